What follows belongs to an exercise in optimizing a design on an open flow for small area, a short achievable clock period and few clock cycles; a production flow would make more cautious choices.
At most, simulation tests tie the RTL to the original design; equivalence was not proved.
Runs are listed by start time; runs that overlapped did not see each other's results, and the first one shown may already differ from the original design.
Some runs may be left out. An edit can pass the tests and still lose a function that they never use.
For run 3, only the layout was checked, not whether the RTL still works.
Power figures rest on the tool's default switching activity, not on a simulated workload.

`design.v`:
```
module ALU(
    input [31:0]A,
    input [31:0]B,
    input [3:0]op,
    output reg [31:0]result,
    output reg branch
    );
    reg [31:0]temp;
    always@(*)
    begin
        temp = 32'b0;
        branch = 1'b0;
        case(op)
            4'b0000:begin 
                result = A + B;
            end    
            4'b0001:begin 
                result = A - B;
            end
            4'b0010:begin 
                result = A & B;
            end
            4'b0011:begin 
                result = A | B;
            end
            4'b0100:begin 
                result = A ^ B;
            end
            4'b0101:begin 
                temp = B[0]?{A[30:0],1'b0}:A;
                temp = B[1]?{temp[29:0],2'b0}:temp;
                temp = B[2]?{temp[27:0],4'b0}:temp;
                temp = B[3]?{temp[23:0],8'b0}:temp;
                temp = B[4]?{temp[15:0],16'b0}:temp;
                result =temp;
            end
            4'b0110:begin 
                temp = B[0]?{1'b0,A[31:1]}:A;
                temp = B[1]?{2'b0,temp[31:2]}:temp;
                temp = B[2]?{4'b0,temp[31:4]}:temp;
                temp = B[3]?{8'b0,temp[31:8]}:temp;
                temp = B[4]?{16'b0,temp[31:16]}:temp;
                result =temp;
            end
            4'b0111:begin 
                temp = B[0]?{A[31],A[31:1]}:A;
                temp = B[1]?{{2{temp[31]}},temp[31:2]}:temp;
                temp = B[2]?{{4{temp[31]}},temp[31:4]}:temp;
                temp = B[3]?{{8{temp[31]}},temp[31:8]}:temp;
                temp = B[4]?{{16{temp[31]}},temp[31:16]}:temp;
                result =temp;
            end
            4'b1000:begin 
                result = A - B;
                branch = (A == B)?1:0;
            end
            4'b1001:begin 
                result = A - B;
                branch = (A == B)?0:1;
            end
            4'b1010:begin 
                result = A-B;
                if($signed(A) < $signed(B))
                    branch = 1;
                else
                    branch = 0;
            end
            4'b1011:begin 
                result = A-B;
                if($signed(A) < $signed(B))
                    branch = 0;
                else
                    branch = 1;
            end
            4'b1100:begin 
                result = {B[19:0],{12{1'b0}}};
            end
            default : result = 32'b0;
        endcase
    end
endmodule
module NPC(
    input [31:0]cur_pc,          
    input [1:0]pc_sel,           
    input [31:0]pc_imm,          
    input branch,
    input Branch,
    input [31:0 ]rs1,
    output reg [31:0]next_pc,     
    output reg jump
    );
always@(*)begin
    case(pc_sel)
        2'b00:begin
            next_pc = cur_pc+4;
            jump = 0;
        end
        2'b11:begin 
            next_pc = (pc_imm+rs1) & 32'hFFFFFFFE;
            jump = 1;
        end
        2'b01:begin
            if(Branch == 1 && branch == 1) begin
                next_pc = pc_imm;
                jump = 1;
            end
            else begin
                next_pc = cur_pc+4;
                jump = 0;
            end
        end
        2'b10:begin 
            next_pc = pc_imm;
            jump = 1;
        end
        default:begin
            next_pc = 0;
            jump = 0;
        end
    endcase
end
endmodule
module PC(
    input clk,               
    input reset,             
    input [31:0]next_pc,   
    output reg [31:0]cur_pc,     
    input stop,
    input jump
    );
always@(posedge clk or negedge reset)
begin
    if(!reset)
        begin
            cur_pc <= 32'h0000_0000;
        end    
    else
        begin
            if(jump) begin
                cur_pc <= next_pc;
            end    
            else if(stop)
                cur_pc <= cur_pc;
            else begin
                cur_pc <= cur_pc+4;
            end
        end
end    
endmodule
module RF(
        input clk,           
        input reset,
        input [4:0] rR1,     
        input [4:0] rR2,     
        input [4:0] wR,      
        input WE,
        input [31:0] wD,     
        output  [31:0] rD1,   
        output  [31:0] rD2    
    );
    reg [31:0] regfile[1:31];
    assign rD1 = (rR1 == 5'd0) ? 32'd0 : regfile[rR1];
    assign rD2 = (rR2 == 5'd0) ? 32'd0 : regfile[rR2];
    always @ (posedge clk)begin
    if(reset == 1)begin
        if(WE == 1'b1 && wR != 5'd0)begin
            regfile[wR] <= wD;
        end
    end
    end
 endmodule
module controlunit(
    input [6:0]opcode,
    input [2:0]func3,
    input [6:0]func7,
    output reg [1:0] npc_op,
    output reg rf_we,
    output reg [3:0]alu_op,
    output reg alub_sel,
    output reg Branch,
    output reg [2:0]imm_sel,
    output reg dram_we,
    output reg j_type,
    output reg mem2reg,
    output reg id_re1,
    output reg id_re2,
    input jump
    );
    always@(*)begin
    npc_op = 2'b00;
    rf_we = 1'b0;
    alu_op = 4'b0000;
    alub_sel = 1'b0;
    Branch = 1'b0;
    imm_sel = 3'b000;
    dram_we = 1'b0;
    j_type = 1'b0;
    mem2reg = 1'b0;
    id_re1 = 1'b0;
    id_re2 = 1'b0;
    if(jump)begin
        npc_op = 2'b00;
        rf_we = 1'b0;
        alub_sel = 1'b0;
        Branch = 1'b0;
        dram_we = 1'b0;
        mem2reg = 1'b0;
        j_type = 1'b0;
        id_re1 = 1'b0;
        id_re2 = 1'b0;
        alu_op = 4'b0000;
    end
    else begin
        if(opcode == 7'b0110011)begin 
            npc_op = 2'b00;
            rf_we = 1'b1;
            alub_sel = 1'b1;
            Branch = 1'b0;
            dram_we = 1'b0;
            mem2reg = 1'b0;
            j_type = 1'b0;
            id_re1 = 1'b1;
            id_re2 = 1'b1;
            case(func3)
                3'b000: begin 
                    case(func7)
                        7'b0000000:begin
                            alu_op = 4'b0000;
                        end
                        7'b0100000:begin
                            alu_op = 4'b0001;
                        end
                    endcase
                end
                3'b111:begin 
                    alu_op = 4'b0010;
                end
                3'b110:begin 
                    alu_op = 4'b0011;
                end
                3'b100:begin 
                    alu_op = 4'b0100;
                end
                3'b001:begin 
                    alu_op = 4'b0101;
                end
                3'b101:begin
                    case(func7)
                        7'b0000000:begin 
                            alu_op = 4'b0110;
                        end
                        7'b0100000:begin 
                            alu_op = 4'b0111;
                        end
                    endcase
                end
            endcase
        end
        else if(opcode == 7'b0010011) begin 
            npc_op = 2'b00;
            rf_we = 1'b1;
            imm_sel = 3'b000;
            alub_sel = 1'b0;
            Branch = 1'b0;
            dram_we = 1'b0;  
            mem2reg = 1'b0;
            j_type = 1'b0;  
            id_re1 = 1'b1;
            id_re2 = 1'b0;  
            case(func3)
                3'b000: begin 
                    alu_op = 4'b0000;
                end
                3'b111:begin 
                    alu_op = 4'b0010;
                end
                3'b110:begin 
                    alu_op = 4'b0011;
                end
                3'b100:begin
                    alu_op = 4'b0100;
                end
                3'b001:begin
                    alu_op = 4'b0101;
                end
                3'b101:begin
                    case(func7)
                        7'b0000000:begin
                            alu_op = 4'b0110;
                        end
                        7'b0100000:begin
                            alu_op = 4'b0111;
                        end
                    endcase
                end
            endcase
        end
        else if(opcode == 7'b0000011) begin 
            npc_op = 2'b00;
            rf_we = 1'b1;
            imm_sel = 2'b000;
            alub_sel = 1'b0;
            Branch = 1'b0;
            alu_op = 4'b0000;
            dram_we = 1'b0;
            mem2reg = 1'b1;
            j_type = 1'b0;
            id_re1 = 1'b1;
            id_re2 = 1'b0;
        end
        else if(opcode == 7'b1100111) begin 
            npc_op = 2'b11;
            rf_we = 1'b1;
            imm_sel = 2'b000;
            alub_sel = 1'b0;
            Branch = 1'b0;
            alu_op = 4'b0000;
            dram_we = 1'b0;    
            j_type = 1'b1;
            id_re1 = 1'b1;
            id_re2 = 1'b0;        
        end
        else if(opcode == 7'b0100011) begin 
            npc_op = 2'b00;
            rf_we = 1'b0;
            imm_sel = 3'b001;
            alub_sel = 1'b0;
            Branch = 1'b0;
            alu_op = 4'b0000;
            dram_we = 1'b1; 
            mem2reg = 1'b1; 
            j_type = 1'b0;    
            id_re1 = 1'b1;
            id_re2 = 1'b1;      
        end
        else if(opcode == 7'b1100011) begin 
            npc_op = 2'b01;
            rf_we = 1'b0;
            imm_sel = 3'b010;
            alub_sel = 1'b1;
            Branch = 1'b1;
            dram_we = 1'b0;
            id_re1 = 1'b1;
            id_re2 = 1'b1;
            case(func3)
                3'b000:begin 
                    alu_op = 4'b1000;
                end
                3'b001:begin 
                    alu_op = 4'b1001;
                end
                3'b100:begin 
                    alu_op = 4'b1010;
                end
                3'b101:begin 
                    alu_op = 4'b1011;
                end
                default:alu_op = 4'b0000;
            endcase
        end
        else if(opcode == 7'b0110111) begin 
            npc_op = 2'b00;
            rf_we = 1'b1;
            imm_sel = 3'b011;
            Branch = 1'b0;
            dram_we = 1'b0;
            alu_op = 4'b1100;
            mem2reg = 1'b0;
            alub_sel = 1'b0;
            j_type = 1'b0;
            id_re1 = 1'b0;
            id_re2 = 1'b0;
        end
        else if(opcode == 7'b1101111) begin 
            npc_op = 2'b10;
            rf_we = 1'b1;
            imm_sel = 3'b100;
            Branch = 1'b0;
            dram_we = 1'b0;
            alu_op = 4'b0000;
            alub_sel = 1'b0;
            j_type = 1'b1; 
            id_re1 = 1'b0;
            id_re2 = 1'b0;
        end
    end
    end  
endmodule
module imm(
    input [31:0]cur_pc,
    input [31:0]ins,
    input [2:0]imm_sel,
    output reg [31:0]imm_i
    );
    always@(*) begin
        if(imm_sel == 3'b000) begin 
            imm_i = {{20{ins[31]}},ins[31:20]};
        end
        else if(imm_sel == 3'b001)begin 
            imm_i = {{20{ins[31]}},ins[31:25],ins[11:7]};
        end
        else if(imm_sel == 3'b010)begin 
            imm_i = {{19{ins[31]}},ins[31],ins[7],ins[30:25],ins[11:8],1'b0}+cur_pc;
        end
        else if(imm_sel == 3'b011)begin 
            imm_i = {{12{1'b0}},ins[31:12]};
        end
        else if(imm_sel == 3'b100)begin 
            imm_i = {{11{ins[31]}},ins[31],ins[19:12],ins[20],ins[30:21],1'b0}+cur_pc;
        end
        else begin
            imm_i = cur_pc;
        end
    end
endmodule
module ins_cut(
    input [31:0] ins,
    output reg [6:0] opcode,
    output reg [2:0] func3,
    output reg [6:0] func7,
    output reg [4:0] rs1,
    output reg [4:0] rs2,
    output reg [4:0] rd,
    input jump
    );
    always@(*) begin
    opcode = 7'b0;
    func3 = ins[14:12];
    func7 = ins[31:25];
    rs1 = ins[19:15];
    rs2 = ins[24:20];
    rd = ins[11:7];
    if(jump)begin
        opcode = 7'b0;
        func3 = 3'b0;
        func7 = 7'b0;
        rs1 = 5'b0;
        rs2 = 5'b0;
        rd = 5'b0;        
    end
    else begin
        if(ins[6:0] == 7'b0110011) begin 
            opcode = 7'b0110011;
            func3 = ins[14:12];
            func7 = ins[31:25];
            rs1 = ins[19:15];
            rs2 = ins[24:20];
            rd = ins[11:7];
        end
        else if(ins[6:0] == 7'b0010011 || ins[6:0] == 7'b0000011 || ins[6:0] == 7'b1100111) begin 
            opcode = ins[6:0];
            func7 = ins[31:25];
            func3 = ins[14:12];
            rs1 = ins[19:15];
            rd = ins[11:7];
        end
        else if(ins[6:0] == 7'b0100011)begin 
            opcode = 7'b0100011;
            func3 = ins[14:12];
            rs1 = ins[19:15];
            rs2 = ins[24:20];
        end
        else if(ins[6:0] == 7'b1100011)begin 
            opcode = 7'b1100011;
            func3 = ins[14:12];
            rs1 = ins[19:15];
            rs2 = ins[24:20];
        end
        else if(ins[6:0] == 7'b0110111)begin 
            opcode = 7'b0110111;
            rd = ins[11:7];
        end
         else if(ins[6:0] == 7'b1101111)begin 
            opcode = 7'b1101111;
            rd = ins[11:7];
        end
    end
    end
endmodule
module reg_if_id(
    input clk,
    input reset,
    input [31:0]if_pc,
    input [31:0]if_inst,
    output reg [31:0]id_pc,
    output reg [31:0]id_inst,
    input stop,
    input jump,
    output reg id_have_inst
    );
    always @(posedge clk or negedge reset) begin
        if(~reset)
            id_pc <= 32'b0;
        else if(jump)
            id_pc <= 32'b0;
        else if(stop)
            id_pc <= id_pc;
        else
            id_pc <= if_pc;
    end
    always @(posedge clk or negedge reset) begin
        if(~reset)
            id_inst <= 32'b0;
        else if(jump)
            id_inst <= 32'b0;
        else if(stop)
            id_inst <= id_inst;
        else
            id_inst <= if_inst;
    end
    always @(posedge clk or negedge reset) begin
        if(~reset)
            id_have_inst <= 32'b0;
        else if(jump)
            id_have_inst <= 32'b0;
        else if(stop)
            id_have_inst <= id_have_inst;
        else
            id_have_inst <= 1;
    end
endmodule
module reg_id_ex(
    input clk,
    input reset,
    input id_mem2reg,
    input [1:0]id_pc_sel,
    input id_dram_we,
    input id_Branch,
    input [3:0]id_alu_op,
    input [31:0]id_pc,
    input [31:0]id_imm,
    input [31:0]id_rd1,
    input [31:0]id_op_a,
    input [31:0]id_op_b,
    input [31:0]id_rd2,
    input [4:0]id_RD,
    input id_rf_WE,
    output reg ex_mem2reg,
    output reg [1:0]ex_pc_sel,
    output reg ex_dram_we,
    output reg ex_Branch,
    output reg [3:0]ex_alu_op,
    output reg [31:0]ex_pc,
    output reg [31:0]ex_imm,
    output reg [31:0]ex_rd1,
    output reg [31:0]ex_op_a,
    output reg [31:0]ex_op_b,
    output reg [31:0]ex_rd2,
    output reg [4:0]ex_RD,
    output reg ex_rf_WE,
    input stop,
    input jump,
    input id_have_inst,
    output reg ex_have_inst,
    input id_j_type,
    output reg ex_j_type
    );
    always @(posedge clk or negedge reset) begin
        if(~reset)
            ex_mem2reg <= 1'b0;
        else if(jump | stop)
            ex_mem2reg <= 1'b0;
        else
            ex_mem2reg <= id_mem2reg;
    end
    always @(posedge clk or negedge reset) begin
        if(~reset)
            ex_pc_sel <= 2'b0; 
        else if(jump | stop)
            ex_pc_sel <= 2'b0;
        else
            ex_pc_sel <= id_pc_sel;
    end
    always @(posedge clk or negedge reset) begin
        if(~reset)
            ex_dram_we <= 1'b0;
        else if(jump | stop)
            ex_dram_we <= 1'b0;
        else
            ex_dram_we <= id_dram_we;
    end
    always @(posedge clk or negedge reset) begin
        if(~reset)
            ex_Branch <= 1'b0;
        else if(jump | stop)
            ex_Branch <= 1'b0;
        else
            ex_Branch <= id_Branch;
    end
    always @(posedge clk or negedge reset) begin
        if(~reset)
            ex_alu_op <= 4'b0;
        else if(jump | stop)
            ex_alu_op <= 4'b0;
        else
            ex_alu_op <= id_alu_op;
    end
    always @(posedge clk or negedge reset) begin
        if(~reset)
            ex_pc <= 32'b0;
        else if(jump | stop)
            ex_pc <= 32'b0;
        else
            ex_pc <= id_pc;
    end
    always @(posedge clk or negedge reset) begin
        if(~reset)
            ex_imm <= 32'b0;
        else if(jump | stop)
            ex_imm <= 32'b0;
        else
            ex_imm <= id_imm;
    end
    always @(posedge clk or negedge reset) begin
        if(~reset)
            ex_rd1 <= 32'b0;
        else if(jump | stop)
            ex_rd1 <= 32'b0;
        else
            ex_rd1 <= id_rd1;
    end
    always @(posedge clk or negedge reset) begin
        if(~reset)
            ex_op_a <= 32'b0;
        else if(jump | stop)
            ex_op_a <= 32'b0;
        else
            ex_op_a <= id_op_a;
    end
    always @(posedge clk or negedge reset) begin
        if(~reset)
            ex_op_b <= 32'b0;
        else if(jump | stop)
            ex_op_b <= 32'b0;
        else
            ex_op_b <= id_op_b;
    end
    always @(posedge clk or negedge reset) begin
        if(~reset)
            ex_rd2 <= 32'b0;
        else if(jump | stop)
            ex_rd2 <= 32'b0;
        else
            ex_rd2 <= id_rd2;
    end
    always @(posedge clk or negedge reset) begin
        if(~reset)
            ex_RD <= 32'b0;
        else if(jump | stop)
            ex_RD <= 32'b0;
        else
            ex_RD <= id_RD;
    end
    always @(posedge clk or negedge reset) begin
        if(~reset)
            ex_rf_WE <= 1'b0;
        else if(jump | stop)
            ex_rf_WE <= 1'b0;
        else
            ex_rf_WE <= id_rf_WE;
    end
    always @(posedge clk or negedge reset) begin
        if(~reset)
            ex_have_inst <= 1'b0;
        else if(jump | stop)
            ex_have_inst <= 1'b0;
        else
            ex_have_inst <= id_have_inst;
    end
    always @(posedge clk or negedge reset) begin
        if(~reset)
            ex_j_type <= 1'b0;
        else if(jump | stop)
            ex_j_type <= 1'b0;
        else
            ex_j_type <= id_j_type;
    end
endmodule
module reg_ex_mem(
    input ex_mem2reg,
    input ex_dram_we,
    input [31:0]ex_result,
    input [31:0]ex_rd2,
    input ex_rf_WE,
    input clk,
    input reset,
    input [4:0]ex_RD,
    output reg [4:0]mem_RD,
    output reg mem_mem2reg,
    output reg mem_dram_we,
    output reg [31:0]mem_result,
    output reg [31:0]mem_rd2,
    output reg mem_rf_WE,
    input ex_have_inst,
    output reg mem_have_inst,
    input ex_j_type,
    output reg mem_j_type,
    input [31:0]ex_pc,
    output reg [31:0]mem_pc
    );
    always @(posedge clk or negedge reset) begin
        if(~reset)
            mem_mem2reg <= 32'b0;
        else
            mem_mem2reg <= ex_mem2reg;
    end
    always @(posedge clk or negedge reset) begin
        if(~reset)
            mem_RD <= 32'b0;
        else
            mem_RD <= ex_RD;
    end
    always @(posedge clk or negedge reset) begin
        if(~reset)
            mem_dram_we <= 32'b0;
        else
            mem_dram_we <= ex_dram_we;
    end
    always @(posedge clk or negedge reset) begin
        if(~reset)
            mem_result <= 32'b0;
        else
            mem_result <= ex_result;
    end
    always @(posedge clk or negedge reset) begin
        if(~reset)
            mem_rd2 <= 32'b0;
        else
            mem_rd2 <= ex_rd2;
    end
    always @(posedge clk or negedge reset) begin
        if(~reset)
            mem_rf_WE <= 1'b0;
        else
            mem_rf_WE <= ex_rf_WE;
    end
    always @(posedge clk or negedge reset) begin
        if(~reset)
            mem_have_inst <= 1'b0;
        else
            mem_have_inst <= ex_have_inst;
    end
    always @(posedge clk or negedge reset) begin
        if(~reset)
            mem_j_type <= 1'b0;
        else
            mem_j_type <= ex_j_type;
    end
    always @(posedge clk or negedge reset) begin
        if(~reset)
            mem_pc <= 1'b0;
        else
            mem_pc <= ex_pc;
    end
endmodule
module reg_mem_wb(
    input [4:0]mem_RD,
    input [31:0]mem_wreg,
    input mem_rf_WE,
    output reg [31:0]wb_wreg,
    output reg [4:0]wb_RD,
    output reg wb_rf_WE,
    input clk,
    input reset,
    input mem_have_inst,
    output reg wb_have_inst,
    input mem_j_type,
    output reg wb_j_type,
    input [31:0]mem_pc,
    output reg [31:0]wb_pc
    );
    always @(posedge clk or negedge reset) begin
        if(~reset)
            wb_RD <= 32'b0;
        else
            wb_RD <= mem_RD;
    end
    always @(posedge clk or negedge reset) begin
        if(~reset)
            wb_wreg <= 32'b0;
        else
            wb_wreg <= mem_wreg;
    end
    always @(posedge clk or negedge reset) begin
        if(~reset)
            wb_rf_WE <= 1'b0;
        else
            wb_rf_WE <= mem_rf_WE;
    end
    always @(posedge clk or negedge reset) begin
        if(~reset)
            wb_have_inst <= 1'b0;
        else
            wb_have_inst <= mem_have_inst;
    end
    always @(posedge clk or negedge reset) begin
        if(~reset)
            wb_j_type <= 1'b0;
        else
            wb_j_type <= mem_j_type;
    end
    always @(posedge clk or negedge reset) begin
        if(~reset)
            wb_pc <= 1'b0;
        else
            wb_pc <= mem_pc;
    end
endmodule
module test_hazard(
    input [4:0]id_rs1,
    input [4:0]id_rs2,
    input [4:0]ex_RD,
    input [4:0]mem_RD,
    input [4:0]wb_RD,
    input ex_rf_WE,
    input mem_rf_WE,
    input wb_rf_WE,
    input id_re1,
    input id_re2,
    output stop
    );
    wire stop_id_ex_1;
    assign stop_id_ex_1 = ((id_rs1 == ex_RD) & ex_rf_WE & id_re1) &&id_rs1;
    wire stop_id_ex_2;
    assign stop_id_ex_2 = ((id_rs2 == ex_RD) & ex_rf_WE & id_re2) &&id_rs2;
    wire stop_id_mem_1;
    assign stop_id_mem_1 = ((id_rs1 == mem_RD) & mem_rf_WE & id_re1) &&id_rs1;
    wire stop_id_mem_2;
    assign stop_id_mem_2 = ((id_rs2 == mem_RD) & mem_rf_WE & id_re2) &&id_rs2;
    wire stop_id_wb_1;
    assign stop_id_wb_1 = ((id_rs1 == wb_RD) & wb_rf_WE & id_re1) &&id_rs1;
    wire stop_id_wb_2;
    assign stop_id_wb_2 = ((id_rs2 == wb_RD) & wb_rf_WE & id_re2) &&id_rs2;
    assign stop = stop_id_ex_1 | stop_id_ex_2 | stop_id_mem_1 | stop_id_mem_2 | stop_id_wb_1 | stop_id_wb_2;
endmodule
module mini_rv(
    input clk,
    input reset,
    input [31:0]mem_rdata,
    input [31:0]if_inst,
    output [31:0]mem_result,
    output mem_dram_we,    
    output [31:0] mem_rd2,
    output [31:0] wb_pc,
    output debug_wb_have_inst,
    output wb_rf_WE,
    output [4:0]wb_RD,
    output [31:0]wb_data,
    output [31:0]if_pc
    );
    wire stop;
    wire jump;
    wire id_re1;
    wire id_re2;
    wire [31:0]next_pc;
    PC pc(
        .clk(clk),               
        .reset(reset),             
        .next_pc(next_pc),   
        .cur_pc(if_pc),     
        .stop(stop),
        .jump(jump)
    );
    wire id_rf_WE;
    wire [4:0]wR;
    wire [6:0]op;
    wire [2:0]func3;
    wire [6:0]func7;
    wire [4:0]rR1;
    wire [4:0]rR2;
    wire [3:0]alu_op;
    wire alub_sel;
    wire id_j_type;
    wire [2:0] imm_sel;
    wire [4:0]id_RD;
    wire [31:0]id_inst;
    wire [31:0]id_pc;
    wire [31:0]id_op_a;
    wire [31:0]id_op_b;
    wire [31:0]id_imm;
    wire [31:0]id_rd1;
    wire [31:0]id_rd2;
    wire [1:0]id_pc_sel;
    wire [3:0]id_alu_op;
    wire id_Branch;
    wire id_dram_we;
    wire id_mem2reg;
    wire id_have_inst;
    assign id_op_a = id_rd1;
    assign id_op_b = alub_sel ? id_rd2:id_imm;
    assign id_RD = wR;
    reg_if_id IF_ID(
    .clk(clk),
    .reset(reset),
    .if_pc(if_pc),
    .if_inst(if_inst),
    .id_pc(id_pc),
    .id_inst(id_inst),
    .stop(stop),
    .jump(jump),
    .id_have_inst(id_have_inst)
    );
    imm IMM(
        .cur_pc(id_pc),
        .ins(id_inst),
        .imm_sel(imm_sel),
        .imm_i(id_imm)
    );
    ins_cut CUT(
        .ins(id_inst),
        .opcode(op),
        .func3(func3),
        .func7(func7),
        .rs1(rR1),
        .rs2(rR2),
        .rd(wR),
        .jump(jump)
    );
    controlunit control(
        .opcode(op),
        .func3(func3),
        .func7(func7),
        .npc_op(id_pc_sel),
        .rf_we(id_rf_WE),
        .alu_op(id_alu_op),
        .alub_sel(alub_sel),
        .Branch(id_Branch),
        .imm_sel(imm_sel),
        .dram_we(id_dram_we),
        .j_type(id_j_type),
        .mem2reg(id_mem2reg),
        .id_re1(id_re1),
        .id_re2(id_re2),
        .jump(jump)
    );
    wire ex_mem2reg;
    wire [1:0]ex_pc_sel;
    wire ex_dram_we;
    wire ex_Branch;
    wire [3:0]ex_alu_op;
    wire [31:0]ex_pc;
    wire [31:0]ex_imm;
    wire [31:0]ex_rd1;
    wire [31:0]ex_rd2;
    wire [4:0]ex_RD;
    wire branch;
    wire [31:0]ex_op_a;
    wire [31:0]ex_op_b;
    wire [31:0]ex_result;
    wire ex_rf_WE;
    wire ex_have_inst;
    wire ex_j_type;
    reg_id_ex ID_EX(
        .clk(clk),
        .reset(reset),
        .id_mem2reg(id_mem2reg),
        .id_pc_sel(id_pc_sel),
        .id_dram_we(id_dram_we),
        .id_Branch(id_Branch),
        .id_alu_op(id_alu_op),
        .id_pc(id_pc),
        .id_imm(id_imm),
        .id_rd1(id_rd1),
        .id_op_a(id_op_a),
        .id_op_b(id_op_b),
        .id_rd2(id_rd2),
        .id_RD(id_RD),
        .id_rf_WE(id_rf_WE),
        .ex_mem2reg(ex_mem2reg),
        .ex_pc_sel(ex_pc_sel),
        .ex_dram_we(ex_dram_we),
        .ex_Branch(ex_Branch),
        .ex_alu_op(ex_alu_op),
        .ex_pc(ex_pc),
        .ex_imm(ex_imm),
        .ex_rd1(ex_rd1),
        .ex_op_a(ex_op_a),
        .ex_op_b(ex_op_b),
        .ex_rd2(ex_rd2),
        .ex_RD(ex_RD),
        .ex_rf_WE(ex_rf_WE),
        .stop(stop),
        .jump(jump),
        .ex_have_inst(ex_have_inst),
        .id_have_inst(id_have_inst),
        .id_j_type(id_j_type),
        .ex_j_type(ex_j_type)
    );
    ALU alu(
        .A(ex_op_a),
        .B(ex_op_b),
        .op(ex_alu_op),
        .result(ex_result),
        .branch(branch)
    );
    NPC npc(
        .cur_pc(ex_pc),
        .pc_sel(ex_pc_sel),
        .pc_imm(ex_imm),
        .branch(branch),
        .Branch(ex_Branch),
        .rs1(ex_rd1),
        .next_pc(next_pc),
        .jump(jump)
    );
    wire [4:0]mem_RD;
    wire mem_mem2reg;
    wire [31:0]mem_wreg;
    wire mem_rf_WE;
    wire mem_have_inst;
    wire mem_j_type;
    wire [31:0]mem_pc;
    assign mem_wreg = mem_mem2reg?mem_rdata:mem_result;
    reg_ex_mem EX_MEM(
        .ex_mem2reg(ex_mem2reg),
        .ex_dram_we(ex_dram_we),
        .ex_result(ex_result),
        .ex_rd2(ex_rd2),
        .ex_rf_WE(ex_rf_WE),
        .clk(clk),
        .reset(reset),
        .ex_RD(ex_RD),
        .mem_RD(mem_RD),
        .mem_mem2reg(mem_mem2reg),
        .mem_dram_we(mem_dram_we),
        .mem_result(mem_result),
        .mem_rd2(mem_rd2),
        .mem_rf_WE(mem_rf_WE),
        .ex_have_inst(ex_have_inst),
        .mem_have_inst(mem_have_inst),
        .ex_j_type(ex_j_type),
        .mem_j_type(mem_j_type),
        .ex_pc(ex_pc),
        .mem_pc(mem_pc)
    );
    wire [31:0]wb_wreg;
    wire wb_j_type;
    assign wb_data = wb_j_type?wb_pc+4:wb_wreg;
    reg_mem_wb MEM_WB(
        .mem_RD(mem_RD),
        .mem_wreg(mem_wreg),
        .mem_rf_WE(mem_rf_WE),
        .wb_wreg(wb_wreg),
        .wb_RD(wb_RD),
        .wb_rf_WE(wb_rf_WE),
        .clk(clk),
        .reset(reset),
        .mem_have_inst(mem_have_inst),
        .wb_have_inst(debug_wb_have_inst),
        .mem_j_type(mem_j_type),
        .wb_j_type(wb_j_type),
        .mem_pc(mem_pc),
        .wb_pc(wb_pc)
    );
    RF regfile(
        .clk(clk),
        .reset(reset),
        .rR1(rR1),
        .rR2(rR2),
        .wR(wb_RD),
        .WE(wb_rf_WE),
        .wD(wb_data),
        .rD1(id_rd1),
        .rD2(id_rd2)
    );
    test_hazard test(
        .id_rs1(rR1),
        .id_rs2(rR2),
        .ex_RD(ex_RD),
        .mem_RD(mem_RD),
        .wb_RD(wb_RD),
        .ex_rf_WE(ex_rf_WE),
        .mem_rf_WE(mem_rf_WE),
        .wb_rf_WE(wb_rf_WE),
        .id_re1(id_re1),
        .id_re2(id_re2),
        .stop(stop)
    );
endmodule
/*verilator lint_off UNOPTFLAT*/
module pipelined_cpu(
    input clk,
    input rst_n,
    output [15:0]imem_addr,
    input [31:0]imem_rdata,
    output [15:0]dmem_addr,
    output dmem_we,
    output [31:0]dmem_wdata,
    input [31:0]dmem_rdata,
    output debug_wb_have_inst,
    output [31:0]debug_wb_pc,
    output debug_wb_ena,
    output [4:0]debug_wb_reg,
    output [31:0]debug_wb_value
    );
   wire [31:0]ins;
   wire [31:0]result;
   wire dram_we;
   wire [31:0]rD2;
   wire [31:0]RD;
   wire [31:0]if_pc;
   mini_rv mini_rv_u(
    .clk(clk),
    .reset(rst_n),
    .mem_rdata(RD),
    .if_inst(ins),
    .mem_result(result),
    .mem_dram_we(dram_we),
    .mem_rd2(rD2),
    .wb_pc(debug_wb_pc),
    .debug_wb_have_inst(debug_wb_have_inst),
    .wb_rf_WE(debug_wb_ena),
    .wb_RD(debug_wb_reg),
    .wb_data(debug_wb_value),
    .if_pc(if_pc)
   );
    assign imem_addr = if_pc[17:2];
    assign ins = imem_rdata;
    assign dmem_addr = result[17:2];
    assign dmem_we = dram_we;
    assign dmem_wdata = rD2;
    assign RD = dmem_rdata;
endmodule
```
`run.sh`:
```
#!/bin/bash
# synth_recipe.tcl (not shown) runs the flow's synth.tcl, then flattens the netlist and writes it again
# the make line also repeats each setting of config.mk as NAME=value (left out here)
make -C /OpenROAD-flow-scripts/flow DESIGN_CONFIG=/design/flow/config.mk WORK_HOME=/design/flow/orfs CLKGATE_MAP_FILE= SYNTH_SCRIPT=/design/flow/synth_recipe.tcl finish
```
`constraint.sdc`:
```
create_clock -name core_clock -period 9.0 [get_ports {clk}]
set_input_delay 1.8000 -clock core_clock [delete_from_list [all_inputs] [get_ports {clk}]]
set_output_delay 1.8000 -clock core_clock [all_outputs]
set_load 0.01 [all_outputs]
```
`config.mk`:
```
export PLATFORM = sky130hd
export DESIGN_NAME = pipelined_cpu
export DESIGN_NICKNAME = pipelined_cpu
export VERILOG_FILES = /design/flow/design.v
export SDC_FILE = /design/flow/constraint.sdc
export NUM_CORES = 8
export LEC_CHECK = 0
export CAP_MARGIN = 20
export CORE_MARGIN = 2
export CORE_UTILIZATION = 40
export SLEW_MARGIN = 20
```
==> results of run 1 <==
==> per-stage QoR <==
| stage | cell area (µm²) | total power [mW] | instances |
|---|---|---|---|
| after floorplan | 76200 | 11.2 | 7257 |
| after global placement | 81200 | 13.6 | 9552 |
| after detailed placement | 81200 | 13.7 | 9552 |
| after CTS | 86500 | 20.3 | 9846 |
| after global routing | 86500 | 21.0 | 9852 |
| final | 86500 | 20.4 | 9856 |
==> synth_stat cells, types with 139 or more instances <==
library cell  number  area (µm²)
a21oi_1          778        3890
clkbuf_1         388        1460
dfrtp_1          451       11300
edfxtp_1         992       29800
ha_1             172        2150
inv_1            139         522
mux2i_1          231        2310
nand2_1          709        2660
nor2_1           573        2150
nor3_1           185         926
o21ai_0          430        2150
o221ai_1         139        1220
o22ai_1          220        1380
==> layer usage <==
layer,share of wire,routed length (µm),up-vias,GRT usage
met2,0.43,146000,4743,0.510
met5,0.0011,374,-,0.00298
met4,0.084,28200,24,0.237
li1,-,-,27500,-
met3,0.11,38500,1172,0.0818
met1,0.37,123000,32500,0.425
==> how the worst min path moves through the flow <==
| stage | cells past startpoint | start | to |
|---|---|---|---|
| global route | 0 | mini_rv_u.ID_EX.ex_pc[20] | mini_rv_u.EX_MEM.mem_pc[20] |
| global placement | 0 | mini_rv_u.ID_EX.ex_pc[15] | mini_rv_u.EX_MEM.mem_pc[15] |
| CTS | 0 | mini_rv_u.ID_EX.ex_pc[20] | mini_rv_u.EX_MEM.mem_pc[20] |
| floorplan | 0 | mini_rv_u.ID_EX.ex_dram_we | mini_rv_u.EX_MEM.mem_dram_we |
| finish | 0 | mini_rv_u.ID_EX.ex_pc[20] | mini_rv_u.EX_MEM.mem_pc[20] |
| detailed placement | 0 | mini_rv_u.EX_MEM.mem_pc[30] | mini_rv_u.MEM_WB.wb_pc[30] |
==> power by group through the flow <==
| stage | logic, mW | clock network [mW] | registers [mW] |
|---|---|---|---|
| 6_report | 5.06 | 6.70 | 8.68 |
| 5_1_grt | 5.32 | 7.00 | 8.69 |
| 4_1_cts | 4.92 | 6.74 | 8.64 |
| 3_5_place_dp | 4.90 | 0 | 8.77 |
| 3_3_place_gp | 4.88 | 0 | 8.77 |
| 2_1_floorplan | 2.77 | 0 | 8.42 |
==> worst max-delay path, cell delays in order, from the launching register on <==
cell       delay [ns]
dfrtp_1          0.85
inv_1            0.14
ha_1             0.49
inv_1            0.12
a21oi_1          0.39
a21oi_1          0.12
a2111oi_0        0.82
a311oi_2         0.34
o21a_2           0.42
nor3_4           0.81
nand2_1          0.35
nand2_1          0.84
buf_4            0.52
o32ai_1          0.26
a221o_1          0.47
or3_1            0.39
a22oi_1          0.17
==> cell families (layout without fill, tap and decap cells) <==
kind of cell	Yosys count	after routing
buffers and inverters	771	851
multiplexers	344	344
flip-flops	1443	1443
other	0	8
XOR/XNOR	123	123
adder cells (fa/ha/maj)	177	177
AO/OA/AOI/OAI	2515	2515
AND/OR/NAND/NOR	1884	1884
==> cell type report <==
class                      count  area, µm²
clock buffer                 213       4490
clock inverter                81        795
sequential                  1443      41100
tap                         2511       3140
antenna                        8       20.0
fill                       17500     103000
timing repair buffer         413       3870
multi-input combinational   5043      32600
inverter                     144        541
==> results.txt, run 1 <==
Final TNS setup 0 ns; GRT Util Overall 0.337; main combinational cell family by area after synthesis compound AO/OA/AOI/OAI gates; Setup CP Type flip-flop to flip-flop; Comb pwr share 0.247; RR Endpoint mini_rv_u.ID_EX.ex_op_b[4]; Power Dens Cells 236 nW/µm²; number of global-route vias before repair around 63000; fin util 0.456; Main synth FF type edfxtp_1; sequential fraction of the synthesis area 0.539; Num CTS Buffers 161; maximum VDD drop 0.139 mV; Worst Reg-to-Reg Cells 16; core region area 190000 µm²; Syn Area/Cell ~11 µm²; reg2reg start mini_rv_u.ID_EX.ex_rd1[23]; final wirelength 335000 µm; Resized Gates After CTS 0; max reg flops 992; Routed WL per cell ~34 µm; clock latency on the worst-skew pair between 0.8 and 0.9 ns; max-slew violations 0; initial antenna violation count 26; post-route ant nets 0; First-pass DRT Iterations 9; H-tree lvl count 4; status finished clean; Worst EP required 9.73 ns; layout cell share with drive strength beyond 1 0.0976; Die Y between 400 and 500 µm; RSZ-0062 raised after global routing no; Nets 7449; Row Count 160; EDFF count, synth 992; final worst slack 1.34 ns; CP endpoint kind flip-flop; yosys synthesis warning count 11; Worst R2R Setup Slack 1.34 ns; IO Port Bufs 201; Syn Inst Count 7257; Static Leak 31.4 nW; most frequent cells in the layout edfxtp_1 (992), a21oi_1 (748), nand2_1 (698); Synth cell types just over 90; setup skew after layout 0.0548 ns; first-pass GRT wire length 469000 µm; Synth Area in XOR/XNOR 0.0141; post-synthesis simple-gate area fraction 0.110; period utilisation layout 0.851; vias per std cell 6.69; Post-Syn Area 76200 µm²; clk sinks 1443; max cap viols 0; Hold Buf Count CTS 0; post-synthesis mux area share 0.0481; Switch Pwr 6.92 mW; Starting DRT DRC Count about 10000; die width 441 µm; register share of total power 0.425; clock buffer depth 3; I/O pin count 202; critical path arrival 8.39 ns; Worst-path clk slew roughly 0.07 ns; post-route DRC violation count 0; initial core utilization 0.402; crit path max fanout 17; CTS tree yes; full die area around 190000 µm²; DP Worst Slack 1.67 ns; commonest non-fill, non-tap cell in the layout edfxtp_1; CP endpoint mini_rv_u.ID_EX.ex_op_b[4]; compound-cell area share of the yosys netlist 0.216; #FFs+latches synth approximately 1400; min Tclk post-route 7.66 ns; hold_ws 0.330 ns; clock power share 0.328; final hold violation count 0; Top reg by flops mini_rv_u.regfile.regfile; Worst-Margin Slew 1.31 ns; post-synthesis adder-cell area fraction 0.0295; RePlAce Congestion 0.987; Internal 13.5 mW; Hold Path Class flip-flop to flip-flop; layout overhead on the synthesized area 13.5%; via count between 60000 and 70000; Fmax 131 MHz; total congestion overflow 0; largest net degree at the start of global routing 152; Final setup viols 0; switching share of power 0.338; startpoint types flip-flop; root buf cell clkbuf_16; CP Launch Point mini_rv_u.ID_EX.ex_rd1[23]; Slew HR 0.129; hpwl dp between 200000 and 250000 µm; setup bufs post-CTS 0; Async S/R FF share, synth 0.313
Testbench counts, summed over its fixed seeds: cycles 188,018.
==> run 2: changes to the inputs <==
==> design.v (replaced) <==
module pipelined_cpu(
    input clk,
    input rst_n,
    output [15:0]imem_addr,
    input [31:0]imem_rdata,
    output [15:0]dmem_addr,
    output dmem_we,
    output [31:0]dmem_wdata,
    input [31:0]dmem_rdata,
    output reg debug_wb_have_inst,
    output reg [31:0]debug_wb_pc,
    output reg debug_wb_ena,
    output reg [4:0]debug_wb_reg,
    output reg [31:0]debug_wb_value
    );
    reg [31:0] pc;       
    reg [31:0] ir;       
    reg        v;        
    reg [31:0] ra;       
    reg [31:0] rb;       
    reg [31:0] rf [1:31];
    wire [4:0] opc = ir[6:2];
    wire is_r    = opc == 5'b01100;
    wire is_i    = opc == 5'b00100;
    wire is_lw   = opc == 5'b00000;
    wire is_jalr = opc == 5'b11001;
    wire is_sw   = opc == 5'b01000;
    wire is_br   = opc == 5'b11000;
    wire is_lui  = opc == 5'b01101;
    wire is_jal  = opc == 5'b11011;
    wire [2:0] f3 = ir[14:12];
    wire [4:0] rd = ir[11:7];
    wire wr_kind = is_r | is_i | is_lw | is_lui | is_jal | is_jalr;
    wire [31:0] imm_i = {{20{ir[31]}}, ir[31:20]};
    wire [31:0] imm_s = {{20{ir[31]}}, ir[31:25], ir[11:7]};
    wire [31:0] imm_b = {{20{ir[31]}}, ir[7], ir[30:25], ir[11:8], 1'b0};
    wire [31:0] imm_j = {{12{ir[31]}}, ir[19:12], ir[20], ir[30:21], 1'b0};
    wire [31:0] opb = is_r ? rb : imm_i;
    wire sub = is_r & ir[30];
    wire [31:0] sum = ra + (sub ? ~opb : opb) + {31'b0, sub};
    wire [4:0] sh = opb[4:0];
    wire [31:0] sll = ra << sh;
    wire [31:0] srx = $signed({ir[30] & ra[31], ra}) >>> sh;
    reg [31:0] alu;
    always @(*) begin
        case (f3)
            3'b000: alu = sum;
            3'b001: alu = sll;
            3'b100: alu = ra ^ opb;
            3'b101: alu = srx;
            3'b110: alu = ra | opb;
            3'b111: alu = ra & opb;
            default: alu = sum;
        endcase
    end
    wire [31:0] pc4 = pc + 32'd4;
    wire [31:0] result = is_lw ? dmem_rdata :
                         (is_jal | is_jalr) ? pc4 :
                         is_lui ? {ir[31:12], 12'b0} : alu;
    wire eq = ra == rb;
    wire lt = $signed(ra) < $signed(rb);
    wire cond = f3[2] ? (lt ^ f3[0]) : (eq ^ f3[0]);
    wire taken = (is_br & cond) | is_jal;
    wire [31:0] tgt = pc + (is_jal ? imm_j : imm_b);
    wire [31:0] next_pc = is_jalr ? {sum[31:1], 1'b0} : taken ? tgt : pc4;
    wire [31:0] maddr = ra + (is_sw ? imm_s : imm_i);
    assign dmem_addr = maddr[17:2];
    assign dmem_we = is_sw;
    assign dmem_wdata = rb;
    assign imem_addr = next_pc[17:2];
    wire we = wr_kind & (rd != 5'd0);
    always @(posedge clk) begin
        if (we) rf[rd] <= result;
    end
    wire [4:0] rs1 = imem_rdata[19:15];
    wire [4:0] rs2 = imem_rdata[24:20];
    wire [31:0] rf1 = (rs1 == 5'd0) ? 32'd0 : rf[rs1];
    wire [31:0] rf2 = (rs2 == 5'd0) ? 32'd0 : rf[rs2];
    always @(posedge clk) begin
        ra <= (we && rd == rs1) ? result : rf1;
        rb <= (we && rd == rs2) ? result : rf2;
        ir[31:7] <= imem_rdata[31:7];
    end
    always @(posedge clk or negedge rst_n) begin
        if (!rst_n) begin
            pc <= 32'hFFFF_FFFC;
            ir[6:0] <= 7'b0000111;    
            v <= 1'b0;
        end else begin
            pc <= next_pc;
            ir[6:0] <= imem_rdata[6:0];
            v <= 1'b1;
        end
    end
    always @(posedge clk or negedge rst_n) begin
        if (!rst_n)
            debug_wb_have_inst <= 1'b0;
        else
            debug_wb_have_inst <= v;
    end
    always @(posedge clk) begin
        debug_wb_pc <= pc;
        debug_wb_ena <= wr_kind;
        debug_wb_reg <= rd;
        debug_wb_value <= result;
    end
endmodule
==> results.txt, run 2 <==
Top reg by flops rf (was mini_rv_u.regfile.regfile); Synth cell types 102 (was 92); Fmax 120 MHz (was 131 MHz); final worst slack 0.653 ns (was 1.34 ns); vias per std cell 6.55 (was 6.69); EDFF count, synth 992 (unchanged); Worst Reg-to-Reg Cells 17 (was 16); max reg flops 992 (unchanged); layout overhead on the synthesized area 14.3% (was 13.5%); clk sinks 1188 (was 1443); post-synthesis adder-cell area fraction 0.0350 (was 0.0295); crit path max fanout 19 (was 17); Worst-Margin Slew 1.29 ns (was 1.31 ns); RePlAce Congestion 1.02 (was 0.987); period utilisation layout 0.927 (was 0.851); Synth Area in XOR/XNOR 0.0183 (was 0.0141); hold path endpoint debug_wb_have_inst (was mini_rv_u.EX_MEM.mem_pc[20]); #FFs+latches synth 1188 (was 1443); most frequent cells in the layout edfxtp_1 (992), mux4_2 (459), a21oi_1 (323) (was edfxtp_1 (992), a21oi_1 (748), nand2_1 (698)); Final TNS setup 0 ns (unchanged); die width 405 µm (was 441 µm); Final setup viols 0 (unchanged); post-synthesis simple-gate area fraction 0.0644 (was 0.110); Num CTS Buffers 133 (was 161); Syn Area/Cell 13.4 µm² (was 10.5 µm²); Hold Path Class flip-flop to flip-flop (unchanged); min Tclk post-route 8.35 ns (was 7.66 ns); worst path cell trace and3b_1, nand2_1, buf_4, nor2_1, a21oi_1, xor2_1, ha_1, a21oi_1, o21ai_0, a2111oi_0, a21oi_1, nor2_1, xnor2_1, nor2_1, a21oi_1, clkdlybuf4s50_1 (was inv_1, ha_1, inv_1, a21oi_1, a21oi_1, a2111oi_0, a311oi_2, o21a_2, nor3_4, nand2_1, nand2_1, buf_4, o32ai_1, a221o_1, or3_1, a22oi_1); final wirelength 260000 µm (was 335000 µm); main combinational cell family by area after synthesis multiplexers (was compound AO/OA/AOI/OAI gates); most frequent cell after synthesis edfxtp_1 (unchanged); sequential fraction of the synthesis area 0.526 (was 0.539); crit-path most repeated cell a21oi_1; max cap viols 0 (unchanged); commonest non-fill, non-tap cell in the layout edfxtp_1 (unchanged); clock latency on the worst-skew pair 0.79 ns (was 0.87 ns); root buf cell clkbuf_16 (unchanged); post-route ant nets 0 (unchanged); reg2reg start ir[3] (was mini_rv_u.ID_EX.ex_rd1[23]); Main synth FF type edfxtp_1 (unchanged); crit path buf inv count 2 (was 3); maximum VDD drop 0.162 mV (was 0.139 mV); Slew HR 0.136 (was 0.129); status finished clean (unchanged); Starting DRT DRC Count 6112 (was 10000); Setup CP Type flip-flop to output pin (was flip-flop to flip-flop); Worst EP required 7.20 ns (was 9.73 ns); placed standard-cell area 69400 µm² (was 81200 µm²); number of global-route vias before repair 45700 (was 63200); hold path startpoint v (was mini_rv_u.ID_EX.ex_pc[20]); I/O pin count 202 (unchanged); total congestion overflow 0 (unchanged); initial antenna violation count 14 (was 26); Power Dens Cells 222 nW/µm² (was 236 nW/µm²); Hold Buf Count CTS 0 (unchanged); RR Endpoint rf[17][31] (was mini_rv_u.ID_EX.ex_op_b[4]); leading area contributor after synthesis edfxtp_1 (unchanged); Syn Inst Count 4797 (was 7257); CP top delay family compound AO/OA/AOI/OAI gates (unchanged); first-pass GRT wire length 359000 µm (was 469000 µm); Fillers 14200 (was 17500); core region area 160000 µm² (was 190000 µm²); Nets 5183 (was 7449); Worst R2R Setup Slack 1.60 ns (was 1.34 ns); Async S/R FF share, synth 0.0320 (was 0.313); Routed WL per cell 36.1 µm (was 34.0 µm); CP endpoint kind output pin (was flip-flop); Static Leak 25.6 nW (was 31.4 nW); Worst Hold Depth 0 (unchanged); hpwl dp 167000 µm (was 218000 µm); H-tree lvl count 4 (unchanged); layout cell share with drive strength beyond 1 0.197 (was 0.0976); Slowest Stage Delay on Critical Path 0.83 ns (was 0.85 ns); CP max-delay cell a21oi_1 (was dfrtp_1); full die area 164000 µm² (was 194000 µm²); compound-cell area share of the yosys netlist 0.118 (was 0.216); Finished Cell Area 73700 µm² (was 86500 µm²); top area cells in the synthesized netlist edfxtp_1 (46%), mux4_2 (16%), dfxtp_1 (4.9%) (was edfxtp_1 (39%), dfrtp_1 (15%), a21oi_1 (5.1%)); CTS tree yes (unchanged); First-pass DRT Iterations 5 (was 9); synth cell count leaders edfxtp_1 (992), mux4_2 (459), a21oi_1 (325) (was edfxtp_1 (992), a21oi_1 (778), nand2_1 (709)); Post-Syn Area 64500 µm² (was 76200 µm²); Worst-path clk slew 0.07 ns (about the same); setup bufs post-CTS 0 (unchanged); largest net degree at the start of global routing 121 (was 152); critical path depth in cells 16 (unchanged); Die Y 405 µm (was 441 µm); Resized Gates After CTS 0 (unchanged); post-route DRC violation count 0 (unchanged); GRT Util Overall 0.313 (was 0.337); share of the synthesized area in the top cell type 0.462 (was 0.391); Row Count 147 (was 160); RSZ-0062 raised after global routing no (unchanged); IO Port Bufs 198 (was 201); post-synthesis mux area share 0.205 (was 0.0481); via count 47200 (was 65900); initial core utilization 0.402 (about the same); startpoint types flip-flop (unchanged); final hold violation count 0 (unchanged); DP Worst Slack 1.79 ns (was 1.67 ns); clock buffer depth 3 (unchanged); setup skew after layout 0.0314 ns (was 0.0548 ns); max-slew violations 0 (unchanged); critical path arrival 6.55 ns (was 8.39 ns); yosys synthesis warning count 1 (was 11)
## run 2: cell types whose count changed in the layout (fill, tap and decap cells not counted), sizes merged, moves of 229 or more
cell,previous run,this run
nand2,709,294
a21oi,778,326
nor2,574,250
o21ai,434,205
mux4,7,459
dfrtp,451,7
## run 2: worst max-delay path by stage
| stage | startpoint | end | slack [ns] |
|---|---|---|---|
| after detailed placement | ir[3] | imem_addr[14] | 1.79 |
| after floorplan | ir[2] | imem_addr[14] | 3.09 |
| after global routing | ir[6] | imem_addr[13] | 0.65 |
| after global placement | ir[3] | imem_addr[14] | 1.74 |
| final | ir[3] | imem_addr[13] | 0.65 |
| after CTS | ir[3] | imem_addr[14] | 0.94 |
## run 2: cell families (layout without fill, tap and decap cells)
kind of cell               Yosys count  count (layout)
DFF                               1188            1188
other                                2               4
muxes                              741             741
buffers and inverters              512             760
and+or+nand+nor                    903             903
adders and majority gates          179             179
xor gates and xnor gates           135             135
AOI/OAI and AO/OA                 1137            1137
## run 2: cell type report
| class | count | area [µm²] | area share |
|---|---|---|---|
| Timing Repair Buffer | 367 | 3330 | 0.0452 |
| Clock buffer | 174 | 3690 | 0.0501 |
| Inverter | 151 | 567 | 0.00769 |
| Clock inverter | 68 | 606 | 0.00822 |
| Multi-Input combinational cell | 3097 | 28800 | 0.391 |
| Sequential cell | 1188 | 33900 | 0.461 |
| Antenna cell | 2 | 5.00 | 0.0000679 |
| Tap cell | 2160 | 2700 | 0.0367 |
## run 2: stage by stage
step                std cells   util  hold slack [ns]  power, mW
floorplan                4797      -            0.329       9.12
global placement         6963  0.432            0.333       11.0
detailed placement       6963  0.432            0.339       11.0
CTS                      7205  0.459            0.352       16.3
global route             7205  0.459            0.367       16.9
finish                   7207  0.459            0.349       16.3
## run 2: where the power goes
part	switching (mW)	internal (mW)
sequential	0.336	6.55
clock	2.34	3.04
combinational	2.59	1.49
total	5.26	11.1
## run 2: per-layer routing
metal	GRT usage	vias up	wire length (µm)	part of all wire
met1	0.401	24500	99100	0.38
met5	0	-	44	0.00017
met2	0.495	2720	120000	0.46
li1	-	19400	-	-
met3	0.0634	599	23600	0.091
met4	0.177	6	17100	0.066
## run 2: worst reg2reg max path: stages (launching register included)
cell,delay (ns)
dfrtp_1,0.48
and3b_1,0.52
nand2_1,0.37
buf_4,0.34
nor2_1,0.12
a21oi_1,0.09
xor2_1,0.22
ha_1,0.39
a21oi_1,0.09
o21ai_0,0.44
a2111oi_0,0.21
a21oi_1,0.83
o31ai_2,0.27
o211a_1,0.28
a311oi_2,0.80
o22ai_1,0.29
o31a_1,0.51
inv_1,0.78
Testbench counts for the RTL of run 2, summed over its fixed seeds: cycles 81,550.
==> run 3: changes to the inputs <==
==> design.v (replaced) <==
module pipelined_cpu(
    input clk,
    input rst_n,
    output [15:0]imem_addr,
    input [31:0]imem_rdata,
    output [15:0]dmem_addr,
    output dmem_we,
    output [31:0]dmem_wdata,
    input [31:0]dmem_rdata,
    output reg debug_wb_have_inst,
    output reg [31:0]debug_wb_pc,
    output reg debug_wb_ena,
    output reg [4:0]debug_wb_reg,
    output reg [31:0]debug_wb_value
    );
    reg [31:0] pc;       
    reg [31:7] ir;       
    reg        v;        
    reg [31:0] ra;       
    reg [31:0] rb;       
    reg        fa;       
    reg        fb;       
    reg is_lw, is_jalr, is_sw, is_br, is_jal, is_link, is_alu, is_rr;
    reg wr_kind, xwe, sub, sra;
    reg s_add, s_sll, s_xor, s_sr, s_or, s_and;
    wire wb_we = debug_wb_ena & (debug_wb_reg != 5'd0);
    wire [31:0] q [0:31];
    assign q[0] = 32'd0;
    genvar gi;
    generate
        for (gi = 1; gi < 32; gi = gi + 1) begin : R
            reg [31:0] r;
            always @(posedge clk) begin
                if (wb_we && debug_wb_reg == gi) r <= debug_wb_value;
            end
            assign q[gi] = r;
        end
    endgenerate
    wire [2:0] f3 = ir[14:12];
    wire [4:0] rd = ir[11:7];
    wire [31:0] imm_i = {{20{ir[31]}}, ir[31:20]};
    wire [31:0] imm_s = {{20{ir[31]}}, ir[31:25], ir[11:7]};
    wire [31:0] imm_b = {{20{ir[31]}}, ir[7], ir[30:25], ir[11:8], 1'b0};
    wire [31:0] imm_j = {{12{ir[31]}}, ir[19:12], ir[20], ir[30:21], 1'b0};
    wire [31:0] a = fa ? debug_wb_value : ra;
    wire [31:0] b = fb ? debug_wb_value : rb;
    wire [31:0] opb = is_rr ? b : (is_sw ? imm_s : imm_i);
    wire [31:0] sum = a + (sub ? ~opb : opb) + {31'b0, sub};
    wire [4:0] sh = is_rr ? b[4:0] : ir[24:20];
    wire [31:0] a_rev;
    wire [31:0] shin;
    wire [31:0] shout;
    wire [31:0] sll;
    genvar gj;
    generate
        for (gj = 0; gj < 32; gj = gj + 1) begin : REV
            assign a_rev[gj] = a[31 - gj];
            assign sll[gj] = shout[31 - gj];
        end
    endgenerate
    assign shin = s_sll ? a_rev : a;
    assign shout = $signed({sra & a[31], shin}) >>> sh;
    wire [31:0] srx = shout;
    wire [31:0] alu = ({32{s_add}} & sum) | ({32{s_sll}} & sll) |
                      ({32{s_xor}} & (a ^ opb)) | ({32{s_sr}} & srx) |
                      ({32{s_or}} & (a | opb)) | ({32{s_and}} & (a & opb));
    wire [31:0] pc4 = pc + 32'd4;
    wire [31:0] other = is_lw ? dmem_rdata : is_link ? pc4 : {ir[31:12], 12'b0};
    wire [31:0] result = is_alu ? alu : other;
    wire eq = a == b;
    wire lt = $signed(a) < $signed(b);
    wire cond = f3[2] ? (lt ^ f3[0]) : (eq ^ f3[0]);
    wire taken = (is_br & cond) | is_jal;
    wire [31:0] tgt = pc + (is_jal ? imm_j : imm_b);
    wire [31:0] next_pc = is_jalr ? {sum[31:1], 1'b0} : taken ? tgt : pc4;
    assign dmem_addr = sum[17:2];
    assign dmem_we = is_sw;
    assign dmem_wdata = b;
    assign imem_addr = next_pc[17:2];
    wire [31:0] fi = imem_rdata;
    wire [4:0] rs1 = fi[19:15];
    wire [4:0] rs2 = fi[24:20];
    wire [4:0] fop = fi[6:2];
    wire [2:0] ff3 = fi[14:12];
    wire f_r    = fop == 5'b01100;
    wire f_i    = fop == 5'b00100;
    wire f_lw   = fop == 5'b00000;
    wire f_jalr = fop == 5'b11001;
    wire f_sw   = fop == 5'b01000;
    wire f_br   = fop == 5'b11000;
    wire f_lui  = fop == 5'b01101;
    wire f_jal  = fop == 5'b11011;
    wire f_alu  = f_r | f_i;
    wire f_wr   = f_alu | f_lw | f_lui | f_jal | f_jalr;
    reg [31:0] rf1, rf2;
    integer k;
    always @(*) begin
        rf1 = 32'd0;
        rf2 = 32'd0;
        for (k = 1; k < 32; k = k + 1) begin
            rf1 = rf1 | (q[k] & {32{rs1 == k}});
            rf2 = rf2 | (q[k] & {32{rs2 == k}});
        end
    end
    always @(posedge clk) begin
        ra <= (wb_we && debug_wb_reg == rs1) ? debug_wb_value : rf1;
        rb <= (wb_we && debug_wb_reg == rs2) ? debug_wb_value : rf2;
        fa <= xwe && rd == rs1;
        fb <= xwe && rd == rs2;
        ir <= fi[31:7];
        sub <= f_r & fi[30];
        sra <= fi[30];
        s_add <= ff3 == 3'b000;
        s_sll <= ff3 == 3'b001;
        s_xor <= ff3 == 3'b100;
        s_sr  <= ff3 == 3'b101;
        s_or  <= ff3 == 3'b110;
        s_and <= ff3 == 3'b111;
        is_rr <= f_r;
    end
    always @(posedge clk or negedge rst_n) begin
        if (!rst_n) begin
            pc <= 32'hFFFF_FFFC;
            v <= 1'b0;
            is_lw <= 1'b0;
            is_jalr <= 1'b0;
            is_sw <= 1'b0;
            is_br <= 1'b0;
            is_jal <= 1'b0;
            is_link <= 1'b0;
            is_alu <= 1'b0;
            wr_kind <= 1'b0;
            xwe <= 1'b0;
        end else begin
            pc <= next_pc;
            v <= 1'b1;
            is_lw <= f_lw;
            is_jalr <= f_jalr;
            is_sw <= f_sw;
            is_br <= f_br;
            is_jal <= f_jal;
            is_link <= f_jal | f_jalr;
            is_alu <= f_alu;
            wr_kind <= f_wr;
            xwe <= f_wr & (fi[11:7] != 5'd0);
        end
    end
    always @(posedge clk or negedge rst_n) begin
        if (!rst_n) begin
            debug_wb_have_inst <= 1'b0;
            debug_wb_ena <= 1'b0;
        end else begin
            debug_wb_have_inst <= v;
            debug_wb_ena <= wr_kind;
        end
    end
    always @(posedge clk) begin
        debug_wb_pc <= pc;
        debug_wb_reg <= rd;
        debug_wb_value <= result;
    end
endmodule
--- a/config.mk
+++ b/config.mk
@@ -9,3 +9,4 @@
 export CORE_MARGIN = 2
-export CORE_UTILIZATION = 40
+export CORE_UTILIZATION = 55
+export SETUP_SLACK_MARGIN = 4.5
 export SLEW_MARGIN = 20
==> results.txt, run 3 <==
Hold Path Class flip-flop to flip-flop (unchanged); Top reg by flops R.r (was rf); Static Leak 24.4 nW (was 25.6 nW); leading area contributor after synthesis edfxtp_1 (unchanged); Fillers 7763 (was 14200); IO Port Bufs 198 (unchanged); startpoint types flip-flop (unchanged); layout cell share with drive strength beyond 1 0.195 (was 0.197); Final setup viols 0 (unchanged); Num CTS Buffers 120 (was 133); root buf cell clkbuf_16 (unchanged); Storage cell area 34300 µm² (was 33900 µm²); Internal 10.8 mW (was 11.1 mW); hpwl dp 172000 µm (was 167000 µm); Worst-path clk slew 0.06 ns (was 0.07 ns); yosys synthesis warning count 1 (unchanged); Main synth FF type edfxtp_1 (unchanged); post-route DRC violation count 0 (unchanged); Post-Syn Area 58100 µm² (was 64500 µm²); RePlAce Congestion 1.02 (about the same); final worst slack 2.57 ns (was 0.653 ns); most frequent cell after synthesis edfxtp_1 (unchanged); RSZ-0062 raised after global routing yes (was no); Comb pwr share 0.239 (was 0.250); top area cells in the synthesized netlist edfxtp_1 (51%), dfxtp_1 (5.8%), a22oi_1 (5.6%) (was edfxtp_1 (46%), mux4_2 (16%), dfxtp_1 (4.9%)); hold_ws 0.349 ns (about the same); GRT Util Overall 0.534 (was 0.313); core region area 105000 µm² (was 160000 µm²); period utilisation layout 0.714 (was 0.927); Syn Inst Count 4705 (was 4797); First-pass DRT Iterations 11 (was 5); vias per std cell 8.13 (was 6.55); Switch Pwr 4.93 mW (was 5.26 mW); Row Count 119 (was 147); final wirelength 296000 µm (was 260000 µm); switching share of power 0.314 (was 0.322); synth cell count leaders edfxtp_1 (992), a22oi_1 (434), nor2_1 (293) (was edfxtp_1 (992), mux4_2 (459), a21oi_1 (325)); CTS tree yes (unchanged); Worst EP required 7.20 ns (about the same); #FFs+latches synth 1202 (was 1188); clock power share 0.334 (was 0.329); share of the synthesized area in the top cell type 0.513 (was 0.462); Routed WL per cell 45.0 µm (was 36.1 µm); Nets 5286 (was 5183); max reg flops 992 (unchanged); Slew HR 0.202 (was 0.136); layout overhead on the synthesized area 20.6% (was 14.3%); commonest non-fill, non-tap cell in the layout edfxtp_1 (unchanged); sequential fraction of the synthesis area 0.590 (was 0.526); max-slew violations 0 (unchanged); crit path max fanout 8 (was 19); largest net degree at the start of global routing 57 (was 121); CP endpoint kind output pin (unchanged); Worst-Margin Slew 1.18 ns (was 1.29 ns); Starting DRT DRC Count 11800 (was 6112); Worst R2R Setup Slack 4.55 ns (was 1.60 ns); first-pass GRT wire length 395000 µm (was 359000 µm); max cap viols 0 (unchanged); setup skew after layout 0.0809 ns (was 0.0314 ns); initial core utilization 0.553 (was 0.402); status finished clean (unchanged); Fmax 156 MHz (was 120 MHz); critical path arrival 4.63 ns (was 6.55 ns); post-route ant nets 0 (unchanged); Power Dens Cells 224 nW/µm² (was 222 nW/µm²); initial antenna violation count 17 (was 14); Async S/R FF share, synth 0.0358 (was 0.0320); clock buffer depth 3 (unchanged); final hold violation count 0 (unchanged); via count 53400 (was 47200); most frequent cells in the layout edfxtp_1 (992), a22oi_1 (434), buf_4 (314) (was edfxtp_1 (992), mux4_2 (459), a21oi_1 (323)); Final TNS setup 0 ns (unchanged); area of the multi-input gates 24100 µm² (was 28800 µm²); maximum VDD drop 0.258 mV (was 0.162 mV); register share of total power 0.427 (was 0.421); clk sinks 1202 (was 1188); die width 329 µm (was 405 µm); I/O pin count 202 (unchanged); number of global-route vias before repair 48900 (was 45700); DP Worst Slack 1.81 ns (was 1.79 ns); H-tree lvl count 3 (was 4); clock latency on the worst-skew pair 0.79 ns (about the same); Die Y 329 µm (was 405 µm); Setup CP Type flip-flop to output pin (unchanged); Syn Area/Cell 12.3 µm² (was 13.4 µm²); EDFF count, synth 992 (unchanged); Synth cell types 83 (was 102); Hold Buf Count CTS 0 (unchanged); total congestion overflow 0 (unchanged); min Tclk post-route 6.43 ns (was 8.35 ns); full die area 108000 µm² (was 164000 µm²)
[run 3: cell types whose count changed after synthesis, sizes merged, moves of 92 or more]
cell	delta
mux4	-429
a22oi	+388
a22o	+226
a221oi	+223
mux2i	-125
nand4	+125
o21ai	-92
[run 3: final timing paths]
path	from	to	cells past startpoint
setup / recovery	fa	imem_addr[6]	20
hold / removal	v	debug_wb_have_inst	0
setup reg to reg	fa	debug_wb_value[26]	18
hold reg to reg	v	debug_wb_have_inst	0
max in group asynchronous	rst_n	debug_wb_have_inst	2
min in group asynchronous	rst_n	is_sw	2
[run 3: what timing repair did]
action | CTS | global route
gates cloned | 2 | 1
resized for setup | 307 | 128
setup endpoints to repair | 154 | 72
buffers inserted | 113 | 72
pin swaps | 54 | 63
[run 3: layout make-up]
cell class | count | area share
Clock inverter | 78 | 0.0122
Tap cell | 1391 | 0.0248
Multi-Input combinational cell | 3031 | 0.343
Timing Repair Buffer | 579 | 0.0763
Sequential cell | 1202 | 0.490
Antenna cell | 18 | 0.000643
Clock buffer | 150 | 0.0462
Inverter | 127 | 0.00686
[run 3: logic make-up after synthesis]
| family | Yosys count | synth area share |
|---|---|---|
| AOI/OAI and AO/OA | 1609 | 0.208 |
| buffers and inverters | 473 | 0.0324 |
| muxes | 178 | 0.0378 |
| adders and majority gates | 159 | 0.0345 |
| and+or+nand+nor | 947 | 0.0770 |
| other | 2 | 0.000129 |
| DFF | 1202 | 0.590 |
| xor gates and xnor gates | 135 | 0.0204 |
[run 3: worst max-delay path, stage by stage (launching register included)]
cell	delay (ns)
dfxtp_4	0.37
buf_4	0.13
buf_12	0.14
mux2i_1	0.20
buf_4	0.18
clkinvlp_4	0.11
ha_1	0.29
nor2b_1	0.14
o211ai_1	0.39
a21o_1	0.25
a31oi_2	0.12
o21ai_2	0.28
xor2_2	0.10
buf_6	0.14
a21o_4	0.25
buf_6	0.13
buf_12	0.14
o21ai_4	0.05
o21ai_2	0.07
o21ai_2	0.24
buf_2	0.18
[run 3: power groups by stage]
| stage | clock [mW] | combinational [mW] | sequential [mW] |
|---|---|---|---|
| after floorplan | 0 | 1.79 | 6.73 |
| after global placement | 0 | 3.15 | 6.79 |
| after detailed placement | 0 | 3.15 | 6.80 |
| after CTS | 5.20 | 3.43 | 6.68 |
| after global routing | 5.41 | 3.91 | 6.71 |
| final | 5.24 | 3.75 | 6.71 |
[run 3: metal layers]
metal  vias to the layer above  GRT usage  wire length [µm]
li1                      19800          -                 -
met1                     25400      0.624             91700
met2                      6125      0.750            118000
met3                      2116      0.257             52300
met4                        29      0.422             33200
met5                         -     0.0113               571
[run 3: stage by stage]
stage | utilization | std cells | power (mW) | area (µm²)
after detailed placement | 0.600 | 6142 | 9.95 | 62900
final | 0.667 | 6576 | 15.7 | 70100
after CTS | 0.657 | 6485 | 15.3 | 68900
after global routing | 0.667 | 6561 | 16.0 | 70000
after global placement | 0.599 | 6142 | 9.95 | 62900
after floorplan | - | 4705 | 8.52 | 58400
==> run 4: changes to the inputs <==
==> design.v (replaced) <==
module pipelined_cpu(
    input clk,
    input rst_n,
    output [15:0]imem_addr,
    input [31:0]imem_rdata,
    output [15:0]dmem_addr,
    output dmem_we,
    output [31:0]dmem_wdata,
    input [31:0]dmem_rdata,
    output reg debug_wb_have_inst,
    output reg [31:0]debug_wb_pc,
    output reg debug_wb_ena,
    output reg [4:0]debug_wb_reg,
    output reg [31:0]debug_wb_value
    );
    reg [31:0] fpc;      
    reg [31:0] pc;       
    reg [31:0] alt;      
    reg [31:7] ir;
    reg [31:0] ra;       
    reg [31:0] rb;       
    reg        fam;      
    reg        fbm;      
    reg        fbm_r;    
    reg        v;        
    reg        kill;     
    reg is_lw, is_jalr, is_sw, is_br, is_link, is_lui, is_rr, pred;
    reg wr_kind, xwe, sub, sra;
    reg s_add, s_sll, s_xor, s_sr, s_or, s_and;
    reg        m_v;
    reg [31:0] m_pc;
    reg [31:0] m_res;    
    reg [31:0] m_data;   
    reg [4:0]  m_rd;
    reg        m_wr, m_we, m_lw, m_sw;
    wire [31:0] q [0:31];
    assign q[0] = 32'd0;
    genvar gi;
    generate
        for (gi = 1; gi < 32; gi = gi + 1) begin : R
            reg [31:0] r;
            always @(posedge clk) begin
                if (m_we && m_rd == gi) r <= m_val;
            end
            assign q[gi] = r;
        end
    endgenerate
    wire [2:0] f3 = ir[14:12];
    wire [4:0] rd = ir[11:7];
    wire x_we = xwe & ~kill;
    wire [31:0] a = fam ? m_res : ra;
    wire [31:0] b = fbm ? m_res : rb;
    wire [31:0] imm = is_sw ? {{20{ir[31]}}, ir[31:25], ir[11:7]} : {{20{ir[31]}}, ir[31:20]};
    wire [31:0] rb_imm = is_rr ? rb : imm;
    wire [31:0] opb = fbm_r ? m_res : rb_imm;
    wire [31:0] sum = a + (sub ? ~opb : opb) + {31'b0, sub};
    wire [4:0] sh = is_rr ? b[4:0] : ir[24:20];
    wire [31:0] a_rev;
    wire [31:0] shout;
    wire [31:0] sll;
    genvar gj;
    generate
        for (gj = 0; gj < 32; gj = gj + 1) begin : REV
            assign a_rev[gj] = a[31 - gj];
            assign sll[gj] = shout[31 - gj];
        end
    endgenerate
    wire [31:0] shin = s_sll ? a_rev : a;
    assign shout = $signed({sra & a[31], shin}) >>> sh;
    wire [31:0] early = ({32{s_xor}} & (a ^ opb)) | ({32{s_or}} & (a | opb)) |
                        ({32{s_and}} & (a & opb)) |
                        ({32{is_link}} & alt) | ({32{is_lui}} & {ir[31:12], 12'b0});
    wire [31:0] xres = ({32{s_add}} & sum) | ({32{s_sll}} & sll) |
                       ({32{s_sr}} & shout) | early;
    wire eq = a == b;
    wire lt = $signed(a) < $signed(b);
    wire cond = f3[2] ? (lt ^ f3[0]) : (eq ^ f3[0]);
    wire redirect = ~kill & (is_jalr | (is_br & (cond ^ pred)));
    wire [31:0] jt = a + {{20{ir[31]}}, ir[31:20]};
    wire [31:0] redirect_pc = is_jalr ? {jt[31:1], 1'b0} : alt;
    assign dmem_addr = m_res[17:2];
    assign dmem_we = m_sw;
    assign dmem_wdata = m_data;
    wire [31:0] m_val = m_lw ? dmem_rdata : m_res;
    assign imem_addr = fpc[17:2];
    wire [31:0] fi = imem_rdata;
    wire [4:0] rs1 = fi[19:15];
    wire [4:0] rs2 = fi[24:20];
    wire [4:0] fop = fi[6:2];
    wire [2:0] ff3 = fi[14:12];
    wire f_jal  = fi[6] & fi[3];
    wire f_jalr = fi[6] & fi[2] & ~fi[3];
    wire f_br   = fi[6] & ~fi[2];
    wire f_lui  = ~fi[6] & fi[2];
    wire f_r    = ~fi[6] & fi[5] & fi[4] & ~fi[2];
    wire f_i    = ~fi[6] & ~fi[5] & fi[4];
    wire f_lw   = ~fi[6] & ~fi[5] & ~fi[4];
    wire f_sw   = ~fi[6] & fi[5] & ~fi[4];
    wire f_alu  = f_r | f_i;
    wire f_wr   = f_alu | f_lw | f_lui | f_jal | f_jalr;
    wire f_use1 = ~(f_lui | f_jal);
    wire f_use2 = f_r | f_sw | f_br;
    wire [31:0] f_imm = fi[3] ? {{12{fi[31]}}, fi[19:12], fi[20], fi[30:21], 1'b0}
                              : {{20{fi[31]}}, fi[7], fi[30:25], fi[11:8], 1'b0};
    wire [31:0] f_tgt = fpc + f_imm;
    wire [31:0] f_pc4 = fpc + 32'd4;
    wire f_pred = f_jal | (f_br & fi[31]);
    wire f_fwd_br = f_br & ~fi[31];
    wire stall = is_lw && x_we && ((f_use1 && rd == rs1) || (f_use2 && rd == rs2));
    wire [31:0] fpc_f = ({32{f_pred & ~stall}} & f_tgt) | ({32{~f_pred & ~stall}} & f_pc4) |
                        ({32{stall}} & fpc);
    always @(posedge clk or negedge rst_n) begin
        if (!rst_n)
            fpc <= 32'd0;
        else
            fpc <= redirect ? redirect_pc : fpc_f;
    end
    reg [31:0] rf1, rf2;
    integer k;
    always @(*) begin
        rf1 = 32'd0;
        rf2 = 32'd0;
        for (k = 1; k < 32; k = k + 1) begin
            rf1 = rf1 | (q[k] & {32{rs1 == k}});
            rf2 = rf2 | (q[k] & {32{rs2 == k}});
        end
    end
    always @(posedge clk) begin
        ra <= (m_we && m_rd == rs1) ? m_val : rf1;
        rb <= (m_we && m_rd == rs2) ? m_val : rf2;
        fam <= x_we && rd == rs1;
        fbm <= x_we && rd == rs2;
        fbm_r <= x_we && rd == rs2 && f_r;
        ir <= fi[31:7];
        pc <= fpc;
        alt <= f_fwd_br ? f_tgt : f_pc4;
        pred <= f_pred;
        sub <= f_r & fi[30];
        sra <= fi[30];
        s_add <= (f_alu & ff3 == 3'b000) | f_lw | f_sw;
        s_sll <= f_alu & ff3 == 3'b001;
        s_xor <= f_alu & ff3 == 3'b100;
        s_sr  <= f_alu & ff3 == 3'b101;
        s_or  <= f_alu & ff3 == 3'b110;
        s_and <= f_alu & ff3 == 3'b111;
        is_rr <= f_r;
        is_lui <= f_lui;
        is_link <= f_jal | f_jalr;
    end
    always @(posedge clk or negedge rst_n) begin
        if (!rst_n) begin
            v <= 1'b0;
            kill <= 1'b0;
            is_lw <= 1'b0;
            is_jalr <= 1'b0;
            is_sw <= 1'b0;
            is_br <= 1'b0;
            wr_kind <= 1'b0;
            xwe <= 1'b0;
        end else begin
            v <= 1'b1;
            kill <= redirect | stall;
            is_lw <= f_lw;
            is_jalr <= f_jalr;
            is_sw <= f_sw;
            is_br <= f_br;
            wr_kind <= f_wr;
            xwe <= f_wr & (fi[11:7] != 5'd0);
        end
    end
    always @(posedge clk or negedge rst_n) begin
        if (!rst_n) begin
            m_v <= 1'b0;
            m_wr <= 1'b0;
            m_we <= 1'b0;
            m_sw <= 1'b0;
        end else begin
            m_v <= v & ~kill;
            m_wr <= wr_kind & ~kill;
            m_we <= x_we;
            m_sw <= is_sw & ~kill;
        end
    end
    always @(posedge clk) begin
        m_pc <= pc;
        m_res <= xres;
        m_data <= b;
        m_rd <= rd;
        m_lw <= is_lw;
    end
    always @(posedge clk or negedge rst_n) begin
        if (!rst_n) begin
            debug_wb_have_inst <= 1'b0;
            debug_wb_ena <= 1'b0;
        end else begin
            debug_wb_have_inst <= m_v;
            debug_wb_ena <= m_wr;
        end
    end
    always @(posedge clk) begin
        debug_wb_pc <= m_pc;
        debug_wb_reg <= m_rd;
        debug_wb_value <= m_val;
    end
endmodule
==> flow/run.sh (new file) <==
#!/bin/bash
# The standard layout (standard.sh), with one change: the port buffers that
# buffer_ports inserts are sky130_fd_sc_hd__buf_2 instead of the delay cell it
# picks by default. Every port still gets its buffer. make's output goes to
# make_finish.log; each tool's full log stays in orfs/logs/.
set -euo pipefail
bash standard.sh "BUFFER_PORTS_ARGS=-buffer_cell sky130_fd_sc_hd__buf_2" finish > make_finish.log 2>&1
test -f out/final.def
==> standard.sh (new file) <==
#!/bin/bash
# synth_recipe.tcl (not shown) runs the flow's synth.tcl, then flattens the netlist and writes it again
# the make line also repeats each setting of config.mk as NAME=value (left out here)
make -C /OpenROAD-flow-scripts/flow DESIGN_CONFIG=/design/flow/config.mk WORK_HOME=/design/flow/orfs CLKGATE_MAP_FILE= SYNTH_SCRIPT=/design/flow/synth_recipe.tcl "${@:-finish}"
--- a/config.mk
+++ b/config.mk
@@ -9,4 +9,7 @@
 export CORE_MARGIN = 2
-export CORE_UTILIZATION = 55
-export SETUP_SLACK_MARGIN = 4.5
+export CORE_UTILIZATION = 40
+export CTS_CLUSTER_DIAMETER = 80
+export CTS_CLUSTER_SIZE = 25
+export SETUP_SLACK_MARGIN = 5
 export SLEW_MARGIN = 20
+export TNS_END_PERCENT = 10
removed: run.sh
==> results.txt, run 4 <==
first-pass GRT wire length 429000 µm (was 395000 µm); EDFF count, synth 992 (unchanged); full die area 166000 µm² (was 108000 µm²); most frequent cells in the layout edfxtp_1 (992), a221oi_1 (465), a22o_1 (451) (was edfxtp_1 (992), a22oi_1 (434), buf_4 (314)); Routed WL per cell 41.6 µm (was 45.0 µm); setup skew after layout 0.0459 ns (was 0.0809 ns); Worst-path clk slew 0.09 ns (was 0.06 ns); Worst-Margin Slew 1.25 ns (was 1.18 ns); Top reg by flops R.r (unchanged); commonest non-fill, non-tap cell in the layout edfxtp_1 (unchanged); Num CTS Buffers 85 (was 120); leading area contributor after synthesis edfxtp_1 (unchanged); CP Launch Point imem_rdata[15] (was fa); Final TNS setup 0 ns (unchanged); crit path max fanout 24 (was 8); DP Worst Slack 3.29 ns (was 1.81 ns); hold path endpoint debug_wb_pc[12] (was debug_wb_have_inst); post-route DRC violation count 0 (unchanged); synth cell count leaders edfxtp_1 (992), a221oi_1 (466), a22o_1 (451) (was edfxtp_1 (992), a22oi_1 (434), nor2_1 (293)); DR WL met2 130000 µm (was 118000 µm); Switch Pwr 6.44 mW (was 4.93 mW); vias per std cell 7.31 (was 8.13); hpwl dp 189000 µm (was 172000 µm); top area cells in the synthesized netlist edfxtp_1 (46%), dfxtp_1 (10%), a221oi_1 (6.3%) (was edfxtp_1 (51%), dfxtp_1 (5.8%), a22oi_1 (5.6%)); Syn Inst Count 5225 (was 4705); CP endpoint kind flip-flop (was output pin); Final setup viols 0 (unchanged); maximum VDD drop 0.159 mV (was 0.258 mV); register share of total power 0.480 (was 0.427); Main synth FF type edfxtp_1 (unchanged); First-pass DRT Iterations 13 (was 11); max cap viols 0 (unchanged); Worst EP required 9.60 ns (was 7.20 ns); Starting DRT DRC Count 10700 (was 11800); clk sinks 1375 (was 1202); Post-Syn Area 65200 µm² (was 58100 µm²); most frequent cell after synthesis edfxtp_1 (unchanged); Placed Cells 7389 (was 6142); post-synthesis simple-gate area fraction 0.0697 (was 0.0770); Syn Area/Cell 12.5 µm² (was 12.3 µm²); Hold Buf Count CTS 0 (unchanged); I/O pin count 202 (unchanged); CTS tree yes (unchanged); period utilisation layout 0.497 (was 0.714); Synth Area in XOR/XNOR 0.0208 (was 0.0204); Worst R2R Setup Slack 4.84 ns (was 4.55 ns); Setup CP Type primary input to flip-flop (was flip-flop to output pin); H-tree lvl count 3 (unchanged); min Tclk post-route 4.47 ns (was 6.43 ns); total power 17.9 mW (was 15.7 mW); fin cells 7651 (was 6576); post-synthesis mux area share 0.0479 (was 0.0378); post-route ant nets 0 (unchanged); Static Leak 26.0 nW (was 24.4 nW); met3 WL 51700 µm (was 52300 µm); Worst Reg-to-Reg Cells 13 (was 18); final wirelength 318000 µm (was 296000 µm); switching share of power 0.360 (was 0.314); max-slew violations 0 (unchanged); total congestion overflow 0 (unchanged); root buf cell clkbuf_16 (unchanged); yosys synthesis warning count 1 (unchanged); IO Port Bufs 199 (was 198); final worst slack 4.53 ns (was 2.57 ns); number of global-route vias before repair 51900 (was 48900); main combinational cell family by area after synthesis compound AO/OA/AOI/OAI gates (unchanged); RePlAce Congestion 1.00 (was 1.02); clock power share 0.255 (was 0.334); Power Dens Cells 242 nW/µm² (was 224 nW/µm²); Fillers 14700 (was 7763); Comb pwr share 0.265 (was 0.239); Fmax 223 MHz (was 156 MHz); core region area 162000 µm² (was 105000 µm²); Synth cell types 100 (was 83); GRT Util Overall 0.369 (was 0.534); initial antenna violation count 22 (was 17); #FFs+latches synth 1375 (was 1202); startpoint types primary input (was flip-flop); Async S/R FF share, synth 0.0335 (was 0.0358); share of the synthesized area in the top cell type 0.457 (was 0.513); Worst Hold Depth 0 (unchanged); RSZ-0062 raised after global routing yes (unchanged); largest net degree at the start of global routing 66 (was 57); fin util 0.457 (was 0.667); final hold violation count 0 (unchanged); layout cell share with drive strength beyond 1 0.174 (was 0.195); Internal 11.5 mW (was 10.8 mW); clock latency on the worst-skew pair 0.78 ns (was 0.79 ns); Hold Path Class flip-flop to flip-flop (unchanged); Row Count 148 (was 119); Die Y 408 µm (was 329 µm); max reg flops 992 (unchanged); via count 55900 (was 53400); hold_ws 0.313 ns (was 0.349 ns); Nets 5652 (was 5286); Met1 Wirelength 107000 µm (was 91700 µm); Finished Cell Area 74100 µm² (was 70100 µm²); Slew HR 0.146 (was 0.202); clock buffer depth 3 (unchanged); placed standard-cell area 69300 µm² (was 62900 µm²); RR Endpoint fpc[2] (was debug_wb_value[26]); compound-cell area share of the yosys netlist 0.209 (was 0.208); critical path arrival 5.07 ns (was 4.63 ns); die width 408 µm (was 329 µm); Top Layer Used met5 (unchanged); status finished clean (unchanged); layout overhead on the synthesized area 13.7% (was 20.6%); hold path startpoint m_pc[12] (was v); sequential fraction of the synthesis area 0.578 (was 0.590); post-synthesis adder-cell area fraction 0.0368 (was 0.0345); initial core utilization 0.402 (was 0.553); reg2reg start fbm (was fa)
## run 4: cell count changes after synthesis, sizes merged, moves of 31 or more
cell,before,now
a221oi,273,466
a22o,241,451
a22oi,434,21
dfrtp,13,46
dfxtp,167,337
inv,126,174
mux2,12,45
mux2i,136,187
nand3,119,52
o21ai,113,150
xnor2,60,91
## run 4: metal layers
metal,global-route usage,up-vias
met3,0.161,1665
met4,0.246,19
li1,-,21400
met5,0.0121,-
met2,0.534,5561
met1,0.443,27200
## run 4: power groups by stage
stage	sequential, mW	combinational, mW	clock [mW]
detailed placement	8.71	4.31	0
floorplan	8.37	2.73	0
global route	8.65	5.01	4.78
finish	8.60	4.74	4.57
CTS	8.58	4.52	4.56
global placement	8.69	4.30	0
## run 4: kinds of logic after synthesis
kind of cell,count (synthesis)
AOI/OAI and AO/OA,1755
adders and majority gates,190
muxes,260
DFF,1375
xor gates and xnor gates,155
buffers and inverters,561
other,1
and+or+nand+nor,928
## run 4: final cells by class
class	instances	area [µm²]	area share
sequential	1375	37700	0.509
multi-input combinational	3290	26500	0.358
timing repair buffer	470	3440	0.0465
tap	2175	2720	0.0367
clock buffer	103	2270	0.0306
clock inverter	52	785	0.0106
inverter	174	667	0.00900
antenna	12	30.0	0.000405
## run 4: worst max-delay path by stage
stage	cells after the start	slack [ns]	end
after global placement	14	3.30	m_res[26]
after floorplan	14	4.50	fpc[15]
after global routing	15	4.75	fpc[23]
after detailed placement	14	3.29	m_res[26]
final	9	4.53	ra[27]
after CTS	10	4.78	ra[29]
## run 4: worst max-delay path, cell delays in order
cell      delay, ns
buf_2          0.39
nand3b_1       0.49
nor2_4         0.65
buf_4          0.63
a22o_1         0.22
a221oi_1       0.05
nand4_1        0.13
nor3_1         0.06
a21oi_1        0.59
## run 4: timing repair
action	in CTS	in global routing
endpoints found under the setup margin	138	113
pin swaps	26	18
buffers inserted	58	30
gates resized for setup	136	55
gates cloned	7	0
Testbench counts for the RTL of run 4, summed over its fixed seeds: cycles 91,727.
==> run 5: changes to the inputs <==
--- a/design.v
+++ b/design.v
@@ -10,3 +10,3 @@
     output reg debug_wb_have_inst,
-    output reg [31:0]debug_wb_pc,
+    output [31:0]debug_wb_pc,
     output reg debug_wb_ena,
@@ -15,5 +15,7 @@
     );
-    reg [31:0] fpc;      
-    reg [31:0] pc;       
-    reg [31:0] alt;      
+    reg [31:2] fpc_q;    
+    wire [31:0] fpc = {fpc_q, 2'b00};
+    reg [31:2] pc;       
+    reg [31:2] alt_q;    
+    wire [31:0] alt = {alt_q, 2'b00};
     reg [31:7] ir;
@@ -30,3 +32,3 @@
     reg        m_v;
-    reg [31:0] m_pc;
+    reg [31:2] m_pc;
     reg [31:0] m_res;    
@@ -113,5 +115,5 @@
         if (!rst_n)
-            fpc <= 32'd0;
+            fpc_q <= 30'd0;
         else
-            fpc <= redirect ? redirect_pc : fpc_f;
+            fpc_q <= redirect ? redirect_pc[31:2] : fpc_f[31:2];
     end
@@ -134,4 +136,4 @@
         ir <= fi[31:7];
-        pc <= fpc;
-        alt <= f_fwd_br ? f_tgt : f_pc4;
+        pc <= fpc_q;
+        alt_q <= f_fwd_br ? f_tgt[31:2] : f_pc4[31:2];
         pred <= f_pred;
@@ -190,2 +192,4 @@
     end
+    reg [31:2] wb_pc;
+    assign debug_wb_pc = {wb_pc, 2'b00};
     always @(posedge clk or negedge rst_n) begin
@@ -200,3 +204,3 @@
     always @(posedge clk) begin
-        debug_wb_pc <= m_pc;
+        wb_pc <= m_pc;
         debug_wb_reg <= m_rd;
--- a/config.mk
+++ b/config.mk
@@ -8,2 +8,3 @@
 export CAP_MARGIN = 20
+export CELL_PAD_IN_SITES_DETAIL_PLACEMENT = 1
 export CORE_MARGIN = 2
@@ -14,2 +15,2 @@
 export SLEW_MARGIN = 20
-export TNS_END_PERCENT = 10
+export TNS_END_PERCENT = 30
==> results.txt, run 5 <==
status finished clean (unchanged); #FFs+latches synth 1366 (was 1375); top area cells in the synthesized netlist edfxtp_1 (47%), dfxtp_1 (10%), a221oi_1 (4.8%) (was edfxtp_1 (46%), dfxtp_1 (10%), a221oi_1 (6.3%)); vias per std cell 7.40 (was 7.31); Num CTS Buffers 79 (was 85); initial antenna violation count 12 (was 22); total congestion overflow 0 (unchanged); CP endpoint kind flip-flop (unchanged); period utilisation layout 0.477 (was 0.497); Placed Cells 7257 (was 7389); critical path arrival 4.93 ns (was 5.07 ns); Worst-Margin Slew 1.18 ns (was 1.25 ns); post-synthesis adder-cell area fraction 0.0371 (was 0.0368); H-tree lvl count 3 (unchanged); Worst-path clk slew 0.10 ns (was 0.09 ns); RSZ-0062 raised after global routing yes (unchanged); worst path cell trace buf_4, nand2b_2, nor2_4, buf_4, buf_4, a22o_1, a221oi_1, nand4_1, nor3_1, a21oi_1 (was buf_2, nand3b_1, nor2_4, buf_4, a22o_1, a221oi_1, nand4_1, nor3_1, a21oi_1); most frequent cells in the layout edfxtp_1 (992), a221oi_1 (343), a22o_1 (330) (was edfxtp_1 (992), a221oi_1 (465), a22o_1 (451)); CP max-delay cell nor3_1 (was nor2_4); startpoint types primary input (unchanged); main combinational cell family by area after synthesis compound AO/OA/AOI/OAI gates (unchanged); clock power share 0.243 (was 0.255); RePlAce Congestion 1.00 (about the same); maximum VDD drop 0.162 mV (was 0.159 mV); register share of total power 0.486 (was 0.480); Synth Area in XOR/XNOR 0.0217 (was 0.0208); Static Leak 25.4 nW (was 26.0 nW); clock buffer depth 3 (unchanged); sequential fraction of the synthesis area 0.588 (was 0.578); Worst EP required 9.64 ns (was 9.60 ns); Syn Inst Count 5207 (was 5225); GRT Util Overall 0.377 (was 0.369); Comb pwr share 0.271 (was 0.265); Final setup viols 0 (unchanged); max reg flops 992 (unchanged); via count 55700 (was 55900); Setup CP Type primary input to flip-flop (unchanged); I/O pin count 202 (unchanged); full die area 163000 µm² (was 166000 µm²); placed standard-cell area 67900 µm² (was 69300 µm²); final hold violation count 0 (unchanged); crit-path most repeated cell buf_4; hpwl dp 190000 µm (was 189000 µm); clock latency on the worst-skew pair 0.78 ns (about the same); Row Count 146 (was 148); switching share of power 0.357 (was 0.360); most frequent cell after synthesis edfxtp_1 (unchanged); synth cell count leaders edfxtp_1 (992), a221oi_1 (348), a22o_1 (330), dfxtp_1 (330), nor2_1 (298) (was edfxtp_1 (992), a221oi_1 (466), a22o_1 (451)); Starting DRT DRC Count 9800 (was 10700); Final TNS setup 0 ns (unchanged); Die Y 403 µm (was 408 µm); number of global-route vias before repair 53600 (was 51900); crit path max fanout 20 (was 24); clk sinks 1366 (was 1375); Synth cell types 87 (was 100); min Tclk post-route 4.29 ns (was 4.47 ns); root buf cell clkbuf_16 (unchanged); first-pass GRT wire length 429000 µm (about the same); Power Dens Cells 241 nW/µm² (was 242 nW/µm²); fin cells 7527 (was 7651); core region area 158000 µm² (was 162000 µm²); Slowest Stage Delay on Critical Path 0.71 ns (was 0.65 ns); die width 403 µm (was 408 µm); commonest non-fill, non-tap cell in the layout edfxtp_1 (unchanged); Switch Pwr 6.28 mW (was 6.44 mW); Nets 5635 (was 5652); Top reg by flops R.r (unchanged); Slew HR 0.213 (was 0.146); max-slew violations 0 (unchanged); crit path buf inv count 3 (was 2); setup skew after layout 0.0698 ns (was 0.0459 ns); initial core utilization 0.403 (was 0.402); CTS tree yes (unchanged); Async S/R FF share, synth 0.0322 (was 0.0335); CP top delay family simple AND/OR/NAND/NOR gates (unchanged); Hold Buf Count CTS 0 (unchanged); post-route ant nets 0 (unchanged); total power 17.6 mW (was 17.9 mW); share of the synthesized area in the top cell type 0.467 (was 0.457); final wirelength 319000 µm (was 318000 µm); layout overhead on the synthesized area 14.5% (was 13.7%); max cap viols 0 (unchanged); First-pass DRT Iterations 10 (was 13); IO Port Bufs 197 (was 199); EDFF count, synth 992 (unchanged); post-route DRC violation count 0 (unchanged); leading area contributor after synthesis edfxtp_1 (unchanged); yosys synthesis warning count 1 (unchanged); Routed WL per cell 42.3 µm (was 41.6 µm); Hold Path Class flip-flop to flip-flop (unchanged); Internal 11.3 mW (was 11.5 mW); Finished Cell Area 73100 µm² (was 74100 µm²); Main synth FF type edfxtp_1 (unchanged); largest net degree at the start of global routing 65 (was 66); Syn Area/Cell 12.3 µm² (was 12.5 µm²); layout cell share with drive strength beyond 1 0.187 (was 0.174); post-synthesis mux area share 0.0414 (was 0.0479); Fmax 233 MHz (was 223 MHz); compound-cell area share of the yosys netlist 0.202 (was 0.209); Post-Syn Area 63800 µm² (was 65200 µm²); post-synthesis simple-gate area fraction 0.0754 (was 0.0697)
run 5: area by class of cell:
type                       count  area (µm²)
sequential                  1366       37500
fill                       16300       85300
antenna                       12        30.0
clock inverter                45         619
clock buffer                  98        2100
inverter                     160         619
multi-input combinational   3296       26000
tap                         2072        2590
timing repair buffer         478        3580
run 5: what timing repair did:
item	in CTS	in global routing
cloned	5	0
endpoints found under the hold margin	0	0
endpoints found under the setup margin	131	108
setup buffers	28	82
pin swaps	25	53
gates resized for setup	143	157
run 5: per-stage QoR:
stage | util | setup slack (ns) | hold WS [ns]
2_1_floorplan | - | 4.51 | 0.310
3_3_place_gp | 0.429 | 3.59 | 0.310
3_5_place_dp | 0.429 | 3.50 | 0.313
4_1_cts | 0.452 | 4.75 | 0.335
5_1_grt | 0.461 | 4.72 | 0.335
6_report | 0.461 | 4.71 | 0.331
run 5: final timing paths:
path | from | end | slack [ns] | cells after the start
setup / recovery | imem_rdata[24] | rb[28] | 4.71 | 10
hold / removal | m_pc[13] | wb_pc[13] | 0.33 | 0
setup reg to reg | fbm | m_res[15] | 4.84 | 12
hold reg to reg | m_pc[13] | wb_pc[13] | 0.33 | 0
max in group asynchronous | rst_n | is_sw | 7.37 | 2
min in group asynchronous | rst_n | m_v | 1.15 | 2
run 5: power by group through the flow:
stage | combinational, mW | sequential, mW | clock [mW]
finish | 4.77 | 8.54 | 4.28
floorplan | 2.58 | 8.28 | 0
global route | 5.02 | 8.58 | 4.47
detailed placement | 4.14 | 8.62 | 0
CTS | 4.34 | 8.49 | 4.27
global placement | 4.03 | 8.60 | 0
run 5: kinds of logic after synthesis:
group | count (synthesis)
AOI/OAI and AO/OA | 1707
DFF | 1366
and+or+nand+nor | 1020
buffers and inverters | 546
muxes | 220
adders and majority gates | 188
xor gates and xnor gates | 158
other | 2
run 5: worst reg2reg max path: cells and delay by family, from the launching register on:
| family | cells | cell delay [ns] |
|---|---|---|
| buffers and inverters | 2 | 0.67 |
| AND/OR/NAND/NOR | 1 | 0.08 |
| flip-flops | 1 | 0.35 |
| AO/OA/AOI/OAI | 5 | 1.40 |
| multiplexers | 4 | 1.56 |
run 5: layer usage:
metal  wire [µm]  track usage  vias to the layer above
met2      132000        0.548                     5513
met5         152            0                        -
met3       50400        0.146                     1801
met4       32100        0.289                       12
li1            -            -                    21100
met1      104000        0.449                    27300
Testbench counts for the RTL of run 5, summed over its fixed seeds: cycles 91,727.
==> run 6: changes to the inputs <==
--- a/design.v
+++ b/design.v
@@ -17,2 +17,3 @@
     wire [31:0] fpc = {fpc_q, 2'b00};
+    reg [1:0] bc0, bc1;
     reg [31:2] pc;       
@@ -82,2 +83,15 @@
     wire [31:0] redirect_pc = is_jalr ? {jt[31:1], 1'b0} : alt;
+    wire [1:0] bcx = pc[2] ? bc1 : bc0;
+    wire x_dis = cond ^ ir[31];
+    wire [1:0] bcn = x_dis ? ((bcx == 2'b11) ? 2'b11 : bcx + 2'b01)
+                           : ((bcx == 2'b00) ? 2'b00 : bcx - 2'b01);
+    always @(posedge clk or negedge rst_n) begin
+        if (!rst_n) begin
+            bc0 <= 2'b00;
+            bc1 <= 2'b00;
+        end else if (is_br & ~kill) begin
+            if (pc[2]) bc1 <= bcn;
+            else bc0 <= bcn;
+        end
+    end
     assign dmem_addr = m_res[17:2];
@@ -108,4 +122,5 @@
     wire [31:0] f_pc4 = fpc + 32'd4;
-    wire f_pred = f_jal | (f_br & fi[31]);
-    wire f_fwd_br = f_br & ~fi[31];
+    wire f_flip = fpc[2] ? bc1[1] : bc0[1];
+    wire f_pred = f_jal | (f_br & (fi[31] ^ f_flip));
+    wire f_fwd_br = f_br & ~(fi[31] ^ f_flip);
     wire stall = is_lw && x_we && ((f_use1 && rd == rs1) || (f_use2 && rd == rs2));
--- a/config.mk
+++ b/config.mk
@@ -15,2 +15,2 @@
 export SLEW_MARGIN = 20
-export TNS_END_PERCENT = 30
+export TNS_END_PERCENT = 100
==> results.txt, run 6 <==
status finished clean (unchanged); Static Leak 26.2 nW (was 25.4 nW); Async S/R FF share, synth 0.0350 (was 0.0322); commonest non-fill, non-tap cell in the layout edfxtp_1 (unchanged); first-pass GRT wire length 449000 µm (was 429000 µm); Worst R2R Setup Slack 4.66 ns (was 4.84 ns); critical path arrival 5.01 ns (was 4.93 ns); vias per std cell 7.44 (was 7.40); hold_ws 0.329 ns (was 0.331 ns); worst path cell trace mux2i_1, ha_1, o21ai_0, a211oi_2, o41ai_4, a2111oi_4, nor4_2, a2111o_1, buf_6, o311ai_4, buf_6, buf_4, buf_16, mux2i_1 (was buf_4, nand2b_2, nor2_4, buf_4, buf_4, a22o_1, a221oi_1, nand4_1, nor3_1, a21oi_1); final wirelength 331000 µm (was 319000 µm); CTS tree yes (unchanged); H-tree lvl count 3 (unchanged); full die area 164000 µm² (was 163000 µm²); crit path max fanout 7 (was 20); Fmax 231 MHz (was 233 MHz); share of the synthesized area in the top cell type 0.462 (was 0.467); Nets 5694 (was 5635); synth cell count leaders edfxtp_1 (992), a221oi_1 (361), a22o_1 (341) (was edfxtp_1 (992), a221oi_1 (348), a22o_1 (330), dfxtp_1 (330), nor2_1 (298)); RSZ-0062 raised after global routing yes (unchanged); min Tclk post-route 4.34 ns (was 4.29 ns); top area cells in the synthesized netlist edfxtp_1 (46%), dfxtp_1 (10%), a221oi_1 (4.9%) (was edfxtp_1 (47%), dfxtp_1 (10%), a221oi_1 (4.8%)); RePlAce Congestion 1.01 (was 1.00); die width 405 µm (was 403 µm); Worst-path clk slew 0.10 ns (about the same); CP top delay family compound AO/OA/AOI/OAI gates (was simple AND/OR/NAND/NOR gates); GRT Util Overall 0.391 (was 0.377); Power Dens Cells 241 nW/µm² (about the same); max cap viols 0 (unchanged); initial core utilization 0.402 (was 0.403); total congestion overflow 0 (unchanged); IO Port Bufs 197 (unchanged); yosys synthesis warning count 1 (unchanged); leading area contributor after synthesis edfxtp_1 (unchanged); area of the multi-input gates 26900 µm² (was 26000 µm²); most frequent cells in the layout edfxtp_1 (992), a221oi_1 (357), a22o_1 (341) (was edfxtp_1 (992), a221oi_1 (343), a22o_1 (330)); clk sinks 1370 (was 1366); CP endpoint kind flip-flop (unchanged); period utilisation layout 0.482 (was 0.477); Final TNS setup 0 ns (unchanged); post-route DRC violation count 0 (unchanged); I/O pin count 202 (unchanged); Syn Area/Cell 12.4 µm² (was 12.3 µm²); Starting DRT DRC Count 9606 (was 9800); crit path buf inv count 4 (was 3); Setup CP Type flip-flop to flip-flop (was primary input to flip-flop); DP Worst Slack 3.10 ns (was 3.50 ns); via count 57100 (was 55700); max reg flops 992 (unchanged); EDFF count, synth 992 (unchanged); number of global-route vias before repair 56100 (was 53600); First-pass DRT Iterations 9 (was 10); largest net degree at the start of global routing 65 (unchanged); core region area 160000 µm² (was 158000 µm²); post-route ant nets 0 (unchanged); startpoint types flip-flop (was primary input); setup skew after layout 0.0491 ns (was 0.0698 ns); Post-Syn Area 64400 µm² (was 63800 µm²); Worst EP required 9.67 ns (was 9.64 ns); final hold violation count 0 (unchanged); Routed WL per cell 43.1 µm (was 42.3 µm); Worst-Margin Slew 1.18 ns (about the same); Synth cell types 95 (was 87); Row Count 147 (was 146); sequential fraction of the synthesis area 0.583 (was 0.588); Main synth FF type edfxtp_1 (unchanged); Die Y 405 µm (was 403 µm); layout overhead on the synthesized area 16.7% (was 14.5%); fin util 0.469 (was 0.461); Slowest Stage Delay on Critical Path 0.81 ns (was 0.71 ns); initial antenna violation count 15 (was 12); root buf cell clkbuf_16 (unchanged); final worst slack 4.66 ns (was 4.71 ns); Top reg by flops R.r (unchanged); max-slew violations 0 (unchanged); Final setup viols 0 (unchanged); Fillers 16300 (about the same); Syn Inst Count 5195 (was 5207); CP max-delay cell dfxtp_1 (was nor3_1); Hold Path Class flip-flop to flip-flop (unchanged); clock latency on the worst-skew pair 0.79 ns (was 0.78 ns); maximum VDD drop 0.172 mV (was 0.162 mV); hpwl dp 193000 µm (was 190000 µm); layout cell share with drive strength beyond 1 0.213 (was 0.187); clock buffer depth 3 (unchanged); most frequent cell after synthesis edfxtp_1 (unchanged); Num CTS Buffers 82 (was 79); #FFs+latches synth 1370 (was 1366); Slew HR 0.216 (was 0.213); Storage cell area 37600 µm² (was 37500 µm²)
==> run 6: cell count changes after synthesis, moves of 13 or more <==
cell / previous run / this run
nand2_1: 272 / 186
a221oi_1: 348 / 361
a22oi_1: 266 / 242
inv_1: 155 / 178
o21ai_0: 166 / 142
mux2_2: 50 / 70
==> run 6: layout make-up <==
class                   instances  share of cell area
multi-input cells            3264               0.358
inverters                     179             0.00915
well taps                    2160              0.0359
clock buffers                 101              0.0291
diodes                         16            0.000532
clock inverters                50             0.00942
flip-flops and latches       1370               0.500
repair buffers                543              0.0579
==> run 6: worst register-to-register path, stage by stage, from the launching register on <==
cell       delay (ns)
dfxtp_1          0.81
mux2i_1          0.36
ha_1             0.40
o21ai_0          0.12
a211oi_2         0.33
o41ai_4          0.16
a2111oi_4        0.43
nor4_2           0.09
a2111o_1         0.46
buf_6            0.18
o311ai_4         0.26
buf_6            0.17
buf_4            0.13
buf_16           0.14
mux2i_1          0.21
==> run 6: per-stage QoR <==
step / instances / power, mW / cell area [µm²]
global route: 7671 / 18.6 / 75200
CTS: 7615 / 17.7 / 74200
detailed placement: 7340 / 12.9 / 68700
finish: 7683 / 18.1 / 75200
global placement: 7339 / 12.7 / 68700
floorplan: 5196 / 10.9 / 64600
==> run 6: routing by layer <==
metal,GRT usage,share of wire
met5,0.00506,0.0011
met4,0.325,0.11
met3,0.164,0.16
met2,0.562,0.41
met1,0.452,0.32
==> run 6: kinds of logic (layout without fill, tap and decap cells) <==
family,count (synthesis),after routing,synth area share
buf+inv,562,873,0.0354
fa+ha+maj,190,190,0.0370
mux,260,260,0.0493
simple gates,958,958,0.0729
compound gates,1700,1700,0.201
xor+xnor,153,153,0.0208
other cells,2,19,0.000117
flops,1370,1370,0.583
==> run 6: power breakdown <==
group          switching, mW  internal [mW]
combinational           3.27           1.79
clock                   2.50           1.98
sequential             0.794           7.81
total                   6.56           11.6
==> run 6: timing repair <==
item | in CTS | in global routing
cloned | 10 | 1
pin swaps | 55 | 35
endpoints found under the setup margin | 140 | 101
setup buffers | 114 | 50
hold buffers | 0 | 0
gates resized for setup | 308 | 107
==> run 6: final timing paths <==
| check | from | endpoint | depth (start not counted) |
|---|---|---|---|
| max | m_res[7] | fpc_q[13] | 14 |
| min | pc[6] | m_pc[6] | 0 |
| max reg2reg | m_res[7] | fpc_q[13] | 14 |
| min reg2reg | pc[6] | m_pc[6] | 0 |
| max in group asynchronous | rst_n | is_sw | 2 |
| min in group asynchronous | rst_n | m_v | 2 |
Testbench counts for the RTL of run 6, summed over its fixed seeds: cycles 90,510.
==> run 7: changes to the inputs <==
--- a/design.v
+++ b/design.v
@@ -21,3 +21,4 @@
     wire [31:0] alt = {alt_q, 2'b00};
-    reg [31:7] ir;
+    reg [14:7] ir;       
+    reg [31:0] immq;     
     reg [31:0] ra;       
@@ -55,3 +56,3 @@
     wire [31:0] b = fbm ? m_res : rb;
-    wire [31:0] imm = is_sw ? {{20{ir[31]}}, ir[31:25], ir[11:7]} : {{20{ir[31]}}, ir[31:20]};
+    wire [31:0] imm = immq;
     wire [31:0] rb_imm = is_rr ? rb : imm;
@@ -59,3 +60,3 @@
     wire [31:0] sum = a + (sub ? ~opb : opb) + {31'b0, sub};
-    wire [4:0] sh = is_rr ? b[4:0] : ir[24:20];
+    wire [4:0] sh = is_rr ? b[4:0] : immq[4:0];
     wire [31:0] a_rev;
@@ -74,3 +75,3 @@
                         ({32{s_and}} & (a & opb)) |
-                        ({32{is_link}} & alt) | ({32{is_lui}} & {ir[31:12], 12'b0});
+                        ({32{is_link}} & alt) | ({32{is_lui}} & immq);
     wire [31:0] xres = ({32{s_add}} & sum) | ({32{s_sll}} & sll) |
@@ -81,6 +82,6 @@
     wire redirect = ~kill & (is_jalr | (is_br & (cond ^ pred)));
-    wire [31:0] jt = a + {{20{ir[31]}}, ir[31:20]};
+    wire [31:0] jt = a + immq;
     wire [31:0] redirect_pc = is_jalr ? {jt[31:1], 1'b0} : alt;
     wire [1:0] bcx = pc[2] ? bc1 : bc0;
-    wire x_dis = cond ^ ir[31];
+    wire x_dis = cond ^ immq[31];
     wire [1:0] bcn = x_dis ? ((bcx == 2'b11) ? 2'b11 : bcx + 2'b01)
@@ -150,3 +151,5 @@
         fbm_r <= x_we && rd == rs2 && f_r;
-        ir <= fi[31:7];
+        ir <= fi[14:7];
+        immq <= f_sw ? {{20{fi[31]}}, fi[31:25], fi[11:7]} :
+                f_lui ? {fi[31:12], 12'b0} : {{20{fi[31]}}, fi[31:20]};
         pc <= fpc_q;
--- a/config.mk
+++ b/config.mk
@@ -15,2 +15,2 @@
 export SLEW_MARGIN = 20
-export TNS_END_PERCENT = 100
+export TNS_END_PERCENT = 30
==> results.txt, run 7 <==
CP max-delay cell nor3_2 (was dfxtp_1); most frequent cells in the layout edfxtp_1 (992), a221oi_1 (454), a22o_1 (449) (was edfxtp_1 (992), a221oi_1 (357), a22o_1 (341)); Synth cell types 87 (was 95); RePlAce Congestion 1.01 (about the same); IO Port Bufs 197 (unchanged); Die Y 408 µm (was 405 µm); Worst-Margin Slew 1.29 ns (was 1.18 ns); setup skew after layout 0.0457 ns (was 0.0491 ns); startpoint types primary input (was flip-flop); Top reg by flops R.r (unchanged); first-pass GRT wire length 449000 µm (about the same); vias per std cell 7.44 (about the same); Routed WL per cell 43.1 µm (about the same); initial core utilization 0.402 (about the same); crit path max fanout 20 (was 7); CP top delay family simple AND/OR/NAND/NOR gates (was compound AO/OA/AOI/OAI gates); largest net degree at the start of global routing 49 (was 65); Syn Area/Cell 12.4 µm² (about the same); Worst-path clk slew 0.10 ns (about the same); Slowest Stage Delay on Critical Path 0.67 ns (was 0.81 ns); Num CTS Buffers 89 (was 82); Setup CP Type primary input to flip-flop (was flip-flop to flip-flop); I/O pin count 202 (unchanged); Final TNS setup 0 ns (unchanged); top area cells in the synthesized netlist edfxtp_1 (46%), dfxtp_1 (11%), a221oi_1 (6.1%) (was edfxtp_1 (46%), dfxtp_1 (10%), a221oi_1 (4.9%)); sequential fraction of the synthesis area 0.581 (was 0.583); Nets 5693 (was 5694); busiest layer in global routing met2 (unchanged); Worst EP required 9.54 ns (was 9.67 ns); Async S/R FF share, synth 0.0347 (was 0.0350); met3 Usage GRT 0.158 (was 0.164); Slew HR 0.114 (was 0.216); clock buffer depth 3 (unchanged); clk sinks 1385 (was 1370); met2 Use GR 0.555 (was 0.562); period utilisation layout 0.479 (was 0.482); yosys synthesis warning count 1 (unchanged); RSZ-0062 raised after global routing yes (unchanged); crit path buf inv count 2 (was 4); CTS tree yes (unchanged); Post-Syn Area 65200 µm² (was 64400 µm²); final worst slack 4.69 ns (was 4.66 ns); Hold Buf Count CTS 0 (unchanged); #FFs+latches synth 1385 (was 1370); number of global-route vias before repair 55400 (was 56100); layout cell share with drive strength beyond 1 0.179 (was 0.213); Fillers 16700 (was 16300); layout overhead on the synthesized area 14.6% (was 16.7%); H-tree lvl count 3 (unchanged); commonest non-fill, non-tap cell in the layout edfxtp_1 (unchanged); share of the synthesized area in the top cell type 0.457 (was 0.462); Main synth FF type edfxtp_1 (unchanged); maximum VDD drop 0.192 mV (was 0.172 mV); Hold Path Class flip-flop to flip-flop (unchanged); initial antenna violation count 17 (was 15); root buf cell clkbuf_16 (unchanged); total congestion overflow 0 (unchanged); Final setup viols 0 (unchanged); max reg flops 992 (unchanged); full die area 166000 µm² (was 164000 µm²); Fmax 232 MHz (was 231 MHz); leading area contributor after synthesis edfxtp_1 (unchanged); die width 408 µm (was 405 µm); EDFF count, synth 992 (unchanged); First-pass DRT Iterations 10 (was 9); status finished clean (unchanged); via count 57300 (was 57100); worst path cell trace buf_2, nand2b_2, nor2_4, buf_12, a22o_1, a221oi_1, nand4_1, nor3_2, a21oi_1 (was mux2i_1, ha_1, o21ai_0, a211oi_2, o41ai_4, a2111oi_4, nor4_2, a2111o_1, buf_6, o311ai_4, buf_6, buf_4, buf_16, mux2i_1); final wirelength 332000 µm (was 331000 µm); core region area 162000 µm² (was 160000 µm²); clock latency on the worst-skew pair 0.76 ns (was 0.79 ns); min Tclk post-route 4.31 ns (was 4.34 ns); most frequent cell after synthesis edfxtp_1 (unchanged); synth cell count leaders edfxtp_1 (992), a221oi_1 (456), a22o_1 (449) (was edfxtp_1 (992), a221oi_1 (361), a22o_1 (341)); Finished Cell Area 74800 µm² (was 75200 µm²); max cap viols 0 (unchanged); CP endpoint kind flip-flop (unchanged); Syn Inst Count 5267 (was 5195); Power Dens Cells 245 nW/µm² (was 241 nW/µm²); placed standard-cell area 69600 µm² (was 68700 µm²); max-slew violations 0 (unchanged); hold_ws 0.324 ns (was 0.329 ns); post-route ant nets 0 (unchanged); GRT Util Overall 0.384 (was 0.391); critical path arrival 4.85 ns (was 5.01 ns); GR Util met1 0.452 (about the same); Static Leak 26.4 nW (was 26.2 nW); post-route DRC violation count 0 (unchanged); Row Count 148 (was 147); final hold violation count 0 (unchanged); DP Worst Slack 3.27 ns (was 3.10 ns); hpwl dp 203000 µm (was 193000 µm); Starting DRT DRC Count 10700 (was 9606)
==> run 7: cell count changes in the layout (fill, tap and decap cells not counted), sizes merged, moves of 28 or more <==
cell	change
a221oi	+95
a22o	+108
a22oi	-225
buf	-66
mux2	-44
nand2	+34
nor2	-28
==> run 7: what timing repair did <==
item	in CTS	in global routing
gates resized for setup	120	108
gates cloned	1	3
endpoints found under the setup margin	133	113
pin swaps	25	25
setup buffers	49	49
==> run 7: path summary, 6_finish.rpt <==
check	cells past startpoint	slack (ns)	endpoint	startpoint
worst max-delay path	9	4.69	rb[20]	imem_rdata[24]
max in group asynchronous	2	7.29	is_sw	rst_n
worst max register to register	15	4.85	fpc_q[7]	fam
worst min-delay path	0	0.32	m_pc[25]	pc[25]
min in group asynchronous	2	1.16	fpc_q[28]	rst_n
worst min register to register	0	0.32	m_pc[25]	pc[25]
==> run 7: logic make-up after synthesis <==
logic type	synth area share
XOR/XNOR	0.0203
flip-flops	0.581
adder cells (fa/ha/maj)	0.0366
multiplexers	0.0435
other	0.000115
AND/OR/NAND/NOR	0.0731
AO/OA/AOI/OAI	0.210
buffers and inverters	0.0352
==> run 7: layout make-up <==
type                            count  area [µm²]  share of cell area
Clock buffer                      110        2410              0.0322
Sequential cell                  1385       37900               0.507
Inverter                          176         664             0.00889
Tap cell                         2175        2720              0.0364
Timing Repair Buffer              473        3430              0.0458
Antenna cell                       10        25.0            0.000335
Clock inverter                     57         833              0.0111
Multi-Input combinational cell   3314       26800               0.358
==> run 7: worst reg2reg max path: stages, from the launching register on <==
cell and delay, ns:
dfxtp_4 0.49, buf_12 0.22, mux2_4 0.42, ha_1 0.35, a41oi_2 0.18, o221ai_1 0.15
o211ai_1 0.32, o211ai_1 0.14, buf_4 0.17, o2111a_2 0.30, or2_4 0.30, o221a_4 0.26
buf_4 0.14, buf_4 0.15, a211oi_1 0.34, a21oi_1 0.07
==> run 7: where the power goes <==
part	internal (mW)	switching [mW]
combinational	1.57	3.23
clock	2.12	2.65
sequential	7.92	0.813
==> run 7: routing by layer <==
layer,up-vias,part of all wire
met5,-,0.0025
met4,34,0.10
met3,1904,0.16
met2,5706,0.41
met1,28100,0.33
li1,21600,-
==> run 7: stage by stage <==
stage | total power [mW] | std cells | utilization
detailed placement | 13.2 | 7419 | 0.428
global placement | 13.1 | 7419 | 0.428
global route | 18.8 | 7692 | 0.460
CTS | 18.0 | 7636 | 0.454
finish | 18.3 | 7700 | 0.460
floorplan | 11.2 | 5268 | -
Testbench counts for the RTL of run 7, summed over its fixed seeds: cycles 90,510.
==> run 8: changes to the inputs <==
--- a/design.v
+++ b/design.v
@@ -31,2 +31,3 @@
     reg is_lw, is_jalr, is_sw, is_br, is_link, is_lui, is_rr, pred;
+    reg k_eq, k_ne, k_lt, k_ge;   
     reg wr_kind, xwe, sub, sra;
@@ -81,3 +82,3 @@
     wire cond = f3[2] ? (lt ^ f3[0]) : (eq ^ f3[0]);
-    wire redirect = ~kill & (is_jalr | (is_br & (cond ^ pred)));
+    wire redirect = ~kill & (is_jalr | (is_br & ((eq & k_eq) | (~eq & k_ne) | (lt & k_lt) | (~lt & k_ge))));
     wire [31:0] jt = a + immq;
@@ -157,2 +158,6 @@
         pred <= f_pred;
+        k_eq <= (ff3 == 3'b000 & ~f_pred) | (ff3 == 3'b001 & f_pred);
+        k_ne <= (ff3 == 3'b000 & f_pred) | (ff3 == 3'b001 & ~f_pred);
+        k_lt <= (ff3 == 3'b100 & ~f_pred) | (ff3 == 3'b101 & f_pred);
+        k_ge <= (ff3 == 3'b100 & f_pred) | (ff3 == 3'b101 & ~f_pred);
         sub <= f_r & fi[30];
==> flow/run.sh (replaced) <==
#!/bin/bash
# The standard layout (standard.sh), with one change: the port buffers that
# buffer_ports inserts are sky130_fd_sc_hd__buf_4 instead of the delay cell it
# picks by default. Every port still gets its buffer. make's output goes to
# make_finish.log; each tool's full log stays in orfs/logs/.
set -euo pipefail
bash standard.sh "BUFFER_PORTS_ARGS=-buffer_cell sky130_fd_sc_hd__buf_4" finish > make_finish.log 2>&1
test -f out/final.def
--- a/config.mk
+++ b/config.mk
@@ -15,2 +15,2 @@
 export SLEW_MARGIN = 20
-export TNS_END_PERCENT = 30
+export TNS_END_PERCENT = 100
==> results.txt, run 8 <==
status finished clean (unchanged); Die Y 409 µm (was 408 µm); H-tree lvl count 3 (unchanged); first-pass GRT wire length 452000 µm (was 449000 µm); min Tclk post-route 4.30 ns (was 4.31 ns); die width 409 µm (was 408 µm); post-route DRC violation count 0 (unchanged); total congestion overflow 0 (unchanged); Fmax 233 MHz (was 232 MHz); fin cells 7767 (was 7700); startpoint types flip-flop (was primary input); Top Layer Used met5 (unchanged); Placed Cells 7445 (was 7419); commonest non-fill, non-tap cell in the layout edfxtp_1 (unchanged); hold path endpoint m_pc[11] (was m_pc[25]); Fillers 16600 (was 16700); Storage cell area 38000 µm² (was 37900 µm²); layout overhead on the synthesized area 17.0% (was 14.6%); initial core utilization 0.403 (was 0.402); maximum VDD drop 0.196 mV (was 0.192 mV); Syn Inst Count 5308 (was 5267); Worst Hold Depth 0 (unchanged); most frequent cell after synthesis edfxtp_1 (unchanged); critical path arrival 4.95 ns (was 4.85 ns); GRT Util Overall 0.384 (about the same); crit path max fanout 7 (was 20); Worst EP required 9.65 ns (was 9.54 ns); share of the synthesized area in the top cell type 0.454 (was 0.457); RSZ-0062 raised after global routing yes (unchanged); crit-path most repeated cell buf_6; clock latency on the worst-skew pair 0.79 ns (was 0.76 ns); max cap viols 0 (unchanged); EDFF count, synth 992 (unchanged); core region area 163000 µm² (was 162000 µm²); number of global-route vias before repair 56400 (was 55400); RePlAce Congestion 1.03 (was 1.01); top area cells in the synthesized netlist edfxtp_1 (45%), dfxtp_1 (11%), a221oi_1 (6.1%) (was edfxtp_1 (46%), dfxtp_1 (11%), a221oi_1 (6.1%)); period utilisation layout 0.478 (was 0.479); setup skew after layout 0.0590 ns (was 0.0457 ns); Synth cell types 95 (was 87); CP max-delay cell dfxtp_1 (was nor3_2); Slew HR 0.120 (was 0.114); layout cell share with drive strength beyond 1 0.198 (was 0.179); most frequent cells in the layout edfxtp_1 (992), a221oi_1 (457), a22o_1 (448) (was edfxtp_1 (992), a221oi_1 (454), a22o_1 (449)); Top reg by flops R.r (unchanged); Row Count 148 (unchanged); full die area 167000 µm² (was 166000 µm²); via count 57800 (was 57300); Slowest Stage Delay on Critical Path 0.96 ns (was 0.67 ns); Nets 5765 (was 5693); leading area contributor after synthesis edfxtp_1 (unchanged); root buf cell clkbuf_16 (unchanged); CTS tree yes (unchanged); First-pass DRT Iterations 9 (was 10); Worst R2R Setup Slack 4.70 ns (was 4.85 ns); met3 WL 53500 µm (was 52100 µm); largest net degree at the start of global routing 66 (was 49); Met1 Wirelength 110000 µm (was 109000 µm); Worst Reg-to-Reg Cells 15 (unchanged); Worst-Margin Slew 1.32 ns (was 1.29 ns); Setup CP Type flip-flop to flip-flop (was primary input to flip-flop); yosys synthesis warning count 1 (unchanged); IO Port Bufs 197 (unchanged); synth cell count leaders edfxtp_1 (992), a221oi_1 (461), a22o_1 (448) (was edfxtp_1 (992), a221oi_1 (456), a22o_1 (449)); Worst-path clk slew 0.09 ns (was 0.10 ns); max reg flops 992 (unchanged); post-route ant nets 0 (unchanged); Async S/R FF share, synth 0.0346 (was 0.0347); reg2reg start m_res[10] (was fam); Starting DRT DRC Count 10200 (was 10700); RR Endpoint fpc_q[20] (was fpc_q[7]); #FFs+latches synth 1388 (was 1385); area of the multi-input gates 27800 µm² (was 26800 µm²); Syn Area/Cell 12.4 µm² (about the same); clk sinks 1388 (was 1385); vias per std cell 7.44 (about the same); Post-Syn Area 65700 µm² (was 65200 µm²); worst path cell trace mux2i_1, ha_1, nand4_1, or4_4, nor2_4, a21boi_2, a311o_1, a2111oi_4, buf_6, a211oi_4, buf_6, buf_12, buf_6, buf_16, a21o_1 (was buf_2, nand2b_2, nor2_4, buf_12, a22o_1, a221oi_1, nand4_1, nor3_2, a21oi_1); DR WL met2 138000 µm (was 137000 µm); Num CTS Buffers 89 (unchanged); CP endpoint kind flip-flop (unchanged); Routed WL per cell 43.2 µm (was 43.1 µm); max-slew violations 0 (unchanged); initial antenna violation count 16 (was 17); clock buffer depth 3 (unchanged); Final setup viols 0 (unchanged); final wirelength 336000 µm (was 332000 µm); Final TNS setup 0 ns (unchanged); Main synth FF type edfxtp_1 (unchanged); Power Dens Cells 248 nW/µm² (was 245 nW/µm²); Hold Buf Count CTS 0 (unchanged); final hold violation count 0 (unchanged); sequential fraction of the synthesis area 0.578 (was 0.581); hpwl dp 200000 µm (was 203000 µm); Hold Path Class flip-flop to flip-flop (unchanged); I/O pin count 202 (unchanged); hold path startpoint pc[11] (was pc[25]); Static Leak 27.0 nW (was 26.4 nW)
[run 8: changes by cell type after synthesis, moves of 11 or more]
cell | before | now
o21ai_0 | 151 | 104
o21ai_1 | 1 | 39
nor3_1 | 92 | 116
o221ai_1 | 28 | 7
mux2i_1 | 178 | 198
o21a_1 | 17 | 33
clkbuf_1 | 312 | 297
a21oi_1 | 269 | 255
inv_1 | 173 | 160
o31ai_1 | 6 | 18
nor2_1 | 259 | 248
[run 8: area by class of cell]
class | count | share of cell area
clock buffer | 107 | 0.0304
tap | 2175 | 0.0354
sequential | 1388 | 0.494
clock inverter | 58 | 0.0120
antenna | 7 | 0.000228
multi-input combinational | 3361 | 0.362
timing repair buffer | 502 | 0.0565
inverter | 169 | 0.00860
[run 8: critical path, delay by kind of cell (launching register included)]
| kind | cells | cell delay (ns) |
|---|---|---|
| AOI/OAI and AO/OA | 5 | 0.96 |
| DFF | 1 | 0.96 |
| and+or+nand+nor | 3 | 0.79 |
| buffers and inverters | 5 | 0.75 |
| adders and majority gates | 1 | 0.43 |
| muxes | 1 | 0.28 |
[run 8: kinds of logic after synthesis]
logic type               after synthesis  share of synthesized area
AO/OA/AOI/OAI                       1768                      0.210
flip-flops                          1388                      0.578
AND/OR/NAND/NOR                      990                     0.0740
buffers and inverters                563                     0.0355
multiplexers                         259                     0.0463
adder cells (fa/ha/maj)              188                     0.0360
XOR/XNOR                             150                     0.0200
other                                  2                   0.000114
[run 8: metrics by stage]
| step | power (mW) | util | cell area (µm²) | setup WS (ns) | hold slack (ns) |
|---|---|---|---|---|---|
| detailed placement | 13.6 | 0.431 | 70300 | 3.27 | 0.313 |
| global route | 19.6 | 0.471 | 76800 | 4.64 | 0.335 |
| CTS | 18.5 | 0.462 | 75300 | 4.82 | 0.331 |
| finish | 19.1 | 0.471 | 76800 | 4.70 | 0.330 |
| global placement | 13.4 | 0.431 | 70300 | 3.33 | 0.310 |
| floorplan | 11.3 | - | 65900 | 4.63 | 0.310 |
[run 8: layer usage]
layer / track usage / up-vias
li1: - / 21800
met1: 0.448 / 28500
met2: 0.556 / 5518
met3: 0.167 / 1940
met4: 0.295 / 18
met5: 0 / -
[run 8: report_power, final]
part	leakage (nW)	total, mW	internal, mW	switching [mW]
sequential	12.5	8.84	7.95	0.888
combinational	13.0	5.49	2.00	3.49
clock	1.55	4.74	2.08	2.66
total	27.0	19.1	12.0	7.04
[run 8: how the worst max path moves through the flow]
stage	end	start	slack, ns
finish	fpc_q[20]	m_res[10]	4.70
global route	fpc_q[20]	m_res[10]	4.64
CTS	fpc_q[30]	imem_rdata[22]	4.82
detailed placement	m_res[30]	fam	3.27
global placement	fpc_q[20]	fam	3.33
floorplan	fpc_q[30]	imem_rdata[3]	4.63
[run 8: repair_timing]
| item | 4_1_cts | 5_1_grt |
|---|---|---|
| endpoints found under the setup margin | 130 | 92 |
| pin swaps | 36 | 62 |
| buffers inserted | 66 | 70 |
| gates resized for setup | 222 | 149 |
| gates cloned | 9 | 5 |
Testbench counts for the RTL of run 8, summed over its fixed seeds: cycles 90,510.
==> run 9: changes to the inputs <==
--- a/design.v
+++ b/design.v
@@ -21,4 +21,3 @@
     wire [31:0] alt = {alt_q, 2'b00};
-    reg [14:7] ir;       
-    reg [31:0] immq;     
+    reg [31:7] ir;
     reg [31:0] ra;       
@@ -31,3 +30,2 @@
     reg is_lw, is_jalr, is_sw, is_br, is_link, is_lui, is_rr, pred;
-    reg k_eq, k_ne, k_lt, k_ge;   
     reg wr_kind, xwe, sub, sra;
@@ -57,3 +55,3 @@
     wire [31:0] b = fbm ? m_res : rb;
-    wire [31:0] imm = immq;
+    wire [31:0] imm = is_sw ? {{20{ir[31]}}, ir[31:25], ir[11:7]} : {{20{ir[31]}}, ir[31:20]};
     wire [31:0] rb_imm = is_rr ? rb : imm;
@@ -61,3 +59,3 @@
     wire [31:0] sum = a + (sub ? ~opb : opb) + {31'b0, sub};
-    wire [4:0] sh = is_rr ? b[4:0] : immq[4:0];
+    wire [4:0] sh = is_rr ? b[4:0] : ir[24:20];
     wire [31:0] a_rev;
@@ -76,3 +74,3 @@
                         ({32{s_and}} & (a & opb)) |
-                        ({32{is_link}} & alt) | ({32{is_lui}} & immq);
+                        ({32{is_link}} & alt) | ({32{is_lui}} & {ir[31:12], 12'b0});
     wire [31:0] xres = ({32{s_add}} & sum) | ({32{s_sll}} & sll) |
@@ -82,7 +80,7 @@
     wire cond = f3[2] ? (lt ^ f3[0]) : (eq ^ f3[0]);
-    wire redirect = ~kill & (is_jalr | (is_br & ((eq & k_eq) | (~eq & k_ne) | (lt & k_lt) | (~lt & k_ge))));
-    wire [31:0] jt = a + immq;
+    wire redirect = ~kill & (is_jalr | (is_br & (cond ^ pred)));
+    wire [31:0] jt = a + {{20{ir[31]}}, ir[31:20]};
     wire [31:0] redirect_pc = is_jalr ? {jt[31:1], 1'b0} : alt;
     wire [1:0] bcx = pc[2] ? bc1 : bc0;
-    wire x_dis = cond ^ immq[31];
+    wire x_dis = cond ^ ir[31];
     wire [1:0] bcn = x_dis ? ((bcx == 2'b11) ? 2'b11 : bcx + 2'b01)
@@ -152,5 +150,3 @@
         fbm_r <= x_we && rd == rs2 && f_r;
-        ir <= fi[14:7];
-        immq <= f_sw ? {{20{fi[31]}}, fi[31:25], fi[11:7]} :
-                f_lui ? {fi[31:12], 12'b0} : {{20{fi[31]}}, fi[31:20]};
+        ir <= fi[31:7];
         pc <= fpc_q;
@@ -158,6 +154,2 @@
         pred <= f_pred;
-        k_eq <= (ff3 == 3'b000 & ~f_pred) | (ff3 == 3'b001 & f_pred);
-        k_ne <= (ff3 == 3'b000 & f_pred) | (ff3 == 3'b001 & ~f_pred);
-        k_lt <= (ff3 == 3'b100 & ~f_pred) | (ff3 == 3'b101 & f_pred);
-        k_ge <= (ff3 == 3'b100 & f_pred) | (ff3 == 3'b101 & ~f_pred);
         sub <= f_r & fi[30];
==> flow/run.sh (replaced) <==
#!/bin/bash
# The standard layout (standard.sh), with one change: the port buffers that
# buffer_ports inserts are sky130_fd_sc_hd__buf_2 instead of the delay cell it
# picks by default. Every port still gets its buffer. make's output goes to
# make_finish.log; each tool's full log stays in orfs/logs/.
set -euo pipefail
bash standard.sh "BUFFER_PORTS_ARGS=-buffer_cell sky130_fd_sc_hd__buf_2" finish > make_finish.log 2>&1
test -f out/final.def
--- a/config.mk
+++ b/config.mk
@@ -15,2 +15,2 @@
 export SLEW_MARGIN = 20
-export TNS_END_PERCENT = 100
+export TNS_END_PERCENT = 30
==> results.txt, run 9 <==
leading area contributor after synthesis edfxtp_1 (unchanged); Row Count 147 (was 148); total congestion overflow 0 (unchanged); vias per std cell 7.40 (was 7.44); setup skew after layout 0.0518 ns (was 0.0590 ns); Static Leak 25.7 nW (was 27.0 nW); Post-Syn Area 64400 µm² (was 65700 µm²); CTS tree yes (unchanged); Power Dens Cells 239 nW/µm² (was 248 nW/µm²); Fillers 16500 (was 16600); CP max-delay cell nor2_4 (was dfxtp_1); CP Launch Point imem_rdata[23] (was m_res[10]); core region area 160000 µm² (was 163000 µm²); Worst-Margin Slew 1.19 ns (was 1.32 ns); critical path arrival 5.11 ns (was 4.95 ns); Setup CP Type primary input to flip-flop (was flip-flop to flip-flop); sequential fraction of the synthesis area 0.583 (was 0.578); layout cell share with drive strength beyond 1 0.189 (was 0.198); yosys synthesis warning count 1 (unchanged); post-route DRC violation count 0 (unchanged); max-slew violations 0 (unchanged); Starting DRT DRC Count 9965 (was 10200); share of the synthesized area in the top cell type 0.462 (was 0.454); Main synth FF type edfxtp_1 (unchanged); reg2reg start fam (was m_res[10]); Slowest Stage Delay on Critical Path 0.98 ns (was 0.96 ns); critical path depth in cells 9 (was 15); Async S/R FF share, synth 0.0350 (was 0.0346); Num CTS Buffers 82 (was 89); root buf cell clkbuf_16 (unchanged); Die Y 405 µm (was 409 µm); Slew HR 0.203 (was 0.120); die width 405 µm (was 409 µm); initial antenna violation count 27 (was 16); synth cell count leaders edfxtp_1 (992), a221oi_1 (361), a22o_1 (341) (was edfxtp_1 (992), a221oi_1 (461), a22o_1 (448)); First-pass DRT Iterations 10 (was 9); most frequent cells in the layout edfxtp_1 (992), a221oi_1 (358), a22o_1 (341) (was edfxtp_1 (992), a221oi_1 (457), a22o_1 (448)); commonest non-fill, non-tap cell in the layout edfxtp_1 (unchanged); maximum VDD drop 0.174 mV (was 0.196 mV); hold path startpoint m_pc[3] (was pc[11]); most frequent cell after synthesis edfxtp_1 (unchanged); placed standard-cell area 68800 µm² (was 70300 µm²); worst path cell trace buf_2, nand3b_1, nor2_4, buf_4, a22o_1, a221oi_1, nand4_1, nor3_1, a21oi_1 (was mux2i_1, ha_1, nand4_1, or4_4, nor2_4, a21boi_2, a311o_1, a2111oi_4, buf_6, a211oi_4, buf_6, buf_12, buf_6, buf_16, a21o_1); layout overhead on the synthesized area 14.6% (was 17.0%); number of global-route vias before repair 54400 (was 56400); total power 17.7 mW (was 19.1 mW); status finished clean (unchanged); crit path buf inv count 2 (was 5); Synth cell types 95 (unchanged); largest net degree at the start of global routing 65 (was 66); min Tclk post-route 4.53 ns (was 4.30 ns); clock latency on the worst-skew pair 0.76 ns (was 0.79 ns); Worst EP required 9.57 ns (was 9.65 ns); max cap viols 0 (unchanged); fin cells 7628 (was 7767); post-route ant nets 0 (unchanged); top area cells in the synthesized netlist edfxtp_1 (46%), dfxtp_1 (10%), a221oi_1 (4.9%) (was edfxtp_1 (45%), dfxtp_1 (11%), a221oi_1 (6.1%)); Syn Inst Count 5195 (was 5308); Fmax 221 MHz (was 233 MHz); Syn Area/Cell 12.4 µm² (about the same); Final setup viols 0 (unchanged); initial core utilization 0.402 (was 0.403); I/O pin count 202 (unchanged); first-pass GRT wire length 439000 µm (was 452000 µm); #FFs+latches synth 1370 (was 1388); RePlAce Congestion 1.02 (was 1.03); Finished Cell Area 73800 µm² (was 76800 µm²); Final TNS setup 0 ns (unchanged); CP endpoint kind flip-flop (unchanged); Worst-path clk slew 0.10 ns (was 0.09 ns); startpoint types primary input (was flip-flop); CP top delay family simple AND/OR/NAND/NOR gates (was compound AO/OA/AOI/OAI gates); period utilisation layout 0.504 (was 0.478); EDFF count, synth 992 (unchanged); clk sinks 1370 (was 1388); RR Endpoint fpc_q[14] (was fpc_q[20]); Worst R2R Setup Slack 4.55 ns (was 4.70 ns); H-tree lvl count 3 (unchanged); final hold violation count 0 (unchanged); hpwl dp 195000 µm (was 200000 µm); Hold Path Class flip-flop to flip-flop (unchanged); GRT Util Overall 0.384 (about the same); IO Port Bufs 197 (unchanged); final wirelength 326000 µm (was 336000 µm); RSZ-0062 raised after global routing yes (unchanged); clock buffer depth 3 (unchanged); Placed Cells 7347 (was 7445); CP endpoint rb[22] (was fpc_q[20]); Routed WL per cell 42.7 µm (was 43.2 µm); Top reg by flops R.r (unchanged); Nets 5634 (was 5765); max reg flops 992 (unchanged); crit path max fanout 15 (was 7); Worst Reg-to-Reg Cells 18 (was 15); full die area 164000 µm² (was 167000 µm²); via count 56400 (was 57800)
==> run 9: changes by cell type in the layout (fill, tap and decap cells not counted), sizes merged, moves of 23 or more <==
| cell | previous run | this run |
|---|---|---|
| mux2 | 28 | 70 |
| nor2 | 248 | 287 |
| nor3 | 116 | 86 |
| a22o | 448 | 341 |
| mux2i | 200 | 153 |
| nand2 | 228 | 186 |
| nand3 | 51 | 83 |
| a22oi | 21 | 242 |
| a221oi | 462 | 361 |
| a21o | 70 | 47 |
==> run 9: worst reg2reg max path: stages (launching register included) <==
cell	delay (ns)
dfxtp_4	0.42
buf_12	0.18
buf_16	0.19
buf_12	0.14
buf_16	0.12
mux2i_1	0.28
inv_2	0.17
ha_1	0.33
nand3_1	0.20
nor4_2	0.33
nand3b_1	0.20
and3_1	0.23
a2111o_1	0.53
o211ai_2	0.25
o311ai_4	0.13
buf_6	0.17
buf_12	0.17
a221oi_2	0.19
a21oi_1	0.07
==> run 9: metal layers <==
metal	share of wire	global-route usage	wire length, µm	vias to the layer above
li1	-	-	-	21200
met1	0.33	0.454	108000	27700
met2	0.41	0.559	135000	5619
met3	0.16	0.151	50700	1906
met4	0.10	0.296	32500	30
met5	0.0014	0.00268	463	-
==> run 9: logic make-up after synthesis <==
| group | Yosys count | synth area share |
|---|---|---|
| muxes | 260 | 0.0493 |
| adders and majority gates | 190 | 0.0370 |
| AOI/OAI and AO/OA | 1700 | 0.201 |
| other | 2 | 0.000117 |
| DFF | 1370 | 0.583 |
| xor gates and xnor gates | 153 | 0.0208 |
| buffers and inverters | 562 | 0.0354 |
| and+or+nand+nor | 958 | 0.0729 |
==> run 9: what timing repair did <==
action                     4_1_cts  5_1_grt
setup buffers                   55       45
gates resized for setup        194       49
gates cloned                     9        0
setup endpoints to repair      141      127
hold buffers                     0        0
pin swaps                       30       34
==> run 9: report_power, final <==
group	internal [mW]	total [mW]	switching, mW
Sequential	7.81	8.58	0.773
Combinational	1.59	4.70	3.11
Clock	1.90	4.40	2.50
==> run 9: layout make-up <==
cell class                 instances  area (µm²)  area share
clock buffer                     110        2240      0.0303
inverter                         179         686     0.00929
sequential                      1370       37600       0.510
antenna                           20        50.0    0.000678
tap                             2160        2700      0.0366
timing repair buffer             483        3670      0.0497
clock inverter                    42         594     0.00805
multi-input combinational       3264       26300       0.356
==> run 9: worst min path at each step <==
stage | endpoint | slack, ns | depth (start not counted)
2_1_floorplan | m_pc[10] | 0.31 | 0
3_3_place_gp | m_pc[17] | 0.31 | 0
3_5_place_dp | m_pc[26] | 0.31 | 0
4_1_cts | wb_pc[3] | 0.33 | 0
5_1_grt | wb_pc[3] | 0.33 | 0
6_report | wb_pc[3] | 0.33 | 0
==> run 9: through the flow <==
| stage | setup WS [ns] | utilization | hold WS, ns |
|---|---|---|---|
| after global placement | 3.13 | 0.429 | 0.310 |
| after global routing | 4.45 | 0.461 | 0.325 |
| after floorplan | 4.36 | - | 0.310 |
| after detailed placement | 2.99 | 0.429 | 0.313 |
| after CTS | 4.69 | 0.457 | 0.329 |
| final | 4.47 | 0.461 | 0.327 |
Testbench counts for the RTL of run 9, summed over its fixed seeds: cycles 90,510.

==> afterwards: timing with drivers on the ports <==
How much do the figures lean on ideal ports? The routed layouts below were timed once more, with nothing changed but the port constraints.
Step 1 assumes that a clkbuf_16 drives the clock port and a buf_2 every other input.
Step 2, shift: input delay + t, output delay - t, t = (earliest + latest rising clock arrival at the registers) / 2. This alone moves slack from input paths to output paths.
Three values: no drivers, after step 1, after step 2; two values: the first two.
run | t, ns | setup WS [ns] | hold slack, ns
run 1 | 0.930 | 1.344 / 1.344 / 1.344 | 0.330 / 0.330 / 0.330
run 2 | 0.861 | 0.653 / 0.565 / 1.426 | 0.349 / 0.349 / 0.349
run 3 | 0.831 | 2.571 / 2.492 / 3.323 | 0.349 / 0.349 / 0.349
run 4 | 0.849 | 4.525 / 4.596 / 3.747 | 0.313 / 0.313 / 0.313
run 5 | 0.843 | 4.710 / 4.765 / 3.922 | 0.331 / 0.331 / 0.331
run 6 | 0.843 | 4.664 / 4.664 / 3.984 | 0.329 / 0.329 / 0.329
run 7 | 0.833 | 4.685 / 4.723 / 3.890 | 0.324 / 0.324 / 0.324
run 8 | 0.844 | 4.702 / 4.702 / 3.966 | 0.330 / 0.330 / 0.330
run 9 | 0.826 | 4.467 / 4.536 / 3.710 | 0.327 / 0.327 / 0.327
After both steps setup and hold are still met in every run listed. The setup slack of run 7, which loses most, moves by +0.038 ns with the drivers and by -0.795 ns with both steps.
